What follows belongs to an exercise in optimizing a design on an open flow for small area; a production flow would make more cautious choices. Only simulation tests tie the RTL to the original design; equivalence was not proved. Order is by start time. A run may have started before the one above it ended, and the first run may already hold edits. The series may have gaps, and a smaller design here may also do less where the tests do not look. In runs 3 to 11 the design's own scripts or RTL, not TritonCTS, make the clock network. No driver is modelled on the clock port, so clock power and skew are understated where the tree is cut down; a real chip needs a root buffer or a tree. No activity file was given, so power comes from the tool's default toggle rates.

### flow/pre_resize.tcl
# The reset input drives every register: give its port buffer more drive.
foreach inst [get_cells input*] {
  replace_cell $inst sky130_fd_sc_hd__buf_2
}
### flow/cts_args.txt
-sink_clustering_enable -repair_clock_nets -dont_use_dummy_load
### flow/run.sh
#!/bin/bash
# Standard flow, with the combinational logic of the standard synthesis
# re-mapped by ABC for area (registers untouched), the ports buffered with
# small buffers and clock-tree settings from flow/cts_args.txt.
set -euo pipefail
HERE=$(pwd)
R=$HERE/orfs/results/$FLOW_PLATFORM/top_module/base
LIB=$FLOW_HOME/platforms/sky130hd/lib/sky130_fd_sc_hd__tt_025C_1v80.lib

bash standard.sh synth > "$HERE/log_synth.txt" 2>&1

cp "$R/1_2_yosys.v" "$HERE/1_2_yosys.std.v"
sed -e "s|{LIB}|$LIB|g" -e "s|{IN}|$HERE/1_2_yosys.std.v|" \
    -e "s|{OUT}|$HERE/1_2_yosys.remap.v|" -e "s|{SCRIPT}|$HERE/flow/abc_area.script|" \
    flow/remap.ys > "$HERE/remap.ys"
yosys -q -l "$HERE/log_remap.txt" -s "$HERE/remap.ys" > /dev/null
cp "$HERE/1_2_yosys.remap.v" "$R/1_2_yosys.v"
rm -f "$R/1_synth.odb" "$R/1_synth.sdc"

# ports get buf_1; the reset input's buffer becomes buf_2 before resizing
export BUFFER_PORTS_ARGS="-buffer_cell sky130_fd_sc_hd__buf_1"
export PRE_RESIZE_TCL="$HERE/flow/pre_resize.tcl"
export CTS_ARGS="$(cat flow/cts_args.txt)"
bash standard.sh finish > "$HERE/log_finish.txt" 2>&1
### flow/abc_area.script
strash
dch
map -a
strash
dch
map -a
topo
dnsize
### flow/remap.ys
# Re-map the combinational cells of the standard synthesis netlist for area.
# Sequential cells stay as they are (same instances, names and cell types).
read_liberty -ignore_miss_func {LIB}
read_verilog {IN}
hierarchy -top top_module
blackbox sky130_fd_sc_hd__df*
flatten
opt -purge
abc -liberty {LIB} -script {SCRIPT} -dont_use sky130_fd_sc_hd__probe_p_8 -dont_use sky130_fd_sc_hd__probec_p_8
opt_clean -purge
stat -liberty {LIB}
write_verilog -noattr -nohex -nodec {OUT}
### constraint.sdc
create_clock -name core_clock -period 10.0 [get_ports {CLK}]
set_input_delay 2.0000 -clock core_clock [delete_from_list [all_inputs] [get_ports {CLK}]]
set_output_delay 2.0000 -clock core_clock [all_outputs]
set_load 0.01 [all_outputs]
### design.v
module top_module
(
    CLK, RSTn, LED_Out
);
    input CLK;
    input RSTn;
    output [3:0] LED_Out;
    reg [13:0] r;
    reg [1:0]  s;
    reg [2:0]  g;
    wire g0 = ~g[2] & ~g[0];       
    wire g2 =  g[1] & ~g[2];       
    wire g3 =  g[2] &  g[0];       
    wire g4 =  g[1] & ~g[0];       
    wire g5 =  g[2] & ~g[1];       
    wire s0 = ~s[1] & ~s[0];       
    wire s3 =  s[1] & ~s[0];       
    wire tick  = (r == 14'd0);
    wire h     = ~(r[3] | r[4] | r[5] | r[11]);
    wire stall = tick & g4 & s3;
    wire fb    = (r[13] ^ r[0] ^ h) & ~stall;
    always @(posedge CLK or negedge RSTn)
        if (!RSTn)
            r <= 14'd0;
        else
            r <= {r[12:0], fb};
    always @(posedge CLK or negedge RSTn)
        if (!RSTn)
            s <= 2'b10;
        else if (tick & ~(g5 & s0))
            s <= {s[0], ~s[1]};
    always @(posedge CLK or negedge RSTn)
        if (!RSTn)
            g <= 3'b100;
        else if (tick & (s3 | g5))
            g <= {g[1:0], ~g[2]};
    wire on = g0 | g4 | (g5 & s0);
    assign LED_Out[0] = on | g2;
    assign LED_Out[1] = on | (g2 & (s[0] | s[1])) | (g3 & s0);
    assign LED_Out[2] = on | (g2 & s[1]) | (g3 & ~s[1]);
    assign LED_Out[3] = on | (g2 & s3) | (g3 & ~s3);
endmodule
### standard.sh
#!/bin/bash
# synth_recipe.tcl (not shown) runs the flow's synth.tcl, then flattens the netlist and writes it again
# the make line also repeats each setting of config.mk as NAME=value (left out here)
make -C /OpenROAD-flow-scripts/flow DESIGN_CONFIG=/design/flow/config.mk WORK_HOME=/design/flow/orfs CLKGATE_MAP_FILE= SYNTH_SCRIPT=/design/flow/synth_recipe.tcl "${@:-finish}"
### config.mk
export PLATFORM = sky130hd
export DESIGN_NAME = top_module
export DESIGN_NICKNAME = top_module
export VERILOG_FILES = /design/flow/design.v
export SDC_FILE = /design/flow/constraint.sdc
export NUM_CORES = 4
export LEC_CHECK = 0
export CAP_MARGIN = 20
export CORE_AREA = 2 2 62 62
export DIE_AREA = 0 0 64 64
export SLEW_MARGIN = 20
==> key figures, run 1 <==
Power
  – Leakage power of the design: 0.000280 µW
  – Proportion of power drawn by flip-flops and latches: between 60% and 70%
  – Clock share of power: 30.3%
  – Comb power frac: 1.3%
  – Worst vdd ir: 0.0000374 V
  – Net Switching: 21.4 µW
  – Sw frac: 19.1%
  – Int Pwr: around 91 µW
  – Total design power: 112 µW
  – Power per cell area: roughly 140 nW/µm²

Drt
  – Avg Vias per Cell: 3.97
  – Average detailed-routed wire length per instance: 9.32 µm
  – Total number of vias: 456
  – DRC violation count after routing: 0
  – Number of routed nets with antenna violations: 0
  – Aggregate routed wire length: 1070 µm
  – DR iter-0 viols: 3
  – Detailed-routing iteration count for the pre-antenna-repair pass: 4

Flow run
  – Max-Cap Viols: 0

Die
  – Area inside the core boundary: 3390 µm²
  – Die width: 64 µm
  – Effective utilization at floorplan: 20.2%
  – Die height: between 60 and 70 µm
  – Die area: 4100 µm²
  – Top-level I/O count: 6
  – Number of standard-cell rows in the floorplan: 21

Finish
  – Final-layout fill cell count: 363
  – Synth-to-layout area growth: 14.6%
  – Ratio of cells with drive above 1 in the final layout: slightly below 9%
  – Antenna cells: 0
  – Final cell utilization of the core: between 20% and 30%
  – Final Cell Area: 785 µm²
  – Layout Nets: between 70 and 80

Clock tree
  – Clk sinks: 19
  – Post-CTS repair timing setup buffer count: 0
  – Clock transition at the registers of the reported paths: 0.11 ns
  – Clock Root Buffer: sky130_fd_sc_hd__clkbuf_4
  – Max clock buf depth: 2
  – Clock latency at the later pin of the worst-skew pair: around 0.29 ns
  – Post-cts hold buffer count: 0
  – Number of instances resized during post-cts repair: 0
  – Number of levels the H-tree was split into: 1
  – TritonCTS clock tree: built
  – Number of buffers inserted during clock tree synthesis: 3

Critical path
  – Setup crit end kind: output pin
  – Worst path slowest cell: sky130_fd_sc_hd__dfstp_2
  – Critical path peak fanout: 7
  – Cell-by-cell listing of the critical path: clkinv_1 > o31ai_1 > o311ai_0 > buf_1
  – Combined buffer and inverter count along the critical path: 2
  – Critical path class: register to output pin
  – Kind of launch point of the worst setup path: register
  – Top cell family by delay on the critical path: flip-flops
  – Required @ worst endpoint: approximately 8.0 ns
  – Data arrival time at the worst-slack endpoint: 1.62 ns
  – Max incr delay on CP: 0.59 ns

Timing
  – Final critical delay including setup and external delays: 3.62 ns
  – Remaining max-slew budget at the tightest pin: 68.2%
  – Final worst-path cycle share: 36.2%
  – Setup Skew: 0.0206 ns
  – Highest Clock Rate: 0.276 GHz
  – Endpoints failing hold: 0
  – Unrepaired setup endpoints after global routing: no
  – Final setup violating endpoints: 0
  – Measured slew at the worst slew-check pin: 0.472 ns
  – Total negative slack: 0 ns
  – Max-slew violation count: 0

Yosys
  – Post-synth net total: 63
  – Mean area per synthesized cell: 11.2 µm²
  – Number of standard cells after synthesis: 61
  – Number of warnings issued by yosys: 1
  – Mapped cell area: 684 µm²

Global routing
  – Wire length of the first global-routing pass: 2110 µm
  – Remaining global-route overflow: 0
  – Largest net degree at the start of global routing: 20
  – Number of antenna violations at the first check in global routing: 0
  – Via count of the first global-routing pass: 511
  – Total global routing track utilization: 6.65%

Place
  – Number of port buffers: 5
  – Detailed placer's ending HPWL: approximately 850 µm
  – Global placer's final weighted congestion: 0.854
  – Post-DP Area: approximately 760 µm²

Status
  – Run status: finished clean

Hold path
  – Worst hold path type: register to register
==> registers in the layout, indices dropped and copies added, names as in the netlist <==
register  count
r            14
s             2
g             3
==> power groups by stage <==
stage                     combinational, µW  sequential [µW]  clock [µW]
after floorplan                   0.0000373             78.3           0
after global placement                 1.49             78.3           0
after detailed placement               1.64             78.3           0
after CTS                              1.64             76.8        35.6
after global routing                   1.83             76.9        40.1
final                                  1.45             76.8        34.1
==> layer usage <==
layer | share of wire [%] | vias up | global-route usage, %
met5 | 0 | - | 0
met4 | 1.3 | 0 | 3.26
met3 | 3.4 | 2 | 2.11
met2 | 47 | 6 | 11.1
met1 | 49 | 218 | 7.67
li1 | - | 230 | -
==> layout by cell type, fill, tap and decap left out, types with 2 or more instances in the layout <==
cell / count
sky130_fd_sc_hd__clkinv_1: 7
sky130_fd_sc_hd__nand2_1: 8
sky130_fd_sc_hd__o21ai_0: 10
sky130_fd_sc_hd__nor2_1: 5
sky130_fd_sc_hd__nor4_1: 3
sky130_fd_sc_hd__dfstp_2: 2
sky130_fd_sc_hd__o311ai_0: 2
sky130_fd_sc_hd__dfrtp_1: 17
sky130_fd_sc_hd__clkbuf_4: 3
sky130_fd_sc_hd__buf_1: 4
==> worst paths after layout <==
kind | endpoint | slack, ns | cells past startpoint | startpoint
setup / recovery | LED_Out[3] | 6.38 | 4 | g[2]
hold / removal | r[8] | 0.39 | 0 | r[7]
setup reg to reg | g[0] | 8.27 | 6 | r[5]
hold reg to reg | r[8] | 0.39 | 0 | r[7]
max in group asynchronous | s[1] | 8.05 | 1 | RSTn
min in group asynchronous | r[11] | 1.61 | 1 | RSTn
==> per-stage QoR <==
| stage | hold slack (ns) | instances | setup WS, ns |
|---|---|---|---|
| after detailed placement | 0.362 | 112 | 6.68 |
| after CTS | 0.389 | 115 | 6.37 |
| after floorplan | 0.354 | 61 | 6.78 |
| after global routing | 0.396 | 115 | 6.20 |
| after global placement | 0.363 | 112 | 6.74 |
| final | 0.386 | 115 | 6.38 |
==> layout make-up <==
class	instances	area, µm²	share of cell area (%)
Clock buffer	3	22.5	2.87
Inverter	7	26.3	3.35
Multi-Input combinational cell	35	180	23.0
Sequential cell	19	478	60.9
Tap cell	46	57.6	7.34
Timing Repair Buffer	5	20.0	2.55
==> run 2: changes to the inputs <==
--- a/flow/run.sh
+++ b/flow/run.sh
@@ -20,5 +20,5 @@
 # ports get buf_1; the reset input's buffer becomes buf_2 before resizing
 export BUFFER_PORTS_ARGS="-buffer_cell sky130_fd_sc_hd__buf_1"
 export PRE_RESIZE_TCL="$HERE/flow/pre_resize.tcl"
-export CTS_ARGS="$(cat flow/cts_args.txt)"
+export PRE_CTS_TCL="$HERE/flow/pre_cts.tcl"
 bash standard.sh finish > "$HERE/log_finish.txt" 2>&1
==> flow/abc_area.script (replaced) <==
strash
&get -n
&deepsyn -J 200 -T 120
&dch -f
&nf -R 1000
&put
dnsize
==> flow/pre_cts.tcl (new file) <==
# Clock tree for a handful of registers: one clock buffer between the clock
# port and every register clock pin, placed at the centre of the registers.
# It replaces the clock_tree_synthesis call that cts.tcl makes next; the
# rest of cts.tcl (legalisation, timing repair) runs as usual.
rename clock_tree_synthesis orfs_clock_tree_synthesis
proc clock_tree_synthesis { args } {
  set block [ord::get_db_block]
  set clk_port [get_ports CLK]
  set clk_net [get_nets -of_objects $clk_port]
  set sinks [get_pins -of_objects $clk_net -filter "direction==input"]
  make_net clknet_0_CLK
  make_instance clkbuf_0_CLK sky130_fd_sc_hd__clkbuf_8
  set sx 0
  set sy 0
  set n 0
  foreach pin $sinks {
    set iname [get_full_name [get_cells -of_objects $pin]]
    set inst [$block findInst $iname]
    set loc [$inst getLocation]
    set sx [expr {$sx + [lindex $loc 0]}]
    set sy [expr {$sy + [lindex $loc 1]}]
    incr n
    disconnect_pin [get_full_name $clk_net] $pin
    connect_pin clknet_0_CLK $pin
  }
  connect_pin [get_full_name $clk_net] clkbuf_0_CLK/A
  connect_pin clknet_0_CLK clkbuf_0_CLK/X
  [$block findNet clknet_0_CLK] setSigType CLOCK
  [$block findNet [get_full_name $clk_net]] setSigType CLOCK
  set buf [$block findInst clkbuf_0_CLK]
  $buf setLocation [expr {$sx / $n}] [expr {$sy / $n}]
  $buf setPlacementStatus PLACED
  set_propagated_clock [all_clocks]
  puts "clock buffer clkbuf_0_CLK drives $n clock pins"
}
removed: flow/cts_args.txt
==> key figures, run 2 <==
Die
  – Top-level I/O count: 6 (unchanged)
  – Die width: 64 µm (unchanged)
  – Die height: 64 µm (unchanged)
  – Number of standard-cell rows in the floorplan: 21 (unchanged)
  – Effective utilization at floorplan: 19.7% (-0.52 points)

Yosys
  – Mapped cell area: 667 µm² (-2.6%)
  – Post-synth net total: 61 (-3.2%)
  – Number of standard cells after synthesis: 59 (-3.3%)
  – Number of warnings issued by yosys: 1 (unchanged)
  – Mean area per synthesized cell: 11.3 µm² (+0.74%)

Place
  – Number of port buffers: 5 (unchanged)
  – Post-DP Area: 744 µm² (-2.3%)
  – Detailed placer's ending HPWL: 734 µm (-13%)
  – Global placer's final weighted congestion: 0.815 (-4.5%)

Status
  – Run status: stopped before the end
  – Error message: [ERROR STA-0100] unsupported object type Port.
  – Terminating stage of the flow: 4_1_cts
-- run 2: worst max-delay path by stage --
| stage | start | end | slack, ns |
|---|---|---|---|
| detailed placement | g[2] | LED_Out[2] | 6.25 |
| global placement | g[2] | LED_Out[2] | 6.35 |
| floorplan | g[2] | LED_Out[2] | 6.35 |
-- run 2: metrics by stage --
step | setup WS [ns] | std cells | total power, µW
2_1_floorplan | 6.35 | 59 | 78.3
3_3_place_gp | 6.35 | 110 | 79.8
3_5_place_dp | 6.25 | 110 | 79.9
-- run 2: power groups by stage --
stage,sequential (µW),combinational [µW],clock (µW)
floorplan,78.3,0.0000695,0
detailed placement,78.3,1.56,0
global placement,78.3,1.46,0
==> run 3: changes to the inputs <==
--- a/design.v
+++ b/design.v
@@ -6,8 +6,10 @@
     input RSTn;
     output [3:0] LED_Out;
     reg [13:0] r;
-    reg [1:0]  s;
-    reg [2:0]  g;
+    reg [1:0]  sn;                 
+    reg [2:0]  gn;                 
+    wire [1:0] s = {~sn[1], sn[0]};
+    wire [2:0] g = {~gn[2], gn[1:0]};
     wire g0 = ~g[2] & ~g[0];       
     wire g2 =  g[1] & ~g[2];       
     wire g3 =  g[2] &  g[0];       
@@ -26,14 +28,14 @@
             r <= {r[12:0], fb};
     always @(posedge CLK or negedge RSTn)
         if (!RSTn)
-            s <= 2'b10;
+            sn <= 2'b00;
         else if (tick & ~(g5 & s0))
-            s <= {s[0], ~s[1]};
+            sn <= {~s[0], ~s[1]};
     always @(posedge CLK or negedge RSTn)
         if (!RSTn)
-            g <= 3'b100;
+            gn <= 3'b000;
         else if (tick & (s3 | g5))
-            g <= {g[1:0], ~g[2]};
+            gn <= {~g[1], g[0], ~g[2]};
     wire on = g0 | g4 | (g5 & s0);
     assign LED_Out[0] = on | g2;
     assign LED_Out[1] = on | (g2 & (s[0] | s[1])) | (g3 & s0);
--- a/flow/run.sh
+++ b/flow/run.sh
@@ -1,7 +1,7 @@
 #!/bin/bash
 # Standard flow, with the combinational logic of the standard synthesis
 # re-mapped by ABC for area (registers untouched), the ports buffered with
-# small buffers and clock-tree settings from flow/cts_args.txt.
+# small buffers and a one-buffer clock tree (flow/pre_cts.tcl).
 set -euo pipefail
 HERE=$(pwd)
 R=$HERE/orfs/results/$FLOW_PLATFORM/top_module/base
@@ -10,7 +10,10 @@
 bash standard.sh synth > "$HERE/log_synth.txt" 2>&1
 
 cp "$R/1_2_yosys.v" "$HERE/1_2_yosys.std.v"
-sed -e "s|{LIB}|$LIB|g" -e "s|{IN}|$HERE/1_2_yosys.std.v|" \
+# the platform's don't-use cells (lpflow_*, probes, spare cell) stay unused
+DONTUSE=$(grep -oE 'cell *\("?sky130_fd_sc_hd__(lpflow_|probe|macro_sparecell)[a-z0-9_]*' "$LIB" \
+          | sed -E 's/.*(sky130_fd_sc_hd__[a-z0-9_]*)/-dont_use \1/' | sort -u | tr '\n' ' ')
+sed -e "s|{LIB}|$LIB|g" -e "s|{IN}|$HERE/1_2_yosys.std.v|" -e "s|{DONTUSE}|$DONTUSE|" \
     -e "s|{OUT}|$HERE/1_2_yosys.remap.v|" -e "s|{SCRIPT}|$HERE/flow/abc_area.script|" \
     flow/remap.ys > "$HERE/remap.ys"
 yosys -q -l "$HERE/log_remap.txt" -s "$HERE/remap.ys" > /dev/null
==> flow/pre_cts.tcl (replaced) <==
# Clock tree for a handful of registers: one clock buffer between the clock
# port and every register clock pin, placed at the centre of the registers.
# It replaces the clock_tree_synthesis call that cts.tcl makes next; the
# rest of cts.tcl (legalisation, timing repair) runs as usual.
rename clock_tree_synthesis orfs_clock_tree_synthesis
proc clock_tree_synthesis { args } {
  set db [ord::get_db]
  set block [ord::get_db_block]
  set clk [$block findNet CLK]
  set leaf [odb::dbNet_create $block clknet_0_CLK]
  set buf [odb::dbInst_create $block [$db findMaster sky130_fd_sc_hd__clkbuf_8] clkbuf_0_CLK]
  set sx 0
  set sy 0
  set n 0
  foreach it [$clk getITerms] {
    set loc [[$it getInst] getLocation]
    set sx [expr {$sx + [lindex $loc 0]}]
    set sy [expr {$sy + [lindex $loc 1]}]
    incr n
    $it disconnect
    $it connect $leaf
  }
  [$buf findITerm A] connect $clk
  [$buf findITerm X] connect $leaf
  $leaf setSigType CLOCK
  $clk setSigType CLOCK
  $buf setLocation [expr {$sx / $n}] [expr {$sy / $n}]
  $buf setPlacementStatus PLACED
  set_propagated_clock [all_clocks]
  puts "clock buffer clkbuf_0_CLK drives $n clock pins"
}
--- a/flow/remap.ys
+++ b/flow/remap.ys
@@ -6,7 +6,7 @@
 blackbox sky130_fd_sc_hd__df*
 flatten
 opt -purge
-abc -liberty {LIB} -script {SCRIPT} -dont_use sky130_fd_sc_hd__probe_p_8 -dont_use sky130_fd_sc_hd__probec_p_8
+abc -liberty {LIB} -script {SCRIPT} {DONTUSE}
 opt_clean -purge
 stat -liberty {LIB}
 write_verilog -noattr -nohex -nodec {OUT}
==> key figures, run 3 <==
Status
  – Run status: finished clean

Clock tree
  – Clock transition at the registers of the reported paths: roughly 0.1 ns
  – Number of instances resized during post-cts repair: 0
  – Post-cts hold buffer count: 0
  – Clock latency at the later pin of the worst-skew pair: 0.16 ns
  – Post-CTS repair timing setup buffer count: 0

Critical path
  – Register-to-register setup slack: 7.94 ns
  – Depth of the most critical reg-to-reg path: 6
  – Critical path class: register to output pin
  – RR Endpoint: gn[2]
  – Worst path slowest cell: sky130_fd_sc_hd__dfrtp_1
  – Critical path peak fanout: 5
  – Top cell family by delay on the critical path: flip-flops
  – Combined buffer and inverter count along the critical path: 1
  – Cell-by-cell listing of the critical path: nor2_1 > nor2_1 > a21oi_1 > o311ai_0 > buf_1
  – Kind of launch point of the worst setup path: register
  – Critical path depth in cells: 5
  – Data arrival time at the worst-slack endpoint: around 1.4 ns
  – Cell repeated most along the worst path: sky130_fd_sc_hd__nor2_1
  – Max incr delay on CP: 0.43 ns
  – Reg2reg start: r[4]
  – Setup crit end kind: output pin
  – Required @ worst endpoint: 8.00 ns

Finish
  – Layout Nets: 64
  – Max FFs per register: 14
  – Synth-to-layout area growth: 13.7%
  – Most common cell after layout, fill and taps aside: sky130_fd_sc_hd__dfrtp_1
  – Largest reg by FF count: r
  – Antenna cells: 0
  – Area taken by flip-flops and latches: 475 µm²
  – Ratio of cells with drive above 1 in the final layout: 3.33%
  – Biggest registers after layout: r: 14 flops, gn: 3 flops, sn: 2 flops
  – Most frequent cells in the layout: sky130_fd_sc_hd__dfrtp_1, sky130_fd_sc_hd__nand2_1, sky130_fd_sc_hd__nor2_1
  – Area used by multi-input combinational logic: 183 µm²
  – Final-layout fill cell count: 350

Hold path
  – Startpoint of the most critical hold path: r[9]
  – Hold path cells: 0
  – Worst hold path type: register to register
  – End point of the worst hold path: r[10]

Drt
  – Aggregate routed wire length: about 1000 µm
  – Detailed-routing iteration count for the pre-antenna-repair pass: 3
  – Number of routed nets with antenna violations: 0
  – DRC violation count after routing: 0
  – DR iter-0 viols: 14
  – Avg Vias per Cell: just under 4
  – Total number of vias: about 420
  – Average detailed-routed wire length per instance: 9.69 µm

Timing
  – Final setup violating endpoints: 0
  – Unrepaired setup endpoints after global routing: no
  – Final worst-path cycle share: between 30% and 40%
  – Hold_ws: 0.391 ns
  – Setup Skew: 0.00178 ns
  – Total negative slack: 0 ns
  – Highest Clock Rate: just under 0.3 GHz
  – Max-slew violation count: 0
  – Remaining max-slew budget at the tightest pin: 69.2%
  – Endpoints failing hold: 0
  – Measured slew at the worst slew-check pin: 0.459 ns
  – Final critical delay including setup and external delays: 3.39 ns

Yosys
  – Number of standard cells after synthesis: 54 (-8.5%)
  – Number of warnings issued by yosys: 1 (unchanged)
  – Mapped cell area: 666 µm² (-0.19%)
  – Post-synth net total: 56 (-8.2%)
  – Mean area per synthesized cell: 12.3 µm² (+9.1%)

Power
  – Worst vdd ir: 0.0000511 V
  – Sw frac: 17.0%
  – Leakage power of the design: 0.000287 µW
  – Clock share of power: 24.7%
  – Int Pwr: 86.2 µW
  – Net Switching: about 18 µW
  – Proportion of power drawn by flip-flops and latches: 73.9%
  – Power per cell area: 137 nW/µm²
  – Comb power frac: 1.4%

Flow run
  – Max-Cap Viols: 0

Die
  – Effective utilization at floorplan: 19.6% (-0.037 points)
  – Area inside the core boundary: approximately 3400 µm²
  – Die height: 64 µm (unchanged)
  – Number of standard-cell rows in the floorplan: 21 (unchanged)
  – Die width: 64 µm (unchanged)
  – Die area: between 4000 and 5000 µm²
  – Top-level I/O count: 6 (unchanged)

Global routing
  – Remaining global-route overflow: 0
  – Total global routing track utilization: 5.61%
  – Largest net degree at the start of global routing: 20
  – Number of antenna violations at the first check in global routing: 0
  – Via count of the first global-routing pass: 438
  – Wire length of the first global-routing pass: 1940 µm

Place
  – Global placer's final weighted congestion: 0.757 (-7.2%)
  – Number of port buffers: 5 (unchanged)
[run 3: worst max path at each step]
| stage | from | end | slack (ns) |
|---|---|---|---|
| 6_report | gn[1] | LED_Out[3] | 6.61 |
| 4_1_cts | gn[1] | LED_Out[3] | 6.60 |
| 2_1_floorplan | gn[1] | LED_Out[3] | 6.97 |
| 3_3_place_gp | gn[1] | LED_Out[3] | 6.87 |
| 5_1_grt | gn[1] | LED_Out[3] | 6.41 |
| 3_5_place_dp | gn[1] | LED_Out[3] | 6.80 |
[run 3: final cells by class]
cell class	count	area share, %
multi-input combinational	33	24.1
inverter	2	0.992
tap	46	7.60
buffer	1	1.82
timing repair buffer	5	2.64
sequential	19	62.8
[run 3: routing by layer]
layer	part of all wire (%)	wire, µm	vias to the layer above	global-route usage [%]
met4	1.8	18	0	0.815
li1	-	-	200	-
met5	0	0	-	0
met1	48	490	212	7.02
met2	48	495	2	10.5
met3	2.3	24	2	0.528
[run 3: power by group through the flow]
stage	Sequential [µW]	Clock [µW]	Combinational, µW
2_1_floorplan	78.3	0	0.0000489
3_3_place_gp	78.3	0	1.49
3_5_place_dp	78.3	0	1.55
4_1_cts	76.8	26.8	1.57
5_1_grt	76.8	31.2	1.82
6_report	76.8	25.7	1.44
[run 3: stage by stage]
stage | cells | utilization (%) | setup WS, ns | total power (µW) | instance area, µm²
after floorplan | 54 | - | 6.97 | 78.3 | 666
after global placement | 105 | 21.9 | 6.87 | 79.8 | 742
after detailed placement | 105 | 21.9 | 6.80 | 79.8 | 743
after CTS | 106 | 22.3 | 6.60 | 105 | 757
after global routing | 106 | 22.3 | 6.41 | 110 | 757
final | 106 | 22.3 | 6.61 | 104 | 757
==> run 4: changes to the inputs <==
==> design.v (replaced) <==
module top_module
(
    CLK, RSTn, LED_Out
);
    input CLK;
    input RSTn;
    output [3:0] LED_Out;
    reg [13:0] r;
    reg [1:0]  s;
    reg [2:1]  gh;
    reg        gl;
    wire [2:0] g = {gh, gl};
    wire rst_st = g[2] & ~g[1];               
    wire x_st   = ~g[2] & g[1] & ~g[0];       
    wire g0  = ~g[2] & ~g[1] & ~g[0];         
    wire g2  = ~g[2] &  g[1] &  g[0];         
    wire g3  =  g[2] &  g[1] &  g[0];         
    wire g4  =  g[2] &  g[1] & ~g[0];         
    wire s0  = ~s[1] & ~s[0];                 
    wire s3  =  s[1] & ~s[0];                 
    wire tick  = (r == 14'd0);
    wire h     = ~(r[3] | r[4] | r[5] | r[11]);
    wire stall = tick & g4 & s3;
    wire fb    = (r[13] ^ r[0] ^ h) & ~stall;
    always @(posedge CLK or negedge RSTn)
        if (!RSTn)
            r <= 14'd0;
        else
            r <= {r[12:0], fb};
    reg [2:0] gn;
    reg [1:0] sn;
    always @(*) begin
        if (rst_st) begin
            gn = 3'b000;  sn = 2'b00;
        end else if (x_st) begin
            gn = 3'b000;  sn = s;
        end else begin
            sn = {s[0], ~s[1]};
            if (!s3)
                gn = g;
            else if (g4)
                gn = 3'b010;
            else
                gn = {g[1:0], ~g[2]};
        end
    end
    always @(posedge CLK or negedge RSTn)
        if (!RSTn)
            gh <= 2'b10;
        else if (tick)
            gh <= gn[2:1];
    always @(posedge CLK)
        if (tick) begin
            gl <= gn[0];
            s  <= sn;
        end
    wire on = g0 | g4 | x_st;
    assign LED_Out[0] = on | g2;
    assign LED_Out[1] = on | (g2 & (s[0] | s[1])) | (g3 & s0);
    assign LED_Out[2] = on | (g2 & s[1]) | (g3 & ~s[1]);
    assign LED_Out[3] = on | (g2 & s3) | (g3 & ~s3);
endmodule
--- a/flow/remap.ys
+++ b/flow/remap.ys
@@ -3,7 +3,7 @@
 read_liberty -ignore_miss_func {LIB}
 read_verilog {IN}
 hierarchy -top top_module
-blackbox sky130_fd_sc_hd__df*
+blackbox sky130_fd_sc_hd__df* sky130_fd_sc_hd__edf* sky130_fd_sc_hd__sdf* sky130_fd_sc_hd__sedf* sky130_fd_sc_hd__dl*
 flatten
 opt -purge
 abc -liberty {LIB} -script {SCRIPT} {DONTUSE}
==> key figures, run 4 <==
Status
  – Run status: finished clean

Clock tree
  – Clock transition at the registers of the reported paths: 0.10 ns (about the same)
  – Clock latency at the later pin of the worst-skew pair: 0.16 ns (about the same)
  – Post-CTS repair timing setup buffer count: 0 (unchanged)
  – Post-cts hold buffer count: 0 (unchanged)
  – Number of instances resized during post-cts repair: 0 (unchanged)

Place
  – Post-placement cell count: 102 (-2.9%)
  – Global placer's final weighted congestion: 0.699 (-7.7%)
  – Detailed placer's ending HPWL: approximately 730 µm
  – Number of port buffers: 5 (unchanged)

Finish
  – Number of standard cells in the final layout excluding fillers: 103 (-2.8%)
  – Final-layout fill cell count: 355 (+1.4%)
  – Biggest registers after layout: r: 14 flops, s: 2 flops
  – Antenna cells: 0 (unchanged)
  – Largest reg by FF count: r
  – Area taken by flip-flops and latches: 492 µm² (+3.4%)
  – Most common cell after layout, fill and taps aside: sky130_fd_sc_hd__dfrtp_1
  – Layout Nets: 61 (-4.7%)
  – Synth-to-layout area growth: 13.9%
  – Most frequent cells in the layout: sky130_fd_sc_hd__dfrtp_1, sky130_fd_sc_hd__nor2_1, sky130_fd_sc_hd__a21oi_1
  – Ratio of cells with drive above 1 in the final layout: 5.26% (+1.9 points)
  – Area used by multi-input combinational logic: 160 µm² (-12%)
  – Max FFs per register: 14 (unchanged)

Drt
  – Total number of vias: 372 (-11%)
  – DR iter-0 viols: 33 (+19)
  – Average detailed-routed wire length per instance: 9.05 µm (-6.6%)
  – Number of routed nets with antenna violations: 0 (unchanged)
  – Avg Vias per Cell: 3.61 (-8.0%)
  – DRC violation count after routing: 0 (unchanged)
  – Aggregate routed wire length: 932 µm (-9.3%)
  – Detailed-routing iteration count for the pre-antenna-repair pass: 4 (+1)

Power
  – Net Switching: 17.8 µW (+0.56%)
  – Clock share of power: 24.6% (about the same)
  – Sw frac: 16.8% (-0.17 points)
  – Leakage power of the design: 0.000267 µW (-6.9%)
  – Power per cell area: 141 nW/µm² (+2.9%)
  – Worst vdd ir: 0.0000606 V (+19%)
  – Int Pwr: 87.7 µW (+1.8%)
  – Proportion of power drawn by flip-flops and latches: 74.2% (+0.3 points)
  – Total design power: 105 µW (+1.6%)
  – Comb power frac: 1.1% (-0.3 points)

Global routing
  – Wire length of the first global-routing pass: 1700 µm (-12%)
  – Remaining global-route overflow: 0 (unchanged)
  – Number of antenna violations at the first check in global routing: 0 (unchanged)
  – Via count of the first global-routing pass: 378 (-14%)
  – Largest net degree at the start of global routing: 20 (unchanged)
  – Total global routing track utilization: 4.93% (-0.68 points)

Timing
  – Measured slew at the worst slew-check pin: 0.470 ns (+0.0112 ns)
  – Unrepaired setup endpoints after global routing: no
  – Final worst-path cycle share: 36.5% (+2.6 points)
  – Max-slew violation count: 0 (unchanged)
  – Remaining max-slew budget at the tightest pin: 68.3% (-0.80 points)
  – Hold_ws: 0.388 ns (-0.00337 ns)
  – Total negative slack: 0 ns (unchanged)
  – Final critical delay including setup and external delays: 3.65 ns (+0.256 ns)
  – Endpoints failing hold: 0 (unchanged)
  – Highest Clock Rate: 0.274 GHz (-7.0%)
  – Final setup violating endpoints: 0 (unchanged)
  – Setup Skew: 0.00223 ns (+0.000450 ns)

Yosys
  – Number of warnings issued by yosys: 1 (unchanged)
  – Mean area per synthesized cell: 12.9 µm² (+4.3%)
  – Mapped cell area: 656 µm² (-1.5%)
  – Number of standard cells after synthesis: 51 (-5.6%)
  – Post-synth net total: 53 (-5.4%)

Critical path
  – Required @ worst endpoint: 8.00 ns (about the same)
  – RR Endpoint: gl
  – Kind of launch point of the worst setup path: register
  – Register-to-register setup slack: 7.94 ns (about the same)
  – Max incr delay on CP: 0.60 ns (+0.17 ns)
  – Setup crit end kind: output pin
  – Last element of the critical path: LED_Out[1]
  – Data arrival time at the worst-slack endpoint: 1.65 ns (+0.26 ns)
  – Cell-by-cell listing of the critical path: nor2_1 > a21oi_1 > clkinv_1 > nand2_1 > o21ai_0 > nor2_1 > a21oi_1 > buf_1
  – Critical path peak fanout: 8 (+3)
  – Worst path slowest cell: sky130_fd_sc_hd__dfstp_2
  – Depth of the most critical reg-to-reg path: 5 (-1)
  – Critical path class: register to output pin
  – Start point of the critical path: gh[2]
  – Reg2reg start: r[4]

Hold path
  – Worst hold path type: register to register

Die
  – Die height: 64 µm (unchanged)
  – Top-level I/O count: 6 (unchanged)
  – Number of standard-cell rows in the floorplan: 21 (unchanged)
  – Effective utilization at floorplan: 19.3% (-0.30 points)
  – Die width: 64 µm (unchanged)
  – Area inside the core boundary: 3390 µm² (unchanged)
  – Die area: 4100 µm² (unchanged)

Flow run
  – Max-Cap Viols: 0 (unchanged)
==> run 4: power groups by stage <==
stage,registers [µW],clock network [µW],logic (µW)
3_5_place_dp,79.8,0,1.35
6_report,78.3,26.0,1.21
5_1_grt,78.3,31.2,1.46
2_1_floorplan,79.8,0,0.0000349
4_1_cts,78.3,27.9,1.33
3_3_place_gp,79.8,0,1.21
==> run 4: worst min-delay path by stage <==
stage          startpoint     to  cells after the start
2_1_floorplan        r[9]  r[10]                      0
3_3_place_gp         r[6]   r[7]                      0
3_5_place_dp         r[2]   r[3]                      0
4_1_cts              r[8]   r[9]                      0
5_1_grt              r[8]   r[9]                      0
6_report             r[8]   r[9]                      0
==> run 4: final cells by class <==
class	instances	share of cell area, %
flip-flops and latches	19	65.8
multi-input cells	31	21.4
well taps	46	7.71
repair buffers	5	2.68
plain buffers	1	1.84
inverters	1	0.503
==> run 4: critical path, delay by kind of cell (launching register included) <==
kind | cells | cell delay, ns
AO/OA/AOI/OAI | 3 | 0.33
buffers and inverters | 2 | 0.24
flip-flops | 1 | 0.60
AND/OR/NAND/NOR | 3 | 0.31
==> run 4: per-stage QoR <==
stage | setup WS [ns] | area, µm² | utilization [%]
3_3_place_gp | 6.62 | 732 | 21.6
4_1_cts | 6.34 | 747 | 22.0
5_1_grt | 6.13 | 747 | 22.0
6_report | 6.35 | 747 | 22.0
2_1_floorplan | 6.57 | 656 | -
3_5_place_dp | 6.55 | 733 | 21.6
==> run 4: layer usage <==
metal / vias up / track usage, % / part of all wire (%)
met5: - / 0 / 0
met4: 0 / 0.272 / 0
met3: 0 / 0.528 / 4.8
met2: 6 / 8.33 / 42
met1: 175 / 7.10 / 53
li1: 191 / - / -
==> run 5: changes to the inputs <==
--- a/flow/pre_cts.tcl
+++ b/flow/pre_cts.tcl
@@ -8,7 +8,7 @@
   set block [ord::get_db_block]
   set clk [$block findNet CLK]
   set leaf [odb::dbNet_create $block clknet_0_CLK]
-  set buf [odb::dbInst_create $block [$db findMaster sky130_fd_sc_hd__clkbuf_8] clkbuf_0_CLK]
+  set buf [odb::dbInst_create $block [$db findMaster sky130_fd_sc_hd__buf_6] clkbuf_0_CLK]
   set sx 0
   set sy 0
   set n 0
==> key figures, run 5 <==
Status
  – Run status: finished clean

Power
  – Total design power: 104 µW (-1.2%)
  – Power per cell area: 140 nW/µm² (-0.86%)
  – Leakage power of the design: 0.000266 µW (-0.43%)
  – Worst vdd ir: 0.0000587 V (-3.2%)

Global routing
  – Met3 Resource Use GR: 0.528% (unchanged)
  – Largest net degree at the start of global routing: 20 (unchanged)
  – Via count of the first global-routing pass: 378 (unchanged)
  – Met1 usage in global routing: 7.10% (unchanged)
  – Remaining global-route overflow: 0 (unchanged)
  – Wire length of the first global-routing pass: 1700 µm (unchanged)
  – Number of antenna violations at the first check in global routing: 0 (unchanged)
  – Total global routing track utilization: 4.93% (unchanged)
  – Met2 usage: 8.33% (unchanged)
  – Layer carrying the most global-route usage: met2

Die
  – Area inside the core boundary: 3390 µm² (unchanged)
  – Die height: 64 µm (unchanged)
  – Die width: 64 µm (unchanged)
  – Top-level I/O count: 6 (unchanged)
  – Number of standard-cell rows in the floorplan: 21 (unchanged)
  – Effective utilization at floorplan: 19.3% (unchanged)
  – Die area: 4100 µm² (unchanged)

Finish
  – Antenna cells: 0 (unchanged)
  – Biggest registers after layout: r: 14 flops, s: 2 flops
  – Largest reg by FF count: r
  – Synth-to-layout area growth: 13.5%
  – Layout Nets: 61 (unchanged)
  – Number of standard cells in the final layout excluding fillers: 103 (unchanged)
  – Most frequent cells in the layout: sky130_fd_sc_hd__dfrtp_1, sky130_fd_sc_hd__nor2_1, sky130_fd_sc_hd__a21oi_1
  – Most common cell after layout, fill and taps aside: sky130_fd_sc_hd__dfrtp_1
  – Ratio of cells with drive above 1 in the final layout: 5.26% (unchanged)
  – Final-layout fill cell count: 354 (-0.28%)
  – Max FFs per register: 14 (unchanged)

Yosys
  – Number of warnings issued by yosys: 1 (unchanged)
  – Mapped cell area: 656 µm² (unchanged)
  – Mean area per synthesized cell: 12.9 µm² (unchanged)
  – Number of standard cells after synthesis: 51 (unchanged)
  – Post-synth net total: 53 (unchanged)

Place
  – Number of port buffers: 5 (unchanged)
  – Detailed placer's ending HPWL: 731 µm (unchanged)
  – Post-placement cell count: 102 (unchanged)
  – Global placer's final weighted congestion: 0.699 (unchanged)

Drt
  – Total number of vias: 372 (unchanged)
  – Number of routed nets with antenna violations: 0 (unchanged)
  – Avg Vias per Cell: 3.61 (unchanged)
  – DRC violation count after routing: 0 (unchanged)
  – Average detailed-routed wire length per instance: 9.02 µm (-0.32%)
  – DR iter-0 viols: 33 (unchanged)
  – Aggregate routed wire length: 929 µm (-0.32%)
  – Detailed-routing iteration count for the pre-antenna-repair pass: 4 (unchanged)

Critical path
  – Critical path class: register to output pin
  – Required @ worst endpoint: 8.00 ns (about the same)
  – Start point of the critical path: gh[2]
  – Kind of launch point of the worst setup path: register
  – Critical path peak fanout: 8 (unchanged)
  – Reg2reg start: r[4]
  – Setup crit end kind: output pin
  – Data arrival time at the worst-slack endpoint: 1.63 ns (-0.02 ns)
  – Depth of the most critical reg-to-reg path: 5 (unchanged)

Clock tree
  – Number of instances resized during post-cts repair: 0 (unchanged)
  – Post-CTS repair timing setup buffer count: 0 (unchanged)
  – Clock transition at the registers of the reported paths: 0.11 ns (about the same)
  – Clock latency at the later pin of the worst-skew pair: 0.13 ns (-0.03 ns)
  – Post-cts hold buffer count: 0 (unchanged)

Hold path
  – Hold path cells: 0 (unchanged)
  – Worst hold path type: register to register
  – Startpoint of the most critical hold path: r[8]

Timing
  – Max-slew violation count: 0 (unchanged)
  – Final critical delay including setup and external delays: 3.63 ns (-0.0194 ns)
  – Total negative slack: 0 ns (unchanged)
  – Highest Clock Rate: 0.276 GHz (+0.53%)
  – Final setup violating endpoints: 0 (unchanged)
  – Setup Skew: 0.00171 ns (-0.000518 ns)
  – Unrepaired setup endpoints after global routing: no
  – Endpoints failing hold: 0 (unchanged)
  – Remaining max-slew budget at the tightest pin: 68.3% (about the same)
  – Measured slew at the worst slew-check pin: 0.470 ns (-0.00000882 ns)
  – Final worst-path cycle share: 36.3% (-0.19 points)

Flow run
  – Max-Cap Viols: 0 (unchanged)
==> run 5: cell count changes in the layout (fill, tap and decap cells not counted), sizes merged <==
cell	change
buf	+1
clkbuf	-1
==> run 5: stage by stage <==
step	hold WS [ns]	cell area, µm²	utilization, %	worst slack [ns]
after floorplan	0.354	656	-	6.57
after global placement	0.359	732	21.6	6.62
after detailed placement	0.364	733	21.6	6.55
after CTS	0.394	744	22.0	6.36
after global routing	0.409	744	22.0	6.14
final	0.390	744	22.0	6.37
==> run 5: report_power, final <==
group          leakage (µW)  internal [µW]  switching, µW  total, µW
clock            0.00000605           8.11           16.6       24.7
sequential         0.000217           78.3              0       78.3
combinational     0.0000436          0.143           1.07       1.21
total              0.000266           86.5           17.7        104
==> run 5: path summary, 6_finish.rpt <==
| path | end | slack [ns] |
|---|---|---|
| worst max-delay path | LED_Out[1] | 6.37 |
| worst min-delay path | r[9] | 0.39 |
| worst max register to register | gl | 7.94 |
| worst min register to register | r[9] | 0.39 |
| max in group asynchronous | gh[2] | 7.97 |
| min in group asynchronous | r[0] | 1.74 |
==> run 5: layer usage <==
metal / vias to the layer above / share of wire, %
met5: - / 0
met4: 0 / 0
met3: 0 / 4.8
met2: 6 / 41
met1: 174 / 54
li1: 192 / -
==> run 5: worst max-delay path, stage by stage, from the launching register on <==
cell                       delay (ns)
sky130_fd_sc_hd__dfstp_2         0.61
sky130_fd_sc_hd__nor2_1          0.10
sky130_fd_sc_hd__a21oi_1         0.18
sky130_fd_sc_hd__clkinv_1        0.11
sky130_fd_sc_hd__nand2_1         0.07
sky130_fd_sc_hd__o21ai_0         0.09
sky130_fd_sc_hd__nor2_1          0.14
sky130_fd_sc_hd__a21oi_1         0.06
sky130_fd_sc_hd__buf_1           0.13
==> run 5: layout make-up <==
cell class / count / area, µm² / area share [%]
Sequential cell: 19 / 492 / 66.1
Multi-Input combinational cell: 31 / 160 / 21.5
Tap cell: 46 / 57.6 / 7.73
Timing Repair Buffer: 5 / 20.0 / 2.69
Buffer: 1 / 11.3 / 1.51
Inverter: 1 / 3.75 / 0.504
==> run 6: changes to the inputs <==
--- a/design.v
+++ b/design.v
@@ -5,7 +5,9 @@
     input CLK;
     input RSTn;
     output [3:0] LED_Out;
-    reg [13:0] r;
+    localparam [13:0] P = 14'b10101010101011;
+    reg  [13:0] y;
+    wire [13:0] r = y ^ P;
     reg [1:0]  s;
     reg [2:1]  gh;
     reg        gl;
@@ -22,11 +24,8 @@
     wire h     = ~(r[3] | r[4] | r[5] | r[11]);
     wire stall = tick & g4 & s3;
     wire fb    = (r[13] ^ r[0] ^ h) & ~stall;
-    always @(posedge CLK or negedge RSTn)
-        if (!RSTn)
-            r <= 14'd0;
-        else
-            r <= {r[12:0], fb};
+    always @(posedge CLK)
+        y <= (rst_st ? 14'd1 : {r[12:0], fb}) ^ P;
     reg [2:0] gn;
     reg [1:0] sn;
     always @(*) begin
@@ -47,10 +46,10 @@
     always @(posedge CLK or negedge RSTn)
         if (!RSTn)
             gh <= 2'b10;
-        else if (tick)
+        else if (tick | rst_st)
             gh <= gn[2:1];
     always @(posedge CLK)
-        if (tick) begin
+        if (tick | rst_st) begin
             gl <= gn[0];
             s  <= sn;
         end
==> flow/run.sh (replaced) <==
#!/bin/bash
# Standard flow, with the combinational logic of the standard synthesis
# re-mapped by ABC for area (registers untouched; best of eight seeds), the
# ports buffered with small buffers and a one-buffer clock tree
# (flow/pre_cts.tcl).
set -euo pipefail
HERE=$(pwd)
R=$HERE/orfs/results/$FLOW_PLATFORM/top_module/base
LIB=$FLOW_HOME/platforms/sky130hd/lib/sky130_fd_sc_hd__tt_025C_1v80.lib

bash standard.sh synth > "$HERE/log_synth.txt" 2>&1

cp "$R/1_2_yosys.v" "$HERE/1_2_yosys.std.v"
# the platform's don't-use cells (lpflow_*, probes, spare cell) stay unused
DONTUSE=$(grep -oE 'cell *\("?sky130_fd_sc_hd__(lpflow_|probe|macro_sparecell)[a-z0-9_]*' "$LIB" \
          | sed -E 's/.*(sky130_fd_sc_hd__[a-z0-9_]*)/-dont_use \1/' | sort -u | tr '\n' ' ')
# ABC is run with eight random seeds; the smallest netlist is kept
for S in 0 1 2 3 4 5 6 7; do
  sed "s/&deepsyn -J 200 -T 120/\&deepsyn -J 200 -T 120 -S $S/" flow/abc_area.script > "$HERE/abc_area_$S.script"
  sed -e "s|{LIB}|$LIB|g" -e "s|{IN}|$HERE/1_2_yosys.std.v|" -e "s|{DONTUSE}|$DONTUSE|" \
      -e "s|{OUT}|$HERE/1_2_yosys.remap_$S.v|" -e "s|{SCRIPT}|$HERE/abc_area_$S.script|" \
      flow/remap.ys > "$HERE/remap_$S.ys"
  yosys -q -l "$HERE/log_remap_$S.txt" -s "$HERE/remap_$S.ys" > /dev/null &
done
wait
BEST=$(for S in 0 1 2 3 4 5 6 7; do
         A=$(grep 'Chip area' "$HERE/log_remap_$S.txt" | tail -1 | awk '{print $NF}' || true)
         if [[ -n "$A" && -s "$HERE/1_2_yosys.remap_$S.v" ]]; then echo "$A $S"; fi
       done | sort -g | head -1 | awk '{print $2}')
echo "remap: seed $BEST" > "$HERE/log_remap_choice.txt"
cp "$HERE/1_2_yosys.remap_$BEST.v" "$HERE/1_2_yosys.remap.v"
cp "$HERE/1_2_yosys.remap.v" "$R/1_2_yosys.v"
rm -f "$R/1_synth.odb" "$R/1_synth.sdc"

# ports get buf_1; the reset input's buffer becomes buf_2 before resizing
export BUFFER_PORTS_ARGS="-buffer_cell sky130_fd_sc_hd__buf_1"
export PRE_RESIZE_TCL="$HERE/flow/pre_resize.tcl"
export PRE_CTS_TCL="$HERE/flow/pre_cts.tcl"
bash standard.sh finish > "$HERE/log_finish.txt" 2>&1
==> key figures, run 6 <==
Drt
  – Avg Vias per Cell: 3.90 (+7.9%)
  – Aggregate routed wire length: 1130 µm (+22%)
  – Average detailed-routed wire length per instance: 9.78 µm (+8.4%)
  – DR iter-0 viols: 49 (+48%)
  – Total number of vias: 452 (+22%)
  – Number of routed nets with antenna violations: 0 (unchanged)
  – Detailed-routing iteration count for the pre-antenna-repair pass: 4 (unchanged)
  – DRC violation count after routing: 0 (unchanged)

Global routing
  – Via count of the first global-routing pass: 456 (+21%)
  – Wire length of the first global-routing pass: 2060 µm (+22%)
  – Remaining global-route overflow: 0 (unchanged)
  – Total global routing track utilization: 5.90% (+0.97 points)
  – Largest net degree at the start of global routing: 20 (unchanged)
  – Number of antenna violations at the first check in global routing: 0 (unchanged)

Timing
  – Final critical delay including setup and external delays: 4.08 ns (+0.451 ns)
  – Setup Skew: 0.00278 ns (+0.00106 ns)
  – Highest Clock Rate: 0.245 GHz (-11%)
  – Endpoints failing hold: 0 (unchanged)
  – Final setup violating endpoints: 0 (unchanged)
  – Final worst-path cycle share: 40.8% (+4.5 points)
  – Total negative slack: 0 ns (unchanged)
  – Unrepaired setup endpoints after global routing: no
  – Remaining max-slew budget at the tightest pin: 55.1% (-13 points)
  – Measured slew at the worst slew-check pin: 0.670 ns (+0.200 ns)
  – Max-slew violation count: 0 (unchanged)

Finish
  – Antenna cells: 0 (unchanged)
  – Most common cell after layout, fill and taps aside: sky130_fd_sc_hd__nor2_1
  – Largest reg by FF count: y
  – Synth-to-layout area growth: 13.6% (about the same)
  – Layout Nets: 74 (+21%)
  – Ratio of cells with drive above 1 in the final layout: 4.29% (-0.98 points)
  – Most frequent cells in the layout: sky130_fd_sc_hd__nor2_1, sky130_fd_sc_hd__dfxtp_1, sky130_fd_sc_hd__nand2_1
  – Biggest registers after layout: y: 14 flops, s: 2 flops
  – Max FFs per register: 14 (unchanged)

Yosys
  – Mapped cell area: 652 µm² (-0.57%)
  – Post-synth net total: 66 (+25%)
  – Number of standard cells after synthesis: 64 (+25%)
  – Mean area per synthesized cell: 10.2 µm² (-21%)
  – Number of warnings issued by yosys: 1 (unchanged)

Critical path
  – Setup crit end kind: output pin
  – Reg2reg start: gh[2]
  – Data arrival time at the worst-slack endpoint: 2.08 ns (+0.45 ns)
  – Critical path class: register to output pin
  – Start point of the critical path: gh[2]
  – Critical path peak fanout: 11 (+3)
  – Required @ worst endpoint: 8.00 ns (about the same)
  – Kind of launch point of the worst setup path: register

Die
  – Die area: 4100 µm² (unchanged)
  – Top-level I/O count: 6 (unchanged)
  – Area inside the core boundary: 3390 µm² (unchanged)
  – Effective utilization at floorplan: 19.2% (-0.11 points)
  – Die width: 64 µm (unchanged)
  – Die height: 64 µm (unchanged)
  – Number of standard-cell rows in the floorplan: 21 (unchanged)

Clock tree
  – Number of instances resized during post-cts repair: 0 (unchanged)
  – Clock latency at the later pin of the worst-skew pair: 0.14 ns (about the same)
  – Clock transition at the registers of the reported paths: 0.11 ns (about the same)
  – Post-CTS repair timing setup buffer count: 0 (unchanged)
  – Post-cts hold buffer count: 0 (unchanged)

Hold path
  – Worst hold path type: register to register
  – Startpoint of the most critical hold path: y[8]

Place
  – Detailed placer's ending HPWL: 900 µm (+23%)
  – Number of port buffers: 5 (unchanged)
  – Global placer's final weighted congestion: 0.792 (+13%)

Status
  – Run status: finished clean

Flow run
  – Max-Cap Viols: 0 (unchanged)
==> run 6: per-stage QoR <==
stage	std cells	utilization (%)	area, µm²	hold WS, ns	worst slack [ns]
6_report	116	21.9	741	0.393	5.92
3_3_place_gp	115	21.5	728	0.361	6.24
5_1_grt	116	21.9	741	0.413	5.72
3_5_place_dp	115	21.5	729	0.364	6.10
2_1_floorplan	64	-	652	0.353	6.33
4_1_cts	116	21.9	741	0.397	5.90
==> run 6: final timing paths <==
path,endpoint,slack [ns],cells past startpoint
worst max register to register,gl,8.07,4
worst min register to register,y[9],0.39,1
worst max-delay path,LED_Out[3],5.92,7
max in group asynchronous,gh[2],8.20,1
min in group asynchronous,async pin,1.62,1
worst min-delay path,y[9],0.39,1
==> run 6: critical path, stage by stage (launching register included) <==
cell and delay (ns):
sky130_fd_sc_hd__dfstp_2 0.60, sky130_fd_sc_hd__clkinv_1 0.11, sky130_fd_sc_hd__nor2_1 0.54, sky130_fd_sc_hd__a21oi_1 0.14, sky130_fd_sc_hd__o32a_1 0.23, sky130_fd_sc_hd__nor2_1 0.13
sky130_fd_sc_hd__a31oi_1 0.06, sky130_fd_sc_hd__buf_1 0.13
==> run 6: cell type report <==
class                   instances  area, µm²
flip-flops and latches         19        422
plain buffers                   1       11.3
repair buffers                  5       20.0
inverters                       2       7.51
multi-input cells              43        223
fillers                       363       2650
well taps                      46       57.6
==> run 6: routing by layer <==
layer	share of wire, %	global-route usage (%)
met2	48	10.7
met4	1.5	0.815
met3	4.5	0.704
met5	0	0
met1	46	7.63
Power of run 6 is not shown: the default activity estimate is doubtful for this run.
==> run 7: changes to the inputs <==
--- a/flow/run.sh
+++ b/flow/run.sh
@@ -32,8 +32,7 @@
 cp "$HERE/1_2_yosys.remap.v" "$R/1_2_yosys.v"
 rm -f "$R/1_synth.odb" "$R/1_synth.sdc"
 
-# ports get buf_1; the reset input's buffer becomes buf_2 before resizing
+# ports get buf_1
 export BUFFER_PORTS_ARGS="-buffer_cell sky130_fd_sc_hd__buf_1"
-export PRE_RESIZE_TCL="$HERE/flow/pre_resize.tcl"
 export PRE_CTS_TCL="$HERE/flow/pre_cts.tcl"
 bash standard.sh finish > "$HERE/log_finish.txt" 2>&1
removed: flow/pre_resize.tcl
==> key figures, run 7 <==
Critical path
  – Required @ worst endpoint: 8.00 ns (about the same)
  – Start point of the critical path: gh[2]
  – Reg2reg start: gh[2]
  – Critical path peak fanout: 11 (unchanged)
  – Data arrival time at the worst-slack endpoint: 2.09 ns (about the same)
  – Kind of launch point of the worst setup path: register
  – Critical path class: register to output pin
  – Setup crit end kind: output pin

Yosys
  – Mean area per synthesized cell: 10.2 µm² (unchanged)
  – Mapped cell area: 652 µm² (unchanged)
  – Number of standard cells after synthesis: 64 (unchanged)
  – Number of warnings issued by yosys: 1 (unchanged)
  – Post-synth net total: 66 (unchanged)

Finish
  – Synth-to-layout area growth: 13.4%
  – Biggest registers after layout: y: 14 flops, s: 2 flops
  – Largest reg by FF count: y
  – Most common cell after layout, fill and taps aside: sky130_fd_sc_hd__nor2_1
  – Final-layout fill cell count: 360 (-0.83%)
  – Antenna cells: 0 (unchanged)
  – Layout Nets: 74 (unchanged)
  – Most frequent cells in the layout: sky130_fd_sc_hd__nor2_1, sky130_fd_sc_hd__dfxtp_1, sky130_fd_sc_hd__nand2_1
  – Max FFs per register: 14 (unchanged)
  – Ratio of cells with drive above 1 in the final layout: 2.86% (-1.4 points)

Hold path
  – Worst hold path type: register to register
  – Startpoint of the most critical hold path: y[8]

Die
  – Top-level I/O count: 6 (unchanged)
  – Area inside the core boundary: 3390 µm² (unchanged)
  – Die area: 4100 µm² (unchanged)
  – Effective utilization at floorplan: 19.2% (unchanged)
  – Die width: 64 µm (unchanged)
  – Die height: 64 µm (unchanged)
  – Number of standard-cell rows in the floorplan: 21 (unchanged)

Timing
  – Unrepaired setup endpoints after global routing: no
  – Highest Clock Rate: 0.245 GHz (-0.14%)
  – Endpoints failing hold: 0 (unchanged)
  – Final setup violating endpoints: 0 (unchanged)
  – Post-layout worst setup margin: 5.91 ns (-0.00578 ns)
  – Total negative slack: 0 ns (unchanged)
  – Hold_ws: 0.396 ns (+0.00269 ns)
  – Setup Skew: 0.00184 ns (-0.000939 ns)
  – Max-slew violation count: 0 (unchanged)
  – Measured slew at the worst slew-check pin: 0.660 ns (-0.0101 ns)
  – Final worst-path cycle share: 40.9% (+0.058 points)
  – Final critical delay including setup and external delays: 4.09 ns (+0.00578 ns)
  – Remaining max-slew budget at the tightest pin: 55.8% (+0.68 points)

Place
  – Number of port buffers: 5 (unchanged)
  – Global placer's final weighted congestion: 0.792 (unchanged)
  – Detailed placer's ending HPWL: 868 µm (-3.5%)
  – Minimum setup slack after placement: 6.11 ns (+0.0122 ns)

Flow run
  – Max-Cap Viols: 0 (unchanged)

Global routing
  – Largest net degree at the start of global routing: 20 (unchanged)
  – Number of antenna violations at the first check in global routing: 0 (unchanged)
  – Total global routing track utilization: 5.38% (-0.52 points)
  – Remaining global-route overflow: 0 (unchanged)
  – Via count of the first global-routing pass: 458 (+0.44%)
  – Wire length of the first global-routing pass: 1900 µm (-8.0%)

Drt
  – Number of routed nets with antenna violations: 0 (unchanged)
  – DR iter-0 viols: 32 (-35%)
  – Detailed-routing iteration count for the pre-antenna-repair pass: 4 (unchanged)
  – Aggregate routed wire length: 1090 µm (-4.0%)
  – Average detailed-routed wire length per instance: 9.39 µm (-4.0%)
  – Total number of vias: 447 (-1.1%)
  – DRC violation count after routing: 0 (unchanged)
  – Avg Vias per Cell: 3.85 (-1.1%)

Clock tree
  – Post-cts hold buffer count: 0 (unchanged)
  – Clock latency at the later pin of the worst-skew pair: 0.14 ns (about the same)
  – Clock transition at the registers of the reported paths: 0.12 ns (about the same)
  – Number of instances resized during post-cts repair: 0 (unchanged)
  – Post-CTS repair timing setup buffer count: 0 (unchanged)

Status
  – Run status: finished clean
==> run 7: critical path: stages, from the launching register on <==
cell and delay, ns:
sky130_fd_sc_hd__dfstp_2 0.61, sky130_fd_sc_hd__clkinv_1 0.11, sky130_fd_sc_hd__nor2_1 0.54, sky130_fd_sc_hd__a21oi_1 0.13, sky130_fd_sc_hd__o32a_1 0.23, sky130_fd_sc_hd__nor2_1 0.13, sky130_fd_sc_hd__a31oi_1 0.06, sky130_fd_sc_hd__buf_1 0.13
==> run 7: metal layers <==
layer / up-vias / routed length [µm] / global-route usage (%)
li1: 230 / - / -
met1: 205 / 503 / 6.86
met2: 10 / 513 / 9.90
met3: 2 / 63 / 0.704
met4: 0 / 9 / 0.543
met5: - / 0 / 0
==> run 7: area by class of cell <==
cell class,count,area [µm²],share of cell area (%)
plain buffers,1,11.3,1.52
flip-flops and latches,19,422,57.0
well taps,46,57.6,7.78
inverters,2,7.51,1.02
multi-input cells,43,223,30.1
repair buffers,5,18.8,2.54
==> run 7: final timing paths <==
path,endpoint,slack [ns],cells after the start
max,LED_Out[1],5.91,7
min,y[9],0.40,1
max reg2reg,gl,8.06,4
min reg2reg,y[9],0.40,1
max in group asynchronous,gh[2],8.19,1
min in group asynchronous,async pin,1.61,1
==> run 7: through the flow <==
step,std cells,utilization (%),area [µm²]
floorplan,64,-,652
global placement,115,21.5,728
detailed placement,115,21.5,728
CTS,116,21.8,739
global route,116,21.8,739
finish,116,21.8,739
Power of run 7 is not shown: the default activity estimate is doubtful for this run.
==> run 8: changes to the inputs <==
--- a/config.mk
+++ b/config.mk
@@ -8,4 +8,5 @@
 export CAP_MARGIN = 20
 export CORE_AREA = 2 2 62 62
 export DIE_AREA = 0 0 64 64
+export PLACE_DENSITY = 0.85
 export SLEW_MARGIN = 20
==> key figures, run 8 <==
Status
  – Run status: finished clean

Yosys
  – Mapped cell area: 652 µm² (unchanged)
  – Post-synth net total: 66 (unchanged)
  – Mean area per synthesized cell: 10.2 µm² (unchanged)
  – Number of warnings issued by yosys: 1 (unchanged)
  – Number of standard cells after synthesis: 64 (unchanged)

Drt
  – DRC violation count after routing: 0 (unchanged)
  – Total number of vias: 446 (-0.22%)
  – Number of routed nets with antenna violations: 0 (unchanged)
  – DR iter-0 viols: 36 (+13%)
  – Aggregate routed wire length: 1060 µm (-2.4%)
  – Detailed-routing iteration count for the pre-antenna-repair pass: 4 (unchanged)
  – Average detailed-routed wire length per instance: 9.16 µm (-2.4%)
  – Avg Vias per Cell: 3.84 (-0.22%)

Clock tree
  – Post-CTS repair timing setup buffer count: 0 (unchanged)
  – Number of instances resized during post-cts repair: 0 (unchanged)
  – Post-cts hold buffer count: 0 (unchanged)
  – Clock transition at the registers of the reported paths: 0.12 ns (about the same)
  – Clock latency at the later pin of the worst-skew pair: 0.14 ns (about the same)

Finish
  – Final-layout fill cell count: 367 (+1.9%)
  – Most common cell after layout, fill and taps aside: sky130_fd_sc_hd__nor2_1
  – Max FFs per register: 14 (unchanged)
  – Largest reg by FF count: y
  – Synth-to-layout area growth: 13.4% (unchanged)
  – Most frequent cells in the layout: sky130_fd_sc_hd__nor2_1, sky130_fd_sc_hd__dfxtp_1, sky130_fd_sc_hd__nand2_1
  – Area taken by flip-flops and latches: 422 µm² (unchanged)
  – Biggest registers after layout: y: 14 flops, s: 2 flops
  – Layout Nets: 74 (unchanged)
  – Antenna cells: 0 (unchanged)
  – Ratio of cells with drive above 1 in the final layout: 2.86% (unchanged)
  – Area used by multi-input combinational logic: 223 µm² (unchanged)

Hold path
  – Worst hold path type: register to register

Die
  – Top-level I/O count: 6 (unchanged)
  – Effective utilization at floorplan: 19.2% (unchanged)
  – Die height: 64 µm (unchanged)
  – Die area: 4100 µm² (unchanged)
  – Area inside the core boundary: 3390 µm² (unchanged)
  – Die width: 64 µm (unchanged)
  – Number of standard-cell rows in the floorplan: 21 (unchanged)

Timing
  – Unrepaired setup endpoints after global routing: no
  – Remaining max-slew budget at the tightest pin: 52.8% (-3.0 points)
  – Total negative slack: 0 ns (unchanged)
  – Endpoints failing hold: 0 (unchanged)
  – Measured slew at the worst slew-check pin: 0.706 ns (+0.0453 ns)
  – Final worst-path cycle share: 41.0% (+0.086 points)
  – Highest Clock Rate: 0.244 GHz (-0.21%)
  – Setup Skew: 0.00359 ns (+0.00175 ns)
  – Final critical delay including setup and external delays: 4.10 ns (+0.00859 ns)
  – Max-slew violation count: 0 (unchanged)
  – Final setup violating endpoints: 0 (unchanged)

Place
  – Detailed placer's ending HPWL: 843 µm (-2.8%)
  – Global placer's final weighted congestion: 0.808 (+2.0%)
  – Number of port buffers: 5 (unchanged)

Critical path
  – Kind of launch point of the worst setup path: register
  – Required @ worst endpoint: 8.00 ns (about the same)
  – Critical path peak fanout: 11 (unchanged)
  – Setup crit end kind: output pin
  – Critical path class: register to output pin
  – Data arrival time at the worst-slack endpoint: 2.10 ns (about the same)

Global routing
  – Via count of the first global-routing pass: 425 (-7.2%)
  – Number of antenna violations at the first check in global routing: 0 (unchanged)
  – Largest net degree at the start of global routing: 20 (unchanged)
  – Total global routing track utilization: 5.19% (-0.19 points)
  – Remaining global-route overflow: 0 (unchanged)
  – Wire length of the first global-routing pass: 1790 µm (-5.4%)

Flow run
  – Max-Cap Viols: 0 (unchanged)
[run 8: area by class of cell]
type	count	area share [%]
sequential	19	57.0
multi-input combinational	43	30.1
timing repair buffer	5	2.54
tap	46	7.78
inverter	2	1.02
buffer	1	1.52
[run 8: through the flow]
stage / cells / cell area (µm²) / hold slack, ns / setup WS [ns] / util [%]
2_1_floorplan: 64 / 652 / 0.353 / 6.33 / -
3_3_place_gp: 115 / 728 / 0.357 / 6.12 / 21.5
3_5_place_dp: 115 / 728 / 0.360 / 6.12 / 21.5
4_1_cts: 116 / 739 / 0.389 / 5.91 / 21.8
5_1_grt: 116 / 739 / 0.411 / 5.74 / 21.8
6_report: 116 / 739 / 0.385 / 5.90 / 21.8
[run 8: worst max-delay path, stage by stage (launching register included)]
cell and delay, ns:
sky130_fd_sc_hd__dfstp_2 0.60, sky130_fd_sc_hd__clkinv_1 0.11, sky130_fd_sc_hd__nor2_1 0.57, sky130_fd_sc_hd__a21oi_1 0.12, sky130_fd_sc_hd__o32a_1 0.23, sky130_fd_sc_hd__nor2_1 0.14, sky130_fd_sc_hd__a31oi_1 0.05, sky130_fd_sc_hd__buf_1 0.13
[run 8: worst paths after layout]
kind	slack (ns)	end	depth (start not counted)	from
min in group asynchronous	1.61	async pin	1	RSTn
max in group asynchronous	8.18	gh[2]	1	RSTn
setup / recovery	5.90	LED_Out[1]	7	gh[2]
hold / removal	0.38	y[5]	1	y[4]
setup reg to reg	8.04	gl	4	gh[2]
hold reg to reg	0.38	y[5]	1	y[4]
[run 8: per-layer routing]
metal | wire (µm) | global-route usage [%]
met1 | 538 | 7.06
met2 | 471 | 9.11
met3 | 52 | 0.704
met4 | 0 | 0.272
met5 | 0 | 0
Power of run 8 is not shown: the default activity estimate is doubtful for this run.
==> run 9: changes to the inputs <==
==> design.v (replaced) <==
module top_module
(
    CLK, RSTn, LED_Out
);
    input CLK;
    input RSTn;
    output [3:0] LED_Out;
    localparam [13:0] P = 14'b10101010101011;
    reg  [13:0] y;                      
    wire [13:0] r = y ^ P;
    reg [2:0]  g;
    reg [1:0]  s;
    wire [4:0] nq;                      
    wire tick  = (r == 14'd0);
    wire h     = ~(r[3] | r[4] | r[5] | r[11]);
    wire stall = tick & ((s[0] & s[1] & g[1] & ~g[2]));       
    wire fb    = (r[13] ^ r[0] ^ h) & ~stall;
    wire rst_st = (g[1] == 1'b0) & (g[0] == 1'b1);
    always @(posedge CLK)
        y <= (rst_st ? 14'd1 : {r[12:0], fb}) ^ P;
    assign nq[0] = (s[1]) | (g[0] & ~g[1]) | (~g[0] & g[1] & ~g[2]);
    assign nq[1] = (~s[0] & ~g[0]) | (~s[0] & g[1]);
    assign nq[2] = (~s[1] & g[0] & g[1]) | (~s[0] & g[0] & g[1]) | (s[0] & s[1] & g[1] & g[2]);
    assign nq[3] = (g[0] & g[1]) | (s[0] & s[1] & ~g[0] & g[2]) | (g[1] & g[2]);
    assign nq[4] = (s[0] & s[1] & ~g[0]) | (~g[0] & g[2]) | (~s[1] & g[1] & g[2]) | (~s[0] & g[1] & g[2]);
    always @(posedge CLK or negedge RSTn)
        if (!RSTn) begin
            g[1] <= 1'b0;
            g[0] <= 1'b1;
        end else if (tick | rst_st) begin
            g[1] <= nq[3];
            g[0] <= nq[2];
        end
    always @(posedge CLK)
        if (tick | rst_st) begin
            g[2] <= nq[4];
            s    <= nq[1:0];
        end
    assign LED_Out[0] = (~g[0] & ~g[2]) | (g[1] & ~g[2]) | (~g[0] & g[1]);
    assign LED_Out[1] = (~g[0] & ~g[2]) | (g[1] & ~g[2]) | (~s[0] & ~g[0] & g[1]) | (s[1] & ~g[0] & g[1]) | (s[0] & ~s[1] & g[0] & g[1]);
    assign LED_Out[2] = (~g[0] & ~g[2]) | (g[1] & ~g[2]) | (s[1] & ~g[0] & g[1]) | (~s[1] & g[0] & g[1]);
    assign LED_Out[3] = (~g[0] & ~g[2]) | (g[1] & ~g[2]) | (s[0] & s[1] & ~g[0] & g[1]) | (~s[1] & g[0] & g[1]) | (~s[0] & g[0] & g[1]);
endmodule
==> key figures, run 9 <==
Status
  – Run status: finished clean

Flow run
  – Max-Cap Viols: 0 (unchanged)

Timing
  – Final critical delay including setup and external delays: 4.25 ns (+0.159 ns)
  – Final setup violating endpoints: 0 (unchanged)
  – Total negative slack: 0 ns (unchanged)
  – Measured slew at the worst slew-check pin: 0.691 ns (-0.0145 ns)
  – Hold_ws: 0.389 ns (+0.00416 ns)
  – Post-layout worst setup margin: 5.75 ns (-0.159 ns)
  – Endpoints failing hold: 0 (unchanged)
  – Final worst-path cycle share: 42.5% (+1.6 points)
  – Remaining max-slew budget at the tightest pin: 53.8% (+1.0 points)
  – Setup Skew: 0.00128 ns (-0.00231 ns)
  – Unrepaired setup endpoints after global routing: no
  – Highest Clock Rate: 0.235 GHz (-3.7%)
  – Max-slew violation count: 0 (unchanged)

Die
  – Die width: 64 µm (unchanged)
  – Die height: 64 µm (unchanged)
  – Area inside the core boundary: 3390 µm² (unchanged)
  – Top-level I/O count: 6 (unchanged)
  – Effective utilization at floorplan: 19.2% (-0.037 points)
  – Number of standard-cell rows in the floorplan: 21 (unchanged)
  – Die area: 4100 µm² (unchanged)

Clock tree
  – Clock transition at the registers of the reported paths: 0.11 ns (about the same)
  – Post-cts hold buffer count: 0 (unchanged)
  – Clock latency at the later pin of the worst-skew pair: 0.14 ns (about the same)
  – Number of instances resized during post-cts repair: 0 (unchanged)
  – Post-CTS repair timing setup buffer count: 0 (unchanged)

Critical path
  – Cell-by-cell listing of the critical path: nor2b_1 > o21ai_0 > o22a_1 > mux2_1 > buf_1
  – Data arrival time at the worst-slack endpoint: 2.25 ns (+0.15 ns)
  – Max incr delay on CP: 0.58 ns (-0.02 ns)
  – Combined buffer and inverter count along the critical path: 1 (-1)
  – Critical path peak fanout: 11 (unchanged)
  – Required @ worst endpoint: 8.00 ns (about the same)
  – Setup crit end kind: output pin
  – Critical path class: register to output pin
  – Top cell family by delay on the critical path: flip-flops
  – Kind of launch point of the worst setup path: register
  – Worst path slowest cell: sky130_fd_sc_hd__dfstp_2

Place
  – Number of port buffers: 5 (unchanged)
  – Global placer's final weighted congestion: 0.755 (-6.5%)
  – Minimum setup slack after placement: 5.91 ns (-0.207 ns)

Yosys
  – Number of standard cells after synthesis: 62 (-3.1%)
  – Post-synth net total: 64 (-3.0%)
  – Number of warnings issued by yosys: 1 (unchanged)
  – Mapped cell area: 651 µm² (-0.19%)
  – Mean area per synthesized cell: 10.5 µm² (+3.0%)

Drt
  – Number of routed nets with antenna violations: 0 (unchanged)
  – DR iter-0 viols: 11 (-69%)
  – Average detailed-routed wire length per instance: 9.28 µm (+1.3%)
  – Total number of vias: 439 (-1.6%)
  – Avg Vias per Cell: 3.85 (+0.16%)
  – Detailed-routing iteration count for the pre-antenna-repair pass: 3 (-1)
  – Aggregate routed wire length: 1060 µm (-0.47%)
  – DRC violation count after routing: 0 (unchanged)

Global routing
  – Wire length of the first global-routing pass: 1720 µm (-4.2%)
  – Largest net degree at the start of global routing: 20 (unchanged)
  – Number of antenna violations at the first check in global routing: 0 (unchanged)
  – Remaining global-route overflow: 0 (unchanged)
  – Total global routing track utilization: 4.93% (-0.26 points)
  – Via count of the first global-routing pass: 401 (-5.6%)

Finish
  – Layout Nets: 72 (-2.7%)
  – Most frequent cells in the layout: sky130_fd_sc_hd__dfxtp_1, sky130_fd_sc_hd__nand2_1, sky130_fd_sc_hd__nor2_1
  – Antenna cells: 0 (unchanged)
  – Most common cell after layout, fill and taps aside: sky130_fd_sc_hd__dfxtp_1
  – Final cell utilization of the core: 21.8% (-0.037 points)
  – Biggest registers after layout: y: 14 flops, g: 3 flops, s: 2 flops
  – Max FFs per register: 14 (unchanged)
  – Largest reg by FF count: y
  – Ratio of cells with drive above 1 in the final layout: 2.94% (+0.084 points)
  – Synth-to-layout area growth: 13.5% (about the same)

Hold path
  – Worst hold path type: register to register
==> run 9: per-stage QoR <==
step | cells | instance area, µm²
6_report | 114 | 738
5_1_grt | 114 | 738
4_1_cts | 114 | 738
3_5_place_dp | 113 | 727
3_3_place_gp | 113 | 727
2_1_floorplan | 62 | 651
==> run 9: layout make-up <==
| class | instances | area (µm²) |
|---|---|---|
| Fill cell | 365 | 2650 |
| Sequential cell | 19 | 422 |
| Multi-Input combinational cell | 43 | 229 |
| Tap cell | 46 | 57.6 |
| Timing Repair Buffer | 5 | 18.8 |
| Buffer | 1 | 11.3 |
==> run 9: final timing paths <==
check                       from         end  slack, ns  depth (start not counted)
max                         g[0]  LED_Out[1]       5.75                          5
min                        y[12]       y[13]       0.39                          1
max reg2reg                y[10]        g[2]       8.39                          3
min reg2reg                y[12]       y[13]       0.39                          1
max in group asynchronous   RSTn        g[0]       8.18                          1
min in group asynchronous   RSTn        g[1]       1.61                          1
==> run 9: per-layer routing <==
| metal | part of all wire [%] | track usage (%) |
|---|---|---|
| met3 | 4.5 | 0.704 |
| met1 | 51 | 6.52 |
| met2 | 45 | 8.85 |
| met4 | 0 | 0.272 |
| met5 | 0 | 0 |
Power of run 9 is not shown: the default activity estimate is doubtful for this run.
==> run 10: changes to the inputs <==
==> design.v (replaced) <==
module top_module
(
    CLK, RSTn, LED_Out
);
    input CLK;
    input RSTn;
    output [3:0] LED_Out;
    localparam [13:0] P = 14'b10101010101011;
    reg  [13:0] y;                      
    wire [13:0] r = y ^ P;
    reg [2:0]  g;
    reg [1:0]  s;
    wire [4:0] nq;                      
    wire tick  = (r == 14'd0);
    wire h     = ~(r[3] | r[4] | r[5] | r[11]);
    wire stall = tick & ((s[0] & s[1] & g[0] & g[2]));       
    wire fb    = (r[13] ^ r[0] ^ h) & ~stall;
    wire rst_st = (g[2] == 1'b0) & (g[1] == 1'b1);
    always @(posedge CLK)
        y <= (rst_st ? 14'd1 : {r[12:0], fb}) ^ P;
    assign nq[0] = (s[1]) | (g[1] & ~g[2]) | (g[0] & g[1]);
    assign nq[1] = (~s[0] & ~g[1]) | (~s[0] & g[2]);
    assign nq[2] = (s[0] & s[1] & ~g[1] & ~g[2]) | (g[0] & ~g[1]);
    assign nq[3] = (g[1] & ~g[2]) | (s[0] & s[1] & g[0] & g[2]) | (~s[1] & g[1]) | (~s[0] & g[1]);
    assign nq[4] = (s[0] & s[1] & g[0]) | (g[1]) | (~s[1] & g[2]) | (~s[0] & g[2]);
    always @(posedge CLK or negedge RSTn)
        if (!RSTn) begin
            g[2] <= 1'b0;
            g[1] <= 1'b1;
        end else if (tick | rst_st) begin
            g[2] <= nq[4];
            g[1] <= nq[3];
        end
    always @(posedge CLK)
        if (tick | rst_st) begin
            g[0] <= nq[2];
            s    <= nq[1:0];
        end
    assign LED_Out[0] = (~g[0] & ~g[1] & ~g[2]) | (g[0] & g[2]) | (g[1] & g[2]);
    assign LED_Out[1] = (~s[0] & ~g[0] & ~g[1] & ~g[2]) | (s[1] & ~g[0] & ~g[1] & ~g[2]) | (s[0] & ~s[1] & g[0] & ~g[1]) | (g[0] & g[2]) | (g[1] & g[2]);
    assign LED_Out[2] = (s[1] & ~g[0] & ~g[1] & ~g[2]) | (~s[1] & g[0] & ~g[1]) | (g[0] & g[2]) | (g[1] & g[2]);
    assign LED_Out[3] = (s[0] & s[1] & ~g[0] & ~g[1] & ~g[2]) | (~s[1] & g[0] & ~g[1]) | (~s[0] & g[0] & ~g[1]) | (g[0] & g[2]) | (g[1] & g[2]);
endmodule
==> key figures, run 10 <==
Status
  – Run status: finished clean

Global routing
  – Wire length of the first global-routing pass: 1780 µm (+3.6%)
  – Remaining global-route overflow: 0 (unchanged)
  – Via count of the first global-routing pass: 415 (+3.5%)
  – Total global routing track utilization: 4.98% (+0.043 points)
  – Number of antenna violations at the first check in global routing: 0 (unchanged)
  – Largest net degree at the start of global routing: 20 (unchanged)

Place
  – Global placer's final weighted congestion: 0.750 (-0.75%)
  – Detailed placer's ending HPWL: 738 µm
  – Number of port buffers: 5 (unchanged)

Finish
  – Biggest registers after layout: y: 14 flops, g: 3 flops, s: 2 flops
  – Layout Nets: 73 (+1.4%)
  – Max FFs per register: 14 (unchanged)
  – Largest reg by FF count: y
  – Most common cell after layout, fill and taps aside: sky130_fd_sc_hd__dfxtp_1
  – Antenna cells: 0 (unchanged)
  – Final cell utilization of the core: 21.6% (-0.15 points)
  – Final-layout fill cell count: 374 (+2.5%)
  – Most frequent cells in the layout: sky130_fd_sc_hd__dfxtp_1, sky130_fd_sc_hd__nand2_1, sky130_fd_sc_hd__nor2_1
  – Synth-to-layout area growth: 13.6% (about the same)
  – Ratio of cells with drive above 1 in the final layout: 2.90% (-0.043 points)

Critical path
  – Setup crit end kind: output pin
  – Cell repeated most along the worst path: sky130_fd_sc_hd__nand2_1
  – Cell-by-cell listing of the critical path: nand2b_1 > nand2_1 > a21oi_1 > nand2_1 > o21ai_0 > buf_1
  – Kind of launch point of the worst setup path: register
  – RR Endpoint: s[0]
  – Max incr delay on CP: 0.45 ns (-0.13 ns)
  – Required @ worst endpoint: 8.00 ns (about the same)
  – Critical path peak fanout: 8 (-3)
  – Data arrival time at the worst-slack endpoint: 1.60 ns (-0.65 ns)
  – Critical path class: register to output pin
  – Combined buffer and inverter count along the critical path: 1 (unchanged)
  – Reg2reg start: g[1]
  – Top cell family by delay on the critical path: simple AND/OR/NAND/NOR gates
  – Depth of the most critical reg-to-reg path: 2 (-1)
  – Worst path slowest cell: sky130_fd_sc_hd__dfrtp_1
  – Register-to-register setup slack: 8.30 ns (-0.09 ns)

Die
  – Area inside the core boundary: 3390 µm² (unchanged)
  – Die area: 4100 µm² (unchanged)
  – Number of standard-cell rows in the floorplan: 21 (unchanged)
  – Die height: 64 µm (unchanged)
  – Effective utilization at floorplan: 19.0% (-0.15 points)
  – Top-level I/O count: 6 (unchanged)
  – Die width: 64 µm (unchanged)

Clock tree
  – Post-CTS repair timing setup buffer count: 0 (unchanged)
  – Clock transition at the registers of the reported paths: 0.11 ns (about the same)
  – Number of instances resized during post-cts repair: 0 (unchanged)
  – Clock latency at the later pin of the worst-skew pair: 0.13 ns (about the same)
  – Post-cts hold buffer count: 0 (unchanged)

Timing
  – Max-slew violation count: 0 (unchanged)
  – Measured slew at the worst slew-check pin: 0.603 ns (-0.0875 ns)
  – Remaining max-slew budget at the tightest pin: 59.7% (+5.8 points)
  – Unrepaired setup endpoints after global routing: no
  – Final setup violating endpoints: 0 (unchanged)
  – Endpoints failing hold: 0 (unchanged)
  – Final worst-path cycle share: 36.0% (-6.6 points)
  – Final critical delay including setup and external delays: 3.60 ns (-0.656 ns)
  – Total negative slack: 0 ns (unchanged)
  – Highest Clock Rate: 0.278 GHz (+18%)
  – Setup Skew: 0.00145 ns (+0.000175 ns)

Yosys
  – Number of warnings issued by yosys: 1 (unchanged)
  – Mean area per synthesized cell: 10.2 µm² (-2.3%)
  – Mapped cell area: 646 µm² (-0.77%)
  – Number of standard cells after synthesis: 63 (+1.6%)
  – Post-synth net total: 65 (+1.6%)

Drt
  – Avg Vias per Cell: 3.71 (-3.6%)
  – Average detailed-routed wire length per instance: 8.19 µm (-12%)
  – Number of routed nets with antenna violations: 0 (unchanged)
  – DRC violation count after routing: 0 (unchanged)
  – Aggregate routed wire length: 942 µm (-11%)
  – Detailed-routing iteration count for the pre-antenna-repair pass: 4 (+1)
  – Total number of vias: 427 (-2.7%)
  – DR iter-0 viols: 18 (+7)

Flow run
  – Max-Cap Viols: 0 (unchanged)

Hold path
  – End point of the worst hold path: y[5]
  – Startpoint of the most critical hold path: y[4]
  – Worst hold path type: register to register
  – Hold path cells: 1 (unchanged)
[run 10: cell count changes in the layout (fill, tap and decap cells not counted), sizes merged, moves of 2 or more]
cell and delta:
o22ai -2, a21oi +3, nor3 +2, nand2b -2
[run 10: metal layers]
| layer | up-vias | share of wire, % | track usage, % |
|---|---|---|---|
| met3 | 0 | 5.6 | 0.880 |
| met1 | 192 | 49 | 6.65 |
| met2 | 6 | 45 | 8.72 |
| met5 | - | 0 | 0 |
| met4 | 0 | 0 | 0.272 |
| li1 | 229 | - | - |
[run 10: final cells by class]
cell class	instances	area [µm²]	area share [%]
inverters	1	3.75	0.512
plain buffers	1	11.3	1.54
repair buffers	5	18.8	2.56
flip-flops and latches	19	422	57.5
multi-input cells	43	220	30.0
well taps	46	57.6	7.85
[run 10: worst max path at each step]
stage	from	endpoint	slack (ns)	depth (start not counted)
2_1_floorplan	g[1]	LED_Out[1]	6.64	5
3_5_place_dp	g[1]	LED_Out[1]	6.57	6
3_3_place_gp	g[2]	LED_Out[3]	6.61	6
6_report	g[2]	LED_Out[1]	6.40	6
4_1_cts	g[1]	LED_Out[1]	6.39	6
5_1_grt	g[2]	LED_Out[1]	6.18	6
[run 10: per-stage QoR]
step,cells,instance area [µm²],hold slack (ns),worst slack [ns]
finish,115,733,0.386,6.40
global route,115,733,0.402,6.18
CTS,115,733,0.391,6.39
detailed placement,114,722,0.363,6.57
global placement,114,722,0.360,6.61
floorplan,63,646,0.352,6.64
Power of run 10 is not shown: the default activity estimate is doubtful for this run.
==> run 11: changes to the inputs <==
==> design.v (replaced) <==
module top_module
(
    CLK, RSTn, LED_Out
);
    input CLK;
    input RSTn;
    output [3:0] LED_Out;
    localparam [13:0] P = 14'b10101010101011;
    reg  [13:0] y;                      
    wire [13:0] r = y ^ P;
    reg [2:0]  g;
    reg [1:0]  s;
    wire [4:0] nq;                      
    wire tick  = (r == 14'd0);
    wire h     = ~(r[3] | r[4] | r[5] | r[11]);
    wire stall = tick & ((~s[0] & ~s[1] & ~g[0] & g[1]));       
    wire fb    = (r[13] ^ r[0] ^ h) & ~stall;
    wire rst_st = (g[1] == 1'b0) & (g[0] == 1'b0);
    always @(posedge CLK)
        y <= (rst_st ? 14'd1 : {r[12:0], fb}) ^ P;
    assign nq[0] = (s[1] & g[0]) | (s[1] & g[1] & ~g[2]);
    assign nq[1] = (~g[0] & ~g[1]) | (~s[0]);
    assign nq[2] = (~g[0] & ~g[1]) | (g[0] & g[1]) | (g[2]) | (s[0] & g[0]) | (s[1] & g[0]);
    assign nq[3] = (~g[0]) | (~s[0] & ~s[1] & ~g[1]) | (s[0] & g[1]) | (s[1] & g[1]);
    assign nq[4] = (~s[0] & ~s[1] & g[1] & ~g[2]) | (g[0] & ~g[1] & g[2]) | (s[1] & g[0] & g[2]) | (s[0] & g[0] & g[2]);
    always @(posedge CLK or negedge RSTn)
        if (!RSTn) begin
            g[1] <= 1'b0;
            g[0] <= 1'b0;
        end else if (tick | rst_st) begin
            g[1] <= nq[3];
            g[0] <= nq[2];
        end
    always @(posedge CLK)
        if (tick | rst_st) begin
            g[2] <= nq[4];
            s    <= nq[1:0];
        end
    assign LED_Out[0] = (g[1]);
    assign LED_Out[1] = (~s[0] & s[1] & g[0] & ~g[2]) | (~g[0] & g[1]) | (~s[1] & g[1]) | (s[0] & g[1]);
    assign LED_Out[2] = (s[1] & g[0] & ~g[2]) | (~g[0] & g[1]) | (~s[1] & g[1]);
    assign LED_Out[3] = (s[0] & g[0] & ~g[2]) | (s[1] & g[0] & ~g[2]) | (~g[0] & g[1]) | (~s[0] & ~s[1] & g[1]);
endmodule
==> key figures, run 11 <==
Status
  – Run status: finished clean

Drt
  – Aggregate routed wire length: 1030 µm (+9.8%)
  – Avg Vias per Cell: 3.79 (+2.1%)
  – Total number of vias: 436 (+2.1%)
  – Average detailed-routed wire length per instance: 8.99 µm (+9.8%)
  – DR iter-0 viols: 19 (+1)
  – Detailed-routing iteration count for the pre-antenna-repair pass: 4 (unchanged)
  – DRC violation count after routing: 0 (unchanged)
  – Number of routed nets with antenna violations: 0 (unchanged)

Timing
  – Measured slew at the worst slew-check pin: 0.545 ns (-0.0590 ns)
  – Highest Clock Rate: 0.260 GHz (-6.5%)
  – Remaining max-slew budget at the tightest pin: 63.3% (+3.6 points)
  – Endpoints failing hold: 0 (unchanged)
  – Unrepaired setup endpoints after global routing: no
  – Final critical delay including setup and external delays: 3.85 ns (+0.249 ns)
  – Setup Skew: 0.00402 ns (+0.00257 ns)
  – Max-slew violation count: 0 (unchanged)
  – Final setup violating endpoints: 0 (unchanged)
  – Final worst-path cycle share: 38.5% (+2.5 points)
  – Total negative slack: 0 ns (unchanged)

Critical path
  – Cell repeated most along the worst path: sky130_fd_sc_hd__nor2_1
  – Cell-by-cell listing of the critical path: nor2_1 > nor2_1 > o21a_1 > nor2_1 > a31oi_1 > nand2_1 > o21ai_0 > buf_1
  – Critical path class: register to output pin
  – Depth of the most critical reg-to-reg path: 3 (+1)
  – Max incr delay on CP: 0.48 ns (+0.03 ns)
  – Required @ worst endpoint: 8.00 ns (about the same)
  – Worst path slowest cell: sky130_fd_sc_hd__dfrtp_1
  – Critical path peak fanout: 9 (+1)
  – Data arrival time at the worst-slack endpoint: 1.85 ns (+0.25 ns)
  – Kind of launch point of the worst setup path: register
  – Setup crit end kind: output pin

Finish
  – Largest reg by FF count: y
  – Ratio of cells with drive above 1 in the final layout: 1.45% (-1.4 points)
  – Area used by multi-input combinational logic: 223 µm² (+1.1%)
  – Layout Nets: 73 (unchanged)
  – Most frequent cells in the layout: sky130_fd_sc_hd__dfxtp_1, sky130_fd_sc_hd__nand2_1, sky130_fd_sc_hd__nor2_1
  – Synth-to-layout area growth: 13.6% (about the same)
  – Max FFs per register: 14 (unchanged)
  – Biggest registers after layout: y: 14 flops, g: 3 flops, s: 2 flops
  – Most common cell after layout, fill and taps aside: sky130_fd_sc_hd__dfxtp_1
  – Final-layout fill cell count: 365 (-2.4%)
  – Antenna cells: 0 (unchanged)
  – Area taken by flip-flops and latches: 420 µm² (-0.30%)

Clock tree
  – Clock transition at the registers of the reported paths: 0.11 ns (about the same)
  – Clock latency at the later pin of the worst-skew pair: 0.14 ns (about the same)
  – Number of instances resized during post-cts repair: 0 (unchanged)
  – Post-cts hold buffer count: 0 (unchanged)
  – Post-CTS repair timing setup buffer count: 0 (unchanged)

Die
  – Die height: 64 µm (unchanged)
  – Number of standard-cell rows in the floorplan: 21 (unchanged)
  – Area inside the core boundary: 3390 µm² (unchanged)
  – Effective utilization at floorplan: 19.0% (-0.074 points)
  – Die area: 4100 µm² (unchanged)
  – Top-level I/O count: 6 (unchanged)
  – Die width: 64 µm (unchanged)

Yosys
  – Post-synth net total: 65 (unchanged)
  – Number of warnings issued by yosys: 1 (unchanged)
  – Number of standard cells after synthesis: 63 (unchanged)
  – Mean area per synthesized cell: 10.2 µm² (-0.39%)
  – Mapped cell area: 643 µm² (-0.39%)

Place
  – Global placer's final weighted congestion: 0.687 (-8.4%)
  – Detailed placer's ending HPWL: 804 µm (+8.9%)
  – Number of port buffers: 5 (unchanged)

Global routing
  – Largest net degree at the start of global routing: 20 (unchanged)
  – Total global routing track utilization: 5.24% (+0.26 points)
  – Number of antenna violations at the first check in global routing: 0 (unchanged)
  – Remaining global-route overflow: 0 (unchanged)
  – Wire length of the first global-routing pass: 1860 µm (+4.3%)
  – Via count of the first global-routing pass: 403 (-2.9%)

Flow run
  – Max-Cap Viols: 0 (unchanged)

Hold path
  – Hold path cells: 1 (unchanged)
  – Worst hold path type: register to register
## run 11: critical path: cells and delay by family, from the launching register on
| family | cells | cell delay, ns |
|---|---|---|
| compound gates | 3 | 0.35 |
| buf+inv | 1 | 0.14 |
| flops | 1 | 0.48 |
| simple gates | 4 | 0.74 |
## run 11: final cells by class
class | count | area share, %
well taps | 46 | 7.88
repair buffers | 5 | 2.57
flip-flops and latches | 19 | 57.5
plain buffers | 1 | 1.54
multi-input cells | 44 | 30.5
## run 11: worst paths after layout
| path | end | start | slack [ns] |
|---|---|---|---|
| worst max register to register | s[0] | y[10] | 7.80 |
| worst min-delay path | y[11] | y[10] | 0.39 |
| min in group asynchronous | g[1] | RSTn | 1.63 |
| worst min register to register | y[11] | y[10] | 0.39 |
| max in group asynchronous | g[0] | RSTn | 8.22 |
| worst max-delay path | LED_Out[3] | g[1] | 6.15 |
## run 11: per-layer routing
| metal | up-vias | share of wire, % | GRT usage, % |
|---|---|---|---|
| li1 | 231 | - | - |
| met1 | 198 | 52 | 7.74 |
| met2 | 7 | 42 | 8.33 |
| met3 | 0 | 5.5 | 0.880 |
| met4 | 0 | 0 | 0.272 |
| met5 | - | 0 | 0 |
## run 11: stage by stage
stage / util [%] / hold WS [ns] / std cells / cell area [µm²] / setup WS (ns)
finish: 21.6 / 0.391 / 115 / 731 / 6.15
global route: 21.6 / 0.402 / 115 / 731 / 5.90
CTS: 21.6 / 0.394 / 115 / 731 / 6.15
detailed placement: 21.2 / 0.365 / 114 / 719 / 6.35
global placement: 21.2 / 0.361 / 114 / 719 / 6.36
floorplan: - / 0.353 / 63 / 643 / 6.56
Power of run 11 is not shown: the default activity estimate is doubtful for this run.

==> separate check: timing with driven ports <==
In the flow no input, the clock included, has a driving cell. The finished layouts below were timed again as built, in two steps.
Step 1 assumes that a clkbuf_16 drives the clock port and a buf_2 every other input.
Step 2 also shifts input and output timing later by t, the mid clock arrival at the registers, as if the neighbouring blocks saw the same clock.
a / b / c = ideal / step 1 / step 2; a / b = the first two.
run | shift t [ns] | setup slack, ns | slew at the worst register clock pin (ns) | worst data-port slew with drivers (ns)
run 1 | 0.298 | 6.380 / 6.362 / 6.661 | 0.11 / 0.11 | 0.03
run 3 | 0.177 | 6.608 / 6.585 / 6.762 | 0.10 / 0.10 | 0.03
run 4 | 0.177 | 6.351 / 6.330 / 6.507 | 0.10 / 0.10 | 0.03
run 5 | 0.156 | 6.371 / 6.348 / 6.504 | 0.11 / 0.11 | 0.03
run 6 | 0.164 | 5.919 / 5.892 / 6.056 | 0.11 / 0.11 | 0.03
run 7 | 0.168 | 5.913 / 5.888 / 6.056 | 0.12 / 0.12 | 0.03
run 8 | 0.160 | 5.905 / 5.883 / 6.043 | 0.12 / 0.12 | 0.03
run 9 | 0.160 | 5.746 / 5.723 / 5.883 | 0.11 / 0.11 | 0.03
run 10 | 0.157 | 6.402 / 6.378 / 6.535 | 0.11 / 0.11 | 0.03
run 11 | 0.160 | 6.153 / 6.131 / 6.291 | 0.11 / 0.11 | 0.03
After both steps every run listed still meets setup and hold.
